Source: an optimization exercise on an open RTL-to-GDS flow (aim: small area). Production flows keep margins and buffers that such runs may drop.
Only simulation tests tie the RTL to the original design; equivalence was not proved.
Order is by start time. A run may have started before the one above it ended, and the first run may already hold edits.
The series may have gaps, and a smaller design here may also do less where the tests do not look.
Power is estimated from default activity; no workload was simulated.

## flow/constraint.sdc

```tcl
create_clock -name core_clock -period 20.0 [get_ports {clk}]
set_input_delay 4.0000 -clock core_clock [delete_from_list [all_inputs] [get_ports {clk}]]
set_output_delay 4.0000 -clock core_clock [all_outputs]
set_load 0.01 [all_outputs]
```

## flow/design.v

```verilog
module seven_seg (A, B, C, D, led_a, led_b, led_c, led_d, led_e, led_f, led_g);
	input A, B, C, D;
	output led_a, led_b, led_c, led_d, led_e, led_f, 
             led_g;
	assign led_a = ~(A | C | B&D | ~B&~D);
	assign led_b = ~(~B | ~C&~D | C&D);
	assign led_c = ~(B | ~C | D);
	assign led_d = ~(~B&~D | C&~D | B&~C&D | ~B&C | A);
	assign led_e = ~(~B&~D | C&~D);
	assign led_f = ~(A | ~C&~D | B&~C | B&~D);
	assign led_g = ~(A | B&~C | ~B&C | C&~D);
endmodule
module clk_div (
    input clk,
    input reset,
    output reg CLK1Hz,
    output tick
);
    localparam [4:0] HALF_COUNT = 5'd24;
    reg [4:0] count;
    assign tick = (count >= HALF_COUNT) && !CLK1Hz;
    always @(posedge clk or posedge reset) begin
        if (reset) begin
            count <= 5'd0;
            CLK1Hz <= 1'b0;
        end else begin
            if (count >= HALF_COUNT) begin
                count <= 5'd0;
                CLK1Hz <= ~CLK1Hz;   
            end else begin
                count <= count + 1'b1;
            end
        end
    end
endmodule
module timer (
    input clk, reset,
    input en,
    output reg [9:0] timer_count  
);
always @(posedge clk or posedge reset)
begin
    if(reset)  
        timer_count <= 10'b0000000000;  
    else if(en) begin
        if(timer_count >= 10'd999)  
            timer_count <= 10'b0000000000;  
        else
            timer_count <= timer_count + 10'b0000000001;  
    end
end
endmodule
module car_enter_exit (
  input clk, reset,
  input car_enter, car_exit,
  input [2:0] car_sel,
  input [9:0] timer_count,
  output reg car1_state, car2_state, car3_state,
  output reg [9:0] car1_enter_time, car2_enter_time, car3_enter_time,
  output reg [9:0] car1_count, car2_count, car3_count,
  output reg [9:0] car1_cost, car2_cost, car3_cost,
  output reg [9:0] current_cost,
  output reg write_entry,
  output reg write_cost,
  output reg [9:0] entry_time_in,
  output reg [9:0] cost_in
);
    always @(posedge clk or posedge reset) begin
        if (reset) begin
            car1_count <= 10'd0;
            car2_count <= 10'd0;
            car3_count <= 10'd0;
            current_cost <= 10'd0;
            car1_state <= 0;  
            car2_state <= 0;  
            car3_state <= 0;  
            car1_cost <= 10'd0;  
            car2_cost <= 10'd0;  
            car3_cost <= 10'd0;  
            car1_enter_time <= 10'd0;  
            car2_enter_time <= 10'd0;  
            car3_enter_time <= 10'd0;  
            write_entry <= 1'b0;
            write_cost <= 1'b0;
            entry_time_in <= 10'd0;
            cost_in <= 10'd0;
        end else begin
            if (car_enter) begin
                case (car_sel)
                    3'b001: begin
                            car1_enter_time <= timer_count;
                            car1_state <= 1;  
                            car1_cost <= 10'd0;  
                            current_cost <= 10'd0;  
                            write_entry <= 1'b1;
                            entry_time_in <= timer_count;
                            cost_in <= 10'd0;
                    end
                    3'b010: begin
                            car2_enter_time <= timer_count;
                            car2_state <= 1;  
                            car2_cost <= 10'd0;  
                            current_cost <= 10'd0;  
                            write_entry <= 1'b1;
                            entry_time_in <= timer_count;
                            cost_in <= 10'd0;
                    end
                    3'b100: begin
                            car3_enter_time <= timer_count;
                            car3_state <= 1;  
                            car3_cost <= 10'd0;  
                            current_cost <= 10'd0;  
                            write_entry <= 1'b1;
                            entry_time_in <= timer_count;
                            cost_in <= 10'd0;
                    end
                    default: begin
                            current_cost <= 10'd0;  
                            write_entry <= 1'b0;
                            write_cost <= 1'b0;
                    end
                endcase
            end else if (car_exit) begin
                case (car_sel)
                    3'b001: begin
                            if (car1_state) begin  
                                car1_state <= 0;  
                                car1_cost <= (timer_count - car1_enter_time);  
                                current_cost <= (timer_count - car1_enter_time);  
                                car1_enter_time <= 10'd0;  
                                write_cost <= 1'b1;
                                cost_in <= (timer_count - car1_enter_time);
                            end
                    end
                    3'b010: begin
                            if (car2_state) begin  
                                car2_state <= 0;  
                                car2_cost <= (timer_count - car2_enter_time);  
                                current_cost <= (timer_count - car2_enter_time);  
                                car2_enter_time <= 10'd0;  
                                write_cost <= 1'b1;
                                cost_in <= (timer_count - car2_enter_time);
                            end
                    end
                    3'b100: begin
                            if (car3_state) begin  
                                car3_state <= 0;  
                                car3_cost <= (timer_count - car3_enter_time);  
                                current_cost <= (timer_count - car3_enter_time);  
                                car3_enter_time <= 10'd0;  
                                write_cost <= 1'b1;
                                cost_in <= (timer_count - car3_enter_time);
                            end
                    end
                    default: begin
                            current_cost <= 10'd0;  
                            write_entry <= 1'b0;
                            write_cost <= 1'b0;
                    end
                endcase
            end else begin
                write_entry <= 1'b0;
                write_cost <= 1'b0;
            end
        end
    end
endmodule
module memory (
    input clk,
    input reset,
    input [2:0] car_sel,          
    input write_entry,            
    input write_cost,             
    input [9:0] entry_time_in,    
    input [9:0] cost_in,          
    output reg [9:0] entry_time_out,  
    output reg [9:0] cost_out         
);
    reg [9:0] entry_time_mem [2:0];
    reg [9:0] cost_mem [2:0];
    integer i;
    reg [1:0] car_index;
    always @(*) begin
        case (car_sel)
            3'b001: car_index = 2'd0;   
            3'b010: car_index = 2'd1;   
            3'b100: car_index = 2'd2;   
            default: car_index = 2'd0;  
        endcase
    end
    always @(posedge clk or posedge reset) begin
        if (reset) begin
            for (i = 0; i < 3; i = i + 1) begin
                entry_time_mem[i] <= 10'd0;
                cost_mem[i] <= 10'd0;
            end
        end else begin
            if (write_entry) begin
                entry_time_mem[car_index] <= entry_time_in;
            end
            if (write_cost) begin
                cost_mem[car_index] <= cost_in;
            end
        end
    end
    always @(*) begin
        entry_time_out = entry_time_mem[car_index];
        cost_out = cost_mem[car_index];
    end
endmodule
module flags (
    input clk,
    input reset,
    input car1_state,
    input car2_state,
    input car3_state,
    output reg full_flag,
    output reg empty_flag
);
    always @(posedge clk or posedge reset) begin
        if (reset) begin
            full_flag <= 0;
            empty_flag <= 1;
        end else begin
            if (car1_state && car2_state && car3_state) begin
                full_flag <= 1;  
                empty_flag <= 0;  
            end else if (!car1_state && !car2_state && !car3_state) begin
                full_flag <= 0;  
                empty_flag <= 1;  
            end else begin
                full_flag <= 0;  
                empty_flag <= 0;  
            end
        end
    end
endmodule
module parking_system_top (
    input clk,
    input reset,
    input car_enter,
    input car_exit,
    input [2:0] car_sel,          
    output wire car1_state,
    output wire car2_state,
    output wire car3_state,
    output full_flag,
    output empty_flag,
    output [6:0] led_timer_1,
    output [6:0] led_timer_2,
    output [6:0] led_timer_3,
    output [6:0] led_cost_1,
    output [6:0] led_cost_2,
    output [6:0] led_cost_3
);
    wire [9:0] timer_count;
    wire [9:0] car1_enter_time, car2_enter_time, car3_enter_time;
    wire [9:0] car1_cost, car2_cost, car3_cost;
    wire [9:0] car1_count, car2_count, car3_count;
    wire [9:0] current_cost;
    wire write_entry;
    wire write_cost;
    wire [9:0] entry_time_in;
    wire [9:0] cost_in;
    wire [9:0] entry_time_out;
    wire [9:0] cost_out;
    wire CLK1Hz;
    wire tick_1hz;
    reg [3:0] bcd_units;     
    reg [3:0] bcd_tens;      
    reg [3:0] bcd_hundreds;  
    reg [3:0] timer_units;     
    reg [3:0] timer_tens;      
    reg [3:0] timer_hundreds;  
    always @(*) begin
        timer_units = timer_count % 10;
        timer_tens = (timer_count / 10) % 10;
        timer_hundreds = (timer_count / 100) % 10;
    end
    seven_seg timer_display1 (
        .A(timer_units[3]),
        .B(timer_units[2]),
        .C(timer_units[1]),
        .D(timer_units[0]),
        .led_a(led_timer_3[0]),
        .led_b(led_timer_3[1]),
        .led_c(led_timer_3[2]),
        .led_d(led_timer_3[3]),
        .led_e(led_timer_3[4]),
        .led_f(led_timer_3[5]),
        .led_g(led_timer_3[6])
    );
    seven_seg timer_display2 (
        .A(timer_tens[3]),
        .B(timer_tens[2]),
        .C(timer_tens[1]),
        .D(timer_tens[0]),
        .led_a(led_timer_2[0]),
        .led_b(led_timer_2[1]),
        .led_c(led_timer_2[2]),
        .led_d(led_timer_2[3]),
        .led_e(led_timer_2[4]),
        .led_f(led_timer_2[5]),
        .led_g(led_timer_2[6])
    );
    seven_seg timer_display3 (
        .A(timer_hundreds[3]),
        .B(timer_hundreds[2]),
        .C(timer_hundreds[1]),
        .D(timer_hundreds[0]),
        .led_a(led_timer_1[0]),
        .led_b(led_timer_1[1]),
        .led_c(led_timer_1[2]),
        .led_d(led_timer_1[3]),
        .led_e(led_timer_1[4]),
        .led_f(led_timer_1[5]),
        .led_g(led_timer_1[6])
    );
    always @(*) begin
        bcd_units = current_cost % 10;
        bcd_tens = (current_cost / 10) % 10;
        bcd_hundreds = (current_cost / 100) % 10;
    end
    clk_div clk_div_inst (
        .clk(clk),
        .reset(reset),
        .CLK1Hz(CLK1Hz),
        .tick(tick_1hz)
    );
    timer timer_inst (
        .clk(clk),
        .reset(reset),
        .en(tick_1hz),
        .timer_count(timer_count)
    );
    car_enter_exit car_ctrl (
        .clk(clk),
        .reset(reset),
        .car_enter(car_enter),
        .car_exit(car_exit),
        .car_sel(car_sel),
        .timer_count(timer_count),
        .car1_state(car1_state),
        .car2_state(car2_state),
        .car3_state(car3_state),
        .car1_enter_time(car1_enter_time),
        .car2_enter_time(car2_enter_time),
        .car3_enter_time(car3_enter_time),
        .car1_count(car1_count),
        .car2_count(car2_count),
        .car3_count(car3_count),
        .car1_cost(car1_cost),
        .car2_cost(car2_cost),
        .car3_cost(car3_cost),
        .current_cost(current_cost),
        .write_entry(write_entry),
        .write_cost(write_cost),
        .entry_time_in(entry_time_in),
        .cost_in(cost_in)
    );
    memory mem (
        .clk(clk),
        .reset(reset),
        .car_sel(car_sel),
        .write_entry(write_entry),
        .write_cost(write_cost),
        .entry_time_in(entry_time_in),
        .cost_in(cost_in),
        .entry_time_out(entry_time_out),
        .cost_out(cost_out)
    );
    flags flag_ctrl (
        .clk(clk),
        .reset(reset),
        .car1_state(car1_state),
        .car2_state(car2_state),
        .car3_state(car3_state),
        .full_flag(full_flag),
        .empty_flag(empty_flag)
    );
    seven_seg cost_display1 (
        .A(bcd_units[3]),
        .B(bcd_units[2]),
        .C(bcd_units[1]),
        .D(bcd_units[0]),
        .led_a(led_cost_3[0]),
        .led_b(led_cost_3[1]),
        .led_c(led_cost_3[2]),
        .led_d(led_cost_3[3]),
        .led_e(led_cost_3[4]),
        .led_f(led_cost_3[5]),
        .led_g(led_cost_3[6])
    );
    seven_seg cost_display2 (
        .A(bcd_tens[3]),
        .B(bcd_tens[2]),
        .C(bcd_tens[1]),
        .D(bcd_tens[0]),
        .led_a(led_cost_2[0]),
        .led_b(led_cost_2[1]),
        .led_c(led_cost_2[2]),
        .led_d(led_cost_2[3]),
        .led_e(led_cost_2[4]),
        .led_f(led_cost_2[5]),
        .led_g(led_cost_2[6])
    );
    seven_seg cost_display3 (
        .A(bcd_hundreds[3]),
        .B(bcd_hundreds[2]),
        .C(bcd_hundreds[1]),
        .D(bcd_hundreds[0]),
        .led_a(led_cost_1[0]),
        .led_b(led_cost_1[1]),
        .led_c(led_cost_1[2]),
        .led_d(led_cost_1[3]),
        .led_e(led_cost_1[4]),
        .led_f(led_cost_1[5]),
        .led_g(led_cost_1[6])
    );
endmodule
```

## flow/run.sh

```bash
#!/bin/bash
# synth_recipe.tcl (not shown) runs the flow's synth.tcl, then flattens the netlist and writes it again
# the make line also repeats each setting of config.mk as NAME=value (left out here)
make -C /OpenROAD-flow-scripts/flow DESIGN_CONFIG=/design/flow/config.mk WORK_HOME=/design/flow/orfs CLKGATE_MAP_FILE= SYNTH_SCRIPT=/design/flow/synth_recipe.tcl finish
```

## flow/config.mk

```make
export PLATFORM = sky130hd
export DESIGN_NAME = parking_system_top
export DESIGN_NICKNAME = parking_system_top
export VERILOG_FILES = /design/flow/design.v
export SDC_FILE = /design/flow/constraint.sdc
export NUM_CORES = 4
export LEC_CHECK = 0
export CAP_MARGIN = 20
export CORE_MARGIN = 2
export CORE_UTILIZATION = 40
export SLEW_MARGIN = 20
```

==> impl_metrics.json, run 1 <==
{
  "cp_common_cell": "ha_1",
  "grt_pass1_vias": 8494,
  "cts_resized": 0,
  "numCtsBuffers": 9,
  "worstPathMaxFanout": 23,
  "cts_tree": "yes",
  "row_count": 55,
  "place_ws_ns": 6.784,
  "drtIter0Drc": 757,
  "cts.path.max_buffers": 2,
  "port_buffers": 53,
  "power_uw": 905.6,
  "sw_frac_of_total": 0.4217,
  "dpl.hpwl_mm": 18.27,
  "synth_seq_cells": 61,
  "numClockSinks": 61,
  "num_vias": 9357,
  "postCtsHoldBufs": 0,
  "dieArea_mm2": 0.02405,
  "synth_top_area_share": 0.1645,
  "worstSetupEndpointType": "output pin",
  "start_util": 0.4057,
  "crit_path_max_incr_delay_ns": 0.83,
  "yosys_warnings": 8,
  "syn_avg_cell_area_um2": 7.171,
  "ant_nets": 0,
  "synth_common_cells": "126 x nand2_1, 116 x nor2_1, 114 x a21oi_1",
  "p_comb_frac": 0.654,
  "syn-cell-area_mm2": 0.009129,
  "gp_congestion": 0.8924,
  "required_ns": 16.00,
  "die_y_um": 155.1,
  "maxSlewViolCount": 0,
  "htree_levels": 3,
  "yosysTopAreaCell": "dfrtp_1",
  "cts_setup_buffers": 0,
  "pwr_density_cell_mw_per_mm2": 92.84,
  "yosysMostFrequentCell": "nand2_1",
  "clock_skew_ns": 0.004417,
  "p_int_uw": 523.7,
  "synth_cells": 1273,
  "clkLatencyLatePin_ns": 0.33,
  "critPathKind": "reg2out",
  "grtUsageTotal": 0.2031,
  "grt_pass1_wl_mm": 41.73,
  "leakagePower_nw": 3.880,
  "antenna_cells": 0,
  "worstPathArrival_ns": 9.66,
  "io-pin-count": 54,
  "post-route-drc-count": 0,
  "power_switching_uw": 381.9,
  "fin_nets": 1262,
  "finish.instance_area_mm2": 0.009754,
  "max-cap-violations": 0,
  "dominantRegCellSynth": "dfrtp_1",
  "grt_start_max_net_pins": 62,
  "synth_edf_count": 0,
  "cp_slowest_cell": "dfrtp_1",
  "via_per_inst": 6.180,
  "setup_violations": 0,
  "tightest_slew_ns": 0.9820,
  "grt-ovfl-total": 0,
  "post-route-period-util": 0.6830,
  "peakVddDrop_mv": 0.07491,
  "power_frac_seq": 0.153,
  "outcome": "timing/DRC/antenna clean",
  "die-width_um": 155.1,
  "clock.fmax_mhz": 73.20,
  "synthArstFlopShare": 1.000,
  "hp-class": "reg2reg",
  "finalSetupTns_ns": 0,
  "first_pass_iters": 5,
  "rsz0062_at_grt": "no",
  "yosysSeqAreaShare": 0.1674,
  "antenna_found_initial": 0,
  "fin_ws_ns": 6.340,
  "area_growth_pct": 6.853,
  "wl_per_cell_um": 16.41,
  "final_cells": 1514,
  "yosys-top-cells-area": "dfrtp_1 16%, a21oi_1 6.3%, nand2_1 5.2%, nor2_1 4.8%, o21ai_0 4.7%",
  "synthesis.nets": 1311,
  "hold_viol": 0,
  "placed_cell_area_mm2": 0.009409,
  "setup.worst_path.start_class": "register",
  "core_mm2": 0.02250,
  "drive_above_1_share": 0.06916,
  "clock_power_share": 0.192,
  "clk_pin_slew_worst_paths_ns": 0.05,
  "dpl.cell_count": 1498,
  "slew_headroom": 0.3454,
  "nFillCells": 2284,
  "ctsRootBufferMaster": "clkbuf_16",
  "wl_mm": 24.84,
  "fin_crit_ns": 13.66,
  "yosysUniqueCellTypes": 109
}
cell families after synthesis:
logic type                 synth area share
xor gates and xnor gates            0.05455
DFF                                  0.1674
AOI/OAI and AO/OA                    0.3531
adders and majority gates           0.04989
and+or+nand+nor                      0.2590
buffers and inverters               0.09484
muxes                               0.02124
layer usage:
layer	up-vias	routed length, µm	track usage
li1	4612	-	-
met1	4440	11450	0.2679
met2	259	11870	0.3458
met3	46	940	0.02201
met4	0	578	0.06966
met5	-	0	0
area by class of cell:
class	count	area, µm²	share of cell area
tap	285	356.6	0.03656
clock inverter	3	65.06	0.006670
clock buffer	13	280.3	0.02873
inverter	49	183.9	0.01886
sequential	61	1528	0.1566
timing repair buffer	63	605.6	0.06208
multi-input combinational	1040	6735	0.6905
state kept, by name, summed over array words and instances (netlist names):
name	cells
car_ctrl.car1_state	1
car_ctrl.car3_enter_time	10
car_ctrl.car1_enter_time	10
flag_ctrl.empty_flag	1
timer_inst.timer_count	10
car_ctrl.car2_enter_time	10
clk_div_inst.CLK1Hz	1
car_ctrl.car2_state	1
car_ctrl.current_cost	10
flag_ctrl.full_flag	1
car_ctrl.car3_state	1
clk_div_inst.count	5
final timing paths:
check,cells after the start,end,from,slack (ns)
min reg2reg,1,clk_div_inst.count[0],clk_div_inst.count[0],0.46
max,30,led_cost_2[6],car_ctrl.current_cost[8],6.34
max in group asynchronous,3,car_ctrl.car1_enter_time[0],reset,15.29
min,1,clk_div_inst.count[0],clk_div_inst.count[0],0.46
min in group asynchronous,3,flag_ctrl.full_flag,reset,4.21
max reg2reg,16,car_ctrl.current_cost[9],car_ctrl.car1_enter_time[1],16.89
per-stage QoR:
stage               hold WS (ns)  utilization
floorplan                 0.4280            -
global placement          0.4530       0.4181
detailed placement        0.4529       0.4181
CTS                       0.4645       0.4335
global route              0.5010       0.4335
finish                    0.4576       0.4335
layout by cell type (no fill, tap or decap), drive strengths merged, types with 11 or more instances in the layout:
cell	synthesis	routed
o21ai	94	94
inv	40	40
nand2	127	127
dfrtp	60	60
or2	11	11
clkbuf	54	13
o31ai	13	13
nor3	38	38
nor2b	12	12
xnor2	49	49
or3	15	15
nor4	11	11
o211ai	16	16
mux2i	11	11
o22ai	21	21
nor2	118	118
ha	30	30
nand2b	20	20
o221ai	12	12
a22o	32	32
a21o	25	25
and2	15	15
a21oi	114	114
a31oi	11	11
nand3	46	46
clkdlybuf4s50	0	53
a211oi	22	22
power by group through the flow:
stage / registers, mW / clock network [mW] / logic [mW]
finish: 0.139 / 0.174 / 0.593
global route: 0.140 / 0.183 / 0.652
CTS: 0.138 / 0.178 / 0.591
detailed placement: 0.140 / 0 / 0.589
global placement: 0.140 / 0 / 0.589
floorplan: 0.135 / 0 / 0.489
worst max-delay path: cells and delay by family, from the launching register on:
| family | cells | cell delay, ns |
|---|---|---|
| DFF | 1 | 0.83 |
| and+or+nand+nor | 10 | 2.77 |
| AOI/OAI and AO/OA | 11 | 3.26 |
| buffers and inverters | 3 | 0.89 |
| muxes | 3 | 0.58 |
| adders and majority gates | 3 | 1.00 |
==> run 2, diff against run 1 <==
==> flow/design.v (replaced) <==
module parking_system_top(clk, reset, car_enter, car_exit, car_sel, car1_state, car2_state, car3_state, full_flag, empty_flag, led_timer_1, led_timer_2, led_timer_3, led_cost_1, led_cost_2, led_cost_3);
  input clk;
  wire clk;
  input reset;
  wire reset;
  input car_enter;
  wire car_enter;
  input car_exit;
  wire car_exit;
  input [2:0] car_sel;
  wire [2:0] car_sel;
  output car1_state;
  wire car1_state;
  output car2_state;
  wire car2_state;
  output car3_state;
  wire car3_state;
  output full_flag;
  wire full_flag;
  output empty_flag;
  wire empty_flag;
  output [6:0] led_timer_1;
  wire [6:0] led_timer_1;
  output [6:0] led_timer_2;
  wire [6:0] led_timer_2;
  output [6:0] led_timer_3;
  wire [6:0] led_timer_3;
  output [6:0] led_cost_1;
  wire [6:0] led_cost_1;
  output [6:0] led_cost_2;
  wire [6:0] led_cost_2;
  output [6:0] led_cost_3;
  wire [6:0] led_cost_3;
  reg car_ctrl_car1_state ;
  reg car_ctrl_car2_state ;
  reg car_ctrl_car3_state ;
  wire car_ctrl_car_enter ;
  wire car_ctrl_car_exit ;
  wire [2:0] car_ctrl_car_sel ;
  wire car_ctrl_clk ;
  wire [3:0] car_ctrl_du ;
  wire [3:0] car_ctrl_eh ;
  wire [3:0] car_ctrl_et ;
  wire [3:0] car_ctrl_eu ;
  wire car_ctrl_in1 ;
  wire car_ctrl_in2 ;
  wire car_ctrl_in3 ;
  wire car_ctrl_mem_clk ;
  reg [11:0] car_ctrl_mem_r1 ;
  reg [11:0] car_ctrl_mem_r2 ;
  reg [11:0] car_ctrl_mem_r3 ;
  wire [11:0] car_ctrl_mem_wdata ;
  wire [2:0] car_ctrl_mem_we ;
  reg [2:0] car_ctrl_ptr ;
  wire [11:0] car_ctrl_r1 ;
  wire [11:0] car_ctrl_r2 ;
  wire [11:0] car_ctrl_r3 ;
  wire car_ctrl_reset ;
  wire [3:0] car_ctrl_sub_h_a ;
  wire [3:0] car_ctrl_sub_t_a ;
  wire [3:0] car_ctrl_sub_u_a ;
  wire car_ctrl_sub_u_bi ;
  wire [4:0] car_ctrl_sub_u_br ;
  wire [3:0] car_ctrl_sub_u_d ;
  wire [3:0] car_ctrl_sub_u_x ;
  wire [11:0] car_ctrl_timer_bcd ;
  wire [11:0] car_ctrl_wdata ;
  wire clk_div_inst_clk ;
  wire clk_div_inst_fb ;
  reg clk_div_inst_ph ;
  reg [4:0] clk_div_inst_q ;
  wire clk_div_inst_reset ;
  wire cost_display1_off14 ;
  wire [6:0] cost_display1_seg ;
  wire cost_display2_off14 ;
  wire [6:0] cost_display2_seg ;
  wire cost_display3_off14 ;
  wire [6:0] cost_display3_seg ;
  wire flag_ctrl_car1_state ;
  wire flag_ctrl_car2_state ;
  wire flag_ctrl_car3_state ;
  wire flag_ctrl_clk ;
  reg flag_ctrl_empty_flag ;
  reg flag_ctrl_full_flag ;
  wire flag_ctrl_reset ;
  wire n_0;
  wire n_1;
  wire n_10;
  wire n_100;
  wire n_101;
  wire n_102;
  wire n_103;
  wire n_104;
  wire n_105;
  wire n_106;
  wire n_107;
  wire n_108;
  wire n_109;
  wire n_11;
  wire n_110;
  wire n_111;
  wire n_112;
  wire n_113;
  wire n_114;
  wire n_115;
  wire n_116;
  wire n_117;
  wire n_118;
  wire n_119;
  wire n_12;
  wire n_120;
  wire n_121;
  wire n_122;
  wire n_123;
  wire n_124;
  wire n_125;
  wire n_126;
  wire n_127;
  wire n_128;
  wire n_129;
  wire n_13;
  wire n_130;
  wire n_131;
  wire n_132;
  wire n_133;
  wire n_134;
  wire n_135;
  wire n_136;
  wire n_137;
  wire n_138;
  wire n_139;
  wire n_14;
  wire n_140;
  wire n_141;
  wire n_142;
  wire n_143;
  wire n_144;
  wire n_145;
  wire n_146;
  wire n_147;
  wire n_148;
  wire n_149;
  wire n_15;
  wire n_150;
  wire n_151;
  wire n_152;
  wire n_153;
  wire n_154;
  wire n_155;
  wire n_156;
  wire n_157;
  wire n_158;
  wire n_159;
  wire n_16;
  wire n_160;
  wire n_161;
  wire n_162;
  wire n_163;
  wire n_164;
  wire n_165;
  wire n_166;
  wire n_167;
  wire n_168;
  wire n_169;
  wire n_17;
  wire n_170;
  wire n_171;
  wire n_172;
  wire n_173;
  wire n_174;
  wire n_175;
  wire n_176;
  wire n_177;
  wire n_178;
  wire n_179;
  wire n_18;
  wire n_180;
  wire n_181;
  wire n_182;
  wire n_183;
  wire n_184;
  wire n_185;
  wire n_186;
  wire n_187;
  wire n_188;
  wire n_189;
  wire n_19;
  wire n_190;
  wire n_191;
  wire n_192;
  wire n_193;
  wire n_194;
  wire n_195;
  wire n_196;
  wire n_197;
  wire n_198;
  wire n_199;
  wire n_2;
  wire n_20;
  wire n_200;
  wire n_201;
  wire n_202;
  wire n_203;
  wire n_204;
  wire n_205;
  wire n_206;
  wire n_207;
  wire n_208;
  wire n_209;
  wire n_21;
  wire n_210;
  wire n_211;
  wire n_212;
  wire n_213;
  wire n_214;
  wire n_215;
  wire n_216;
  wire n_217;
  wire n_218;
  wire n_219;
  wire n_22;
  wire n_220;
  wire n_221;
  wire n_222;
  wire n_223;
  wire n_224;
  wire n_225;
  wire n_226;
  wire n_227;
  wire n_228;
  wire n_229;
  wire n_23;
  wire n_230;
  wire n_231;
  wire n_232;
  wire n_233;
  wire n_234;
  wire n_235;
  wire n_236;
  wire n_237;
  wire n_238;
  wire n_239;
  wire n_24;
  wire n_240;
  wire n_241;
  wire n_242;
  wire n_243;
  wire n_244;
  wire n_245;
  wire n_246;
  wire n_247;
  wire n_248;
  wire n_249;
  wire n_25;
  wire n_250;
  wire n_251;
  wire n_252;
  wire n_253;
  wire n_254;
  wire n_255;
  wire n_256;
  wire n_257;
  wire n_258;
  wire n_259;
  wire n_26;
  wire n_260;
  wire n_261;
  wire n_262;
  wire n_263;
  wire n_264;
  wire n_265;
  wire n_266;
  wire n_267;
  wire n_268;
  wire n_269;
  wire n_27;
  wire n_270;
  wire n_271;
  wire n_272;
  wire n_273;
  wire n_274;
  wire n_275;
  wire n_276;
  wire n_277;
  wire n_278;
  wire n_279;
  wire n_28;
  wire n_280;
  wire n_29;
  wire n_3;
  wire n_30;
  wire n_31;
  wire n_32;
  wire n_33;
  wire n_34;
  wire n_35;
  wire n_36;
  wire n_37;
  wire n_38;
  wire n_39;
  wire n_4;
  wire n_40;
  wire n_41;
  wire n_42;
  wire n_43;
  wire n_44;
  wire n_45;
  wire n_46;
  wire n_47;
  wire n_48;
  wire n_49;
  wire n_5;
  wire n_50;
  wire n_51;
  wire n_52;
  wire n_53;
  wire n_54;
  wire n_55;
  wire n_56;
  wire n_57;
  wire n_58;
  wire n_59;
  wire n_6;
  wire n_60;
  wire n_61;
  wire n_62;
  wire n_63;
  wire n_64;
  wire n_65;
  wire n_66;
  wire n_67;
  wire n_68;
  wire n_69;
  wire n_7;
  wire n_70;
  wire n_71;
  wire n_72;
  wire n_73;
  wire n_74;
  wire n_75;
  wire n_76;
  wire n_77;
  wire n_78;
  wire n_79;
  wire n_8;
  wire n_80;
  wire n_81;
  wire n_82;
  wire n_83;
  wire n_84;
  wire n_85;
  wire n_86;
  wire n_87;
  wire n_88;
  wire n_89;
  wire n_9;
  wire n_90;
  wire n_91;
  wire n_92;
  wire n_93;
  wire n_94;
  wire n_95;
  wire n_96;
  wire n_97;
  wire n_98;
  wire n_99;
  wire [11:0] timer_bcd;
  wire [3:0] timer_display1_d ;
  wire timer_display1_off14 ;
  wire [6:0] timer_display1_seg ;
  wire [3:0] timer_display2_d ;
  wire timer_display2_off14 ;
  wire [6:0] timer_display2_seg ;
  wire [3:0] timer_display3_d ;
  wire timer_display3_off14 ;
  wire [6:0] timer_display3_seg ;
  wire timer_inst_clk ;
  reg [3:0] timer_inst_hun ;
  reg [3:0] timer_inst_one ;
  wire timer_inst_reset ;
  reg [3:0] timer_inst_ten ;
  assign n_116 = ~timer_inst_hun [0];
  assign n_115 = car_sel[1] & ~(car_sel[0]);
  assign n_114 = n_115 & ~(car_sel[2]);
  assign n_113 = car_exit & ~(car_enter);
  assign n_112 = car_ctrl_car2_state  & n_113;
  assign n_196 = n_114 & n_112;
  assign n_111 = ~(car_ctrl_mem_r2 [11] & n_196);
  assign n_110 = ~(car_sel[1] | car_sel[0]);
  assign n_109 = car_sel[2] & n_110;
  assign n_108 = car_ctrl_car3_state  & n_113;
  assign n_144 = n_109 & n_108;
  assign n_107 = car_sel[0] & ~(car_sel[1]);
  assign n_106 = n_107 & ~(car_sel[2]);
  assign n_105 = car_ctrl_car1_state  & n_113;
  assign n_195 = n_106 & n_105;
  assign n_104 = ~((car_ctrl_mem_r3 [11] & n_144) | (n_195 & car_ctrl_mem_r1 [11]));
  assign n_103 = n_111 & n_104;
  assign n_102 = ~(timer_inst_hun [3] | n_103);
  assign n_101 = ~(car_ctrl_mem_r2 [10] & n_196);
  assign n_100 = ~((car_ctrl_mem_r3 [10] & n_144) | (n_195 & car_ctrl_mem_r1 [10]));
  assign n_99 = n_101 & n_100;
  assign n_98 = timer_inst_hun [2] | n_99;
  assign n_97 = ~(car_ctrl_mem_r3 [9] & n_144);
  assign n_96 = ~((car_ctrl_mem_r2 [9] & n_196) | (n_195 & car_ctrl_mem_r1 [9]));
  assign n_95 = n_97 & n_96;
  assign n_94 = ~(timer_inst_hun [1] | n_95);
  assign n_93 = ~(car_ctrl_mem_r2 [8] & n_196);
  assign n_92 = ~((car_ctrl_mem_r3 [8] & n_144) | (n_195 & car_ctrl_mem_r1 [8]));
  assign n_91 = n_93 & n_92;
  assign n_90 = timer_inst_hun [0] | n_91;
  assign n_89 = ~(car_ctrl_mem_r3 [7] & n_144);
  assign n_88 = ~((car_ctrl_mem_r2 [7] & n_196) | (n_195 & car_ctrl_mem_r1 [7]));
  assign n_87 = n_89 & n_88;
  assign n_86 = ~(timer_inst_ten [3] | n_87);
  assign n_85 = ~(car_ctrl_mem_r2 [6] & n_196);
  assign n_84 = ~((car_ctrl_mem_r3 [6] & n_144) | (n_195 & car_ctrl_mem_r1 [6]));
  assign n_83 = n_85 & n_84;
  assign n_82 = timer_inst_ten [2] | n_83;
  assign n_81 = ~(car_ctrl_mem_r3 [5] & n_144);
  assign n_80 = ~((car_ctrl_mem_r2 [5] & n_196) | (n_195 & car_ctrl_mem_r1 [5]));
  assign n_79 = n_81 & n_80;
  assign n_78 = ~(timer_inst_ten [1] | n_79);
  assign n_77 = ~(car_ctrl_mem_r3 [4] & n_144);
  assign n_76 = ~((car_ctrl_mem_r2 [4] & n_196) | (n_195 & car_ctrl_mem_r1 [4]));
  assign n_75 = n_77 & n_76;
  assign n_74 = timer_inst_ten [0] | n_75;
  assign n_73 = ~(car_ctrl_mem_r2 [3] & n_196);
  assign n_72 = ~((car_ctrl_mem_r3 [3] & n_144) | (n_195 & car_ctrl_mem_r1 [3]));
  assign n_71 = n_73 & n_72;
  assign n_70 = ~(timer_inst_one [3] | n_71);
  assign n_69 = ~(car_ctrl_mem_r3 [2] & n_144);
  assign n_68 = ~((car_ctrl_mem_r2 [2] & n_196) | (n_195 & car_ctrl_mem_r1 [2]));
  assign n_67 = n_69 & n_68;
  assign n_66 = timer_inst_one [2] | n_67;
  assign n_65 = ~(car_ctrl_mem_r2 [1] & n_196);
  assign n_64 = ~((car_ctrl_mem_r3 [1] & n_144) | (n_195 & car_ctrl_mem_r1 [1]));
  assign n_63 = n_65 & n_64;
  assign n_62 = ~(timer_inst_one [1] | n_63);
  assign n_61 = ~(car_ctrl_mem_r2 [0] & n_196);
  assign n_60 = ~((car_ctrl_mem_r3 [0] & n_144) | (n_195 & car_ctrl_mem_r1 [0]));
  assign n_59 = n_61 & n_60;
  assign n_58 = ~(timer_inst_one [0] | n_59);
  assign n_57 = ~(timer_inst_one [1] & n_63);
  assign n_56 = n_62 | ~(n_57);
  assign n_55 = ~((n_58 & n_57) | n_62);
  assign n_54 = ~(timer_inst_one [2] ^ n_67);
  assign n_53 = ~((n_55 | n_54) & n_66);
  assign n_52 = timer_inst_one [3] ^ n_71;
  assign n_51 = ~((n_53 & n_52) | n_70);
  assign n_50 = ~(timer_inst_ten [0] ^ n_75);
  assign n_49 = ~((n_51 | n_50) & n_74);
  assign n_48 = ~(timer_inst_ten [1] & n_79);
  assign n_47 = n_78 | ~(n_48);
  assign n_46 = ~((n_49 & n_48) | n_78);
  assign n_45 = ~(timer_inst_ten [2] ^ n_83);
  assign n_44 = ~((n_46 | n_45) & n_82);
  assign n_43 = ~(timer_inst_ten [3] & n_87);
  assign n_42 = n_86 | ~(n_43);
  assign n_41 = ~((n_44 & n_43) | n_86);
  assign n_40 = ~(timer_inst_hun [0] ^ n_91);
  assign n_39 = ~((n_41 | n_40) & n_90);
  assign n_38 = ~(timer_inst_hun [1] & n_95);
  assign n_37 = n_94 | ~(n_38);
  assign n_36 = ~((n_39 & n_38) | n_94);
  assign n_35 = ~(timer_inst_hun [2] ^ n_99);
  assign n_34 = ~((n_36 | n_35) & n_98);
  assign n_33 = ~(timer_inst_hun [3] ^ n_103);
  assign n_32 = ~n_33;
  assign n_31 = ~((n_34 & n_32) | n_102);
  assign n_30 = ~n_31;
  assign n_29 = ~(n_55 ^ n_54);
  assign n_28 = n_58 ^ n_56;
  assign n_27 = n_51 | ~(n_28);
  assign n_26 = ~((n_29 & n_28) | n_51);
  assign n_25 = ~(n_29 ^ n_27);
  assign n_24 = ~(n_53 ^ n_52);
  assign n_23 = ~(n_26 ^ n_24);
  assign n_22 = n_31 | n_23;
  assign n_21 = n_31 | ~(n_25);
  assign n_20 = ~(n_31 ^ n_25);
  assign car_ctrl_eu [2] = n_22 & n_20;
  assign n_19 = n_51 ^ n_28;
  assign n_18 = ~n_19;
  assign n_17 = ~(n_21 & n_18);
  assign car_ctrl_eu [1] = ~(n_22 & n_17);
  assign n_16 = n_51 ^ n_50;
  assign n_15 = ~((n_21 | n_19) & n_22);
  assign n_14 = n_16 | ~(n_15);
  assign n_13 = ~(n_44 ^ n_42);
  assign n_12 = ~(n_49 ^ n_47);
  assign n_11 = n_46 ^ n_45;
  assign n_10 = ~(n_12 | n_11);
  assign n_9 = ~(n_41 | n_10);
  assign n_8 = ~(n_13 ^ n_9);
  assign n_7 = ~n_8;
  assign n_6 = n_14 | n_8;
  assign n_5 = ~(n_41 | n_12);
  assign n_4 = ~(n_11 ^ n_5);
  assign n_3 = ~(n_41 ^ n_12);
  assign n_2 = n_11 & ~(n_3);
  assign n_1 = n_4 & n_3;
  assign n_0 = ~((n_14 & n_1) | n_2);
  assign n_280 = ~((n_6 | n_4) & n_0);
  assign car_ctrl_et [2] = n_30 ? n_280 : n_4;
  assign n_279 = n_8 | ~(n_3);
  assign n_278 = ~(n_14 & n_279);
  assign n_277 = ~((n_6 | n_2) & n_278);
  assign n_276 = n_30 ? n_277 : n_3;
  assign car_ctrl_et [1] = ~n_276;
  assign car_ctrl_et [0] = ~(n_16 ^ n_15);
  assign n_275 = n_36 ^ n_35;
  assign n_274 = ~(n_39 ^ n_37);
  assign n_273 = ~(n_31 | n_274);
  assign n_272 = ~(n_11 | n_3);
  assign n_271 = n_14 | ~(n_272);
  assign n_270 = ~((n_7 & n_271) | n_31);
  assign n_269 = n_41 ^ n_40;
  assign n_268 = n_270 & ~(n_269);
  assign n_267 = n_273 | n_268;
  assign car_ctrl_eh [2] = ~(n_275 ^ n_267);
  assign n_266 = ~(n_31 ^ n_274);
  assign n_265 = ~(n_34 ^ n_33);
  assign n_264 = ~(n_275 | n_274);
  assign n_263 = ~(n_31 | n_264);
  assign n_262 = ~(n_265 ^ n_263);
  assign n_261 = ~n_262;
  assign n_260 = ~(n_268 & n_261);
  assign n_259 = n_266 | n_260;
  assign car_ctrl_eh [1] = n_266 ^ n_260;
  assign car_ctrl_eh [0] = ~(n_270 ^ n_269);
  assign n_258 = clk_div_inst_q [4] & ~(clk_div_inst_q [3]);
  assign n_257 = ~(clk_div_inst_q [1] | clk_div_inst_q [0]);
  assign n_256 = ~(n_258 & n_257);
  assign n_255 = ~(clk_div_inst_ph  | n_256);
  assign n_254 = timer_inst_one [0] & n_255;
  assign n_253 = ~(timer_inst_one [1] & timer_inst_one [0]);
  assign n_252 = ~(timer_inst_one [1] & n_254);
  assign n_251 = timer_inst_one [2] & ~(n_253);
  assign n_194 = ~(timer_inst_one [2] ^ n_252);
  assign n_250 = timer_inst_one [3] | ~(n_254);
  assign n_193 = ~(timer_inst_one [1] ^ n_250);
  assign n_192 = timer_inst_one [0] ^ n_255;
  assign n_249 = timer_inst_one [3] & n_254;
  assign n_248 = ~(timer_inst_one [3] & n_254);
  assign n_247 = timer_inst_ten [0] & n_249;
  assign n_246 = ~(timer_inst_ten [0] & n_249);
  assign n_245 = timer_inst_ten [2] | ~(timer_inst_ten [1]);
  assign n_244 = ~(timer_inst_ten [1] & timer_inst_ten [0]);
  assign n_243 = timer_inst_ten [2] & n_244;
  assign n_242 = ~((n_248 | n_244) & timer_inst_ten [2]);
  assign n_191 = ~((n_246 | n_245) & n_242);
  assign n_241 = n_247 & ~(timer_inst_ten [3]);
  assign n_240 = timer_inst_ten [1] & n_241;
  assign n_190 = timer_inst_ten [1] ^ n_241;
  assign n_189 = ~(timer_inst_ten [0] ^ n_248);
  assign n_239 = ~(timer_inst_ten [3] & n_247);
  assign n_238 = n_116 | n_239;
  assign n_237 = timer_inst_hun [2] | ~(timer_inst_hun [1]);
  assign n_236 = ~(timer_inst_hun [1] & timer_inst_hun [0]);
  assign n_235 = timer_inst_hun [2] & n_236;
  assign n_234 = ~((n_239 | n_236) & timer_inst_hun [2]);
  assign n_188 = ~((n_238 | n_237) & n_234);
  assign n_233 = ~(timer_inst_hun [3] | n_238);
  assign n_232 = timer_inst_hun [1] & n_233;
  assign n_187 = timer_inst_hun [1] ^ n_233;
  assign n_186 = ~(timer_inst_hun [0] ^ n_239);
  assign n_231 = ~(car_ctrl_mem_r1 [9] & car_ctrl_ptr [0]);
  assign n_230 = ~((car_ctrl_mem_r2 [9] & car_ctrl_ptr [1]) | (car_ctrl_ptr [2] & car_ctrl_mem_r3 [9]));
  assign n_229 = n_231 & n_230;
  assign n_228 = ~(car_ctrl_mem_r1 [8] & car_ctrl_ptr [0]);
  assign n_227 = ~((car_ctrl_mem_r2 [8] & car_ctrl_ptr [1]) | (car_ctrl_ptr [2] & car_ctrl_mem_r3 [8]));
  assign n_226 = n_228 & n_227;
  assign n_225 = n_229 | n_226;
  assign n_224 = ~(car_ctrl_mem_r2 [10] & car_ctrl_ptr [1]);
  assign n_223 = ~((car_ctrl_mem_r1 [10] & car_ctrl_ptr [0]) | (car_ctrl_ptr [2] & car_ctrl_mem_r3 [10]));
  assign n_222 = n_224 & n_223;
  assign n_221 = ~(car_ctrl_mem_r2 [11] & car_ctrl_ptr [1]);
  assign n_220 = ~((car_ctrl_mem_r1 [11] & car_ctrl_ptr [0]) | (car_ctrl_ptr [2] & car_ctrl_mem_r3 [11]));
  assign n_219 = n_221 & n_220;
  assign n_218 = n_222 & n_219;
  assign n_217 = n_225 & ~(n_218);
  assign n_216 = n_222 & ~(n_229);
  assign led_cost_1[6] = ~(n_217 | n_216);
  assign n_215 = timer_inst_ten [2] & ~(timer_inst_ten [1]);
  assign led_timer_2[4] = timer_inst_ten [0] | n_215;
  assign n_214 = timer_inst_ten [3] | timer_inst_ten [2];
  assign n_213 = ~(timer_inst_ten [1] | n_214);
  assign timer_display2_off14  = timer_inst_ten [0] ? n_213 : n_215;
  assign n_212 = timer_inst_ten [1] | timer_inst_ten [0];
  assign led_timer_2[1] = n_243 & n_212;
  assign led_timer_2[2] = ~(timer_inst_ten [0] | n_245);
  assign n_211 = timer_inst_ten [2] & ~(n_244);
  assign led_timer_2[3] = timer_display2_off14  | n_211;
  assign n_210 = ~(n_244 & n_214);
  assign led_timer_2[5] = n_212 & n_210;
  assign led_timer_2[6] = n_245 & n_210;
  assign n_209 = timer_inst_one [2] & ~(timer_inst_one [1]);
  assign led_timer_3[4] = timer_inst_one [0] | n_209;
  assign n_208 = timer_inst_one [2] | timer_inst_one [3];
  assign n_207 = ~(timer_inst_one [1] | n_208);
  assign timer_display1_off14  = timer_inst_one [0] ? n_207 : n_209;
  assign n_206 = ~(timer_inst_one [1] | timer_inst_one [0]);
  assign n_205 = timer_inst_one [2] & n_253;
  assign led_timer_3[1] = n_205 & ~(n_206);
  assign n_204 = timer_inst_one [1] & ~(timer_inst_one [2]);
  assign led_timer_3[2] = n_204 & ~(timer_inst_one [0]);
  assign led_timer_3[3] = n_251 | timer_display1_off14 ;
  assign n_203 = ~(car_ctrl_mem_r1 [4] & car_ctrl_ptr [0]);
  assign n_202 = ~((car_ctrl_mem_r2 [4] & car_ctrl_ptr [1]) | (car_ctrl_ptr [2] & car_ctrl_mem_r3 [4]));
  assign n_201 = n_203 & n_202;
  assign n_200 = ~(car_ctrl_mem_r1 [5] & car_ctrl_ptr [0]);
  assign n_199 = ~((car_ctrl_mem_r2 [5] & car_ctrl_ptr [1]) | (car_ctrl_ptr [2] & car_ctrl_mem_r3 [5]));
  assign n_198 = n_200 & n_199;
  assign n_197 = ~(car_ctrl_mem_r1 [6] & car_ctrl_ptr [0]);
  assign n_185 = ~((car_ctrl_mem_r2 [6] & car_ctrl_ptr [1]) | (car_ctrl_ptr [2] & car_ctrl_mem_r3 [6]));
  assign n_184 = n_197 & n_185;
  assign n_183 = ~(car_ctrl_mem_r1 [7] & car_ctrl_ptr [0]);
  assign n_182 = ~((car_ctrl_mem_r2 [7] & car_ctrl_ptr [1]) | (car_ctrl_ptr [2] & car_ctrl_mem_r3 [7]));
  assign n_181 = n_183 & n_182;
  assign n_180 = n_184 & n_181;
  assign n_179 = ~(n_198 & n_180);
  assign n_178 = n_184 | ~(n_198);
  assign n_177 = n_201 & ~(n_198);
  assign led_cost_2[4] = ~(n_201 & n_178);
  assign n_176 = n_201 ? n_178 : n_179;
  assign cost_display2_off14  = ~n_176;
  assign led_timer_3[5] = ~((n_253 & n_208) | n_206);
  assign n_175 = timer_inst_hun [2] & ~(timer_inst_hun [1]);
  assign led_timer_1[4] = timer_inst_hun [0] | n_175;
  assign n_174 = timer_inst_hun [3] | timer_inst_hun [2];
  assign n_173 = ~(timer_inst_hun [1] | n_174);
  assign timer_display3_off14  = timer_inst_hun [0] ? n_173 : n_175;
  assign n_172 = ~(n_201 & n_198);
  assign n_171 = n_201 | n_198;
  assign n_170 = n_172 & n_171;
  assign led_cost_2[1] = n_170 & ~(n_184);
  assign led_timer_3[6] = n_251 | n_207;
  assign n_169 = car_ctrl_car1_state  & car_ctrl_car2_state ;
  assign n_167 = car_ctrl_car3_state  & n_169;
  assign n_168 = ~(car_ctrl_car1_state  | car_ctrl_car2_state );
  assign n_166 = n_168 & ~(car_ctrl_car3_state );
  assign car_ctrl_eu [3] = ~((n_30 | n_23) & (n_21 | n_18));
  assign led_cost_2[2] = n_184 & n_177;
  assign n_165 = n_184 | n_171;
  assign led_cost_2[3] = ~(n_176 & n_165);
  assign n_164 = n_229 ^ n_226;
  assign led_cost_1[1] = n_164 & ~(n_222);
  assign n_163 = timer_inst_hun [1] | timer_inst_hun [0];
  assign led_timer_1[1] = n_235 & n_163;
  assign n_162 = ~(n_180 & n_172);
  assign led_cost_2[5] = ~(n_171 & n_162);
  assign n_161 = n_14 ? n_272 : n_1;
  assign car_ctrl_et [3] = n_30 ? n_161 : n_8;
  assign car_ctrl_eh [3] = ~((n_268 | n_261) & (n_259 | n_275));
  assign car_ctrl_in1  = car_enter & n_106;
  assign car_ctrl_in2  = car_enter & n_114;
  assign car_ctrl_in3  = car_enter & n_109;
  assign car_ctrl_mem_we [2] = n_144 | car_ctrl_in3 ;
  assign car_ctrl_mem_we [0] = n_195 | car_ctrl_in1 ;
  assign car_ctrl_mem_we [1] = n_196 | car_ctrl_in2 ;
  assign n_160 = n_222 | ~(n_229);
  assign led_cost_1[4] = ~(n_226 & n_160);
  assign n_159 = ~((n_229 & n_218) | n_226);
  assign cost_display3_off14  = led_cost_1[4] & ~(n_159);
  assign n_158 = ~(n_236 & n_174);
  assign led_timer_1[6] = n_237 & n_158;
  assign led_cost_1[5] = ~((n_229 & n_226) | n_217);
  assign led_cost_1[2] = n_226 & n_216;
  assign led_cost_2[6] = ~(n_179 & n_165);
  assign led_timer_1[2] = n_116 & ~(n_237);
  assign car_ctrl_eu [0] = ~(timer_inst_one [0] ^ n_59);
  assign n_157 = ~(n_225 | n_222);
  assign led_cost_1[3] = cost_display3_off14  | n_157;
  assign n_156 = ~(car_ctrl_mem_r1 [0] & car_ctrl_ptr [0]);
  assign n_117 = ~((car_ctrl_mem_r2 [0] & car_ctrl_ptr [1]) | (car_ctrl_ptr [2] & car_ctrl_mem_r3 [0]));
  assign n_118 = n_156 & n_117;
  assign n_119 = ~(car_ctrl_mem_r1 [1] & car_ctrl_ptr [0]);
  assign n_120 = ~((car_ctrl_mem_r2 [1] & car_ctrl_ptr [1]) | (car_ctrl_ptr [2] & car_ctrl_mem_r3 [1]));
  assign n_121 = n_119 & n_120;
  assign n_123 = ~(car_ctrl_mem_r1 [2] & car_ctrl_ptr [0]);
  assign n_125 = ~((car_ctrl_mem_r2 [2] & car_ctrl_ptr [1]) | (car_ctrl_ptr [2] & car_ctrl_mem_r3 [2]));
  assign n_128 = n_123 & n_125;
  assign n_129 = ~(car_ctrl_mem_r1 [3] & car_ctrl_ptr [0]);
  assign n_131 = ~((car_ctrl_mem_r2 [3] & car_ctrl_ptr [1]) | (car_ctrl_ptr [2] & car_ctrl_mem_r3 [3]));
  assign n_132 = n_129 & n_131;
  assign n_133 = n_128 & n_132;
  assign n_134 = ~(n_121 & n_133);
  assign n_135 = n_128 | ~(n_121);
  assign n_136 = n_118 & ~(n_121);
  assign led_cost_3[4] = ~(n_118 & n_135);
  assign n_137 = n_118 ? n_135 : n_134;
  assign cost_display1_off14  = ~n_137;
  assign n_138 = ~(n_118 & n_121);
  assign n_139 = n_118 | n_121;
  assign n_140 = n_128 | ~(n_139);
  assign led_cost_3[1] = n_138 & ~(n_140);
  assign led_cost_3[2] = n_128 & n_136;
  assign n_141 = n_128 | n_139;
  assign led_cost_3[3] = ~(n_137 & n_141);
  assign n_142 = n_114 | ~(car_exit);
  assign n_143 = n_106 | n_142;
  assign n_145 = ~(car_enter | n_195);
  assign n_146 = ~(n_196 | n_144);
  assign n_147 = n_145 & n_146;
  assign n_130 = ~((n_109 | n_143) & n_147);
  assign n_148 = timer_inst_hun [2] & ~(n_236);
  assign led_timer_1[3] = timer_display3_off14  | n_148;
  assign n_149 = ~((n_255 & n_251) | timer_inst_one [3]);
  assign n_127 = n_248 & ~(n_149);
  assign n_150 = ~((timer_inst_ten [3] & n_246) | (n_240 & timer_inst_ten [2]));
  assign n_126 = ~n_150;
  assign n_151 = ~(n_133 & n_138);
  assign led_cost_3[5] = ~(n_139 & n_151);
  assign n_152 = ~((timer_inst_hun [3] & n_238) | (n_232 & timer_inst_hun [2]));
  assign n_124 = ~n_152;
  assign n_153 = clk_div_inst_q [0] | ~(clk_div_inst_q [3]);
  assign n_154 = ~(clk_div_inst_q [0] & clk_div_inst_q [2]);
  assign n_155 = clk_div_inst_q [2] & ~(clk_div_inst_q [4]);
  assign clk_div_inst_fb  = ~((clk_div_inst_q [4] & n_154) | (n_155 & n_153));
  assign n_122 = ~(clk_div_inst_ph  ^ n_256);
  assign led_timer_1[5] = n_163 & n_158;
  assign led_cost_3[6] = ~(n_134 & n_141);
  always @(posedge clk, posedge reset)
    if (reset) car_ctrl_ptr [0] <= 1'h0;
    else if (n_130) car_ctrl_ptr [0] <= n_195;
  always @(posedge clk, posedge reset)
    if (reset) car_ctrl_ptr [1] <= 1'h0;
    else if (n_130) car_ctrl_ptr [1] <= n_196;
  always @(posedge clk, posedge reset)
    if (reset) car_ctrl_ptr [2] <= 1'h0;
    else if (n_130) car_ctrl_ptr [2] <= n_144;
  always @(posedge clk, posedge reset)
    if (reset) car_ctrl_car1_state  <= 1'h0;
    else if (car_ctrl_mem_we [0]) car_ctrl_car1_state  <= car_ctrl_in1 ;
  always @(posedge clk, posedge reset)
    if (reset) car_ctrl_car3_state  <= 1'h0;
    else if (car_ctrl_mem_we [2]) car_ctrl_car3_state  <= car_ctrl_in3 ;
  always @(posedge clk, posedge reset)
    if (reset) car_ctrl_car2_state  <= 1'h0;
    else if (car_ctrl_mem_we [1]) car_ctrl_car2_state  <= car_ctrl_in2 ;
  always @(posedge clk)
    if (car_ctrl_mem_we [2]) car_ctrl_mem_r3 [0] <= car_ctrl_eu [0];
  always @(posedge clk)
    if (car_ctrl_mem_we [2]) car_ctrl_mem_r3 [1] <= car_ctrl_eu [1];
  always @(posedge clk)
    if (car_ctrl_mem_we [2]) car_ctrl_mem_r3 [2] <= car_ctrl_eu [2];
  always @(posedge clk)
    if (car_ctrl_mem_we [2]) car_ctrl_mem_r3 [3] <= car_ctrl_eu [3];
  always @(posedge clk)
    if (car_ctrl_mem_we [2]) car_ctrl_mem_r3 [4] <= car_ctrl_et [0];
  always @(posedge clk)
    if (car_ctrl_mem_we [2]) car_ctrl_mem_r3 [5] <= car_ctrl_et [1];
  always @(posedge clk)
    if (car_ctrl_mem_we [2]) car_ctrl_mem_r3 [6] <= car_ctrl_et [2];
  always @(posedge clk)
    if (car_ctrl_mem_we [2]) car_ctrl_mem_r3 [7] <= car_ctrl_et [3];
  always @(posedge clk)
    if (car_ctrl_mem_we [2]) car_ctrl_mem_r3 [8] <= car_ctrl_eh [0];
  always @(posedge clk)
    if (car_ctrl_mem_we [2]) car_ctrl_mem_r3 [9] <= car_ctrl_eh [1];
  always @(posedge clk)
    if (car_ctrl_mem_we [2]) car_ctrl_mem_r3 [10] <= car_ctrl_eh [2];
  always @(posedge clk)
    if (car_ctrl_mem_we [2]) car_ctrl_mem_r3 [11] <= car_ctrl_eh [3];
  always @(posedge clk)
    if (car_ctrl_mem_we [1]) car_ctrl_mem_r2 [0] <= car_ctrl_eu [0];
  always @(posedge clk)
    if (car_ctrl_mem_we [1]) car_ctrl_mem_r2 [1] <= car_ctrl_eu [1];
  always @(posedge clk)
    if (car_ctrl_mem_we [1]) car_ctrl_mem_r2 [2] <= car_ctrl_eu [2];
  always @(posedge clk)
    if (car_ctrl_mem_we [1]) car_ctrl_mem_r2 [3] <= car_ctrl_eu [3];
  always @(posedge clk)
    if (car_ctrl_mem_we [1]) car_ctrl_mem_r2 [4] <= car_ctrl_et [0];
  always @(posedge clk)
    if (car_ctrl_mem_we [1]) car_ctrl_mem_r2 [5] <= car_ctrl_et [1];
  always @(posedge clk)
    if (car_ctrl_mem_we [1]) car_ctrl_mem_r2 [6] <= car_ctrl_et [2];
  always @(posedge clk)
    if (car_ctrl_mem_we [1]) car_ctrl_mem_r2 [7] <= car_ctrl_et [3];
  always @(posedge clk)
    if (car_ctrl_mem_we [1]) car_ctrl_mem_r2 [8] <= car_ctrl_eh [0];
  always @(posedge clk)
    if (car_ctrl_mem_we [1]) car_ctrl_mem_r2 [9] <= car_ctrl_eh [1];
  always @(posedge clk)
    if (car_ctrl_mem_we [1]) car_ctrl_mem_r2 [10] <= car_ctrl_eh [2];
  always @(posedge clk)
    if (car_ctrl_mem_we [1]) car_ctrl_mem_r2 [11] <= car_ctrl_eh [3];
  always @(posedge clk)
    if (car_ctrl_mem_we [0]) car_ctrl_mem_r1 [0] <= car_ctrl_eu [0];
  always @(posedge clk)
    if (car_ctrl_mem_we [0]) car_ctrl_mem_r1 [1] <= car_ctrl_eu [1];
  always @(posedge clk)
    if (car_ctrl_mem_we [0]) car_ctrl_mem_r1 [2] <= car_ctrl_eu [2];
  always @(posedge clk)
    if (car_ctrl_mem_we [0]) car_ctrl_mem_r1 [3] <= car_ctrl_eu [3];
  always @(posedge clk)
    if (car_ctrl_mem_we [0]) car_ctrl_mem_r1 [4] <= car_ctrl_et [0];
  always @(posedge clk)
    if (car_ctrl_mem_we [0]) car_ctrl_mem_r1 [5] <= car_ctrl_et [1];
  always @(posedge clk)
    if (car_ctrl_mem_we [0]) car_ctrl_mem_r1 [6] <= car_ctrl_et [2];
  always @(posedge clk)
    if (car_ctrl_mem_we [0]) car_ctrl_mem_r1 [7] <= car_ctrl_et [3];
  always @(posedge clk)
    if (car_ctrl_mem_we [0]) car_ctrl_mem_r1 [8] <= car_ctrl_eh [0];
  always @(posedge clk)
    if (car_ctrl_mem_we [0]) car_ctrl_mem_r1 [9] <= car_ctrl_eh [1];
  always @(posedge clk)
    if (car_ctrl_mem_we [0]) car_ctrl_mem_r1 [10] <= car_ctrl_eh [2];
  always @(posedge clk)
    if (car_ctrl_mem_we [0]) car_ctrl_mem_r1 [11] <= car_ctrl_eh [3];
  always @(posedge clk, posedge reset)
    if (reset) clk_div_inst_q [0] <= 1'h0;
    else clk_div_inst_q [0] <= clk_div_inst_fb ;
  always @(posedge clk, posedge reset)
    if (reset) clk_div_inst_q [1] <= 1'h0;
    else clk_div_inst_q [1] <= clk_div_inst_q [0];
  always @(posedge clk, posedge reset)
    if (reset) clk_div_inst_q [2] <= 1'h0;
    else clk_div_inst_q [2] <= clk_div_inst_q [1];
  always @(posedge clk, posedge reset)
    if (reset) clk_div_inst_q [3] <= 1'h0;
    else clk_div_inst_q [3] <= clk_div_inst_q [2];
  always @(posedge clk, posedge reset)
    if (reset) clk_div_inst_q [4] <= 1'h0;
    else clk_div_inst_q [4] <= clk_div_inst_q [3];
  always @(posedge clk, posedge reset)
    if (reset) clk_div_inst_ph  <= 1'h0;
    else clk_div_inst_ph  <= n_122;
  always @(posedge clk, posedge reset)
    if (reset) timer_inst_one [0] <= 1'h0;
    else timer_inst_one [0] <= n_192;
  always @(posedge clk, posedge reset)
    if (reset) timer_inst_one [1] <= 1'h0;
    else timer_inst_one [1] <= n_193;
  always @(posedge clk, posedge reset)
    if (reset) timer_inst_one [2] <= 1'h0;
    else timer_inst_one [2] <= n_194;
  always @(posedge clk, posedge reset)
    if (reset) timer_inst_one [3] <= 1'h0;
    else timer_inst_one [3] <= n_127;
  always @(posedge clk, posedge reset)
    if (reset) timer_inst_hun [0] <= 1'h0;
    else timer_inst_hun [0] <= n_186;
  always @(posedge clk, posedge reset)
    if (reset) timer_inst_hun [1] <= 1'h0;
    else timer_inst_hun [1] <= n_187;
  always @(posedge clk, posedge reset)
    if (reset) timer_inst_hun [2] <= 1'h0;
    else timer_inst_hun [2] <= n_188;
  always @(posedge clk, posedge reset)
    if (reset) timer_inst_hun [3] <= 1'h0;
    else timer_inst_hun [3] <= n_124;
  always @(posedge clk, posedge reset)
    if (reset) timer_inst_ten [0] <= 1'h0;
    else timer_inst_ten [0] <= n_189;
  always @(posedge clk, posedge reset)
    if (reset) timer_inst_ten [1] <= 1'h0;
    else timer_inst_ten [1] <= n_190;
  always @(posedge clk, posedge reset)
    if (reset) timer_inst_ten [2] <= 1'h0;
    else timer_inst_ten [2] <= n_191;
  always @(posedge clk, posedge reset)
    if (reset) timer_inst_ten [3] <= 1'h0;
    else timer_inst_ten [3] <= n_126;
  always @(posedge clk, posedge reset)
    if (reset) flag_ctrl_full_flag  <= 1'h0;
    else flag_ctrl_full_flag  <= n_167;
  always @(posedge clk, posedge reset)
    if (reset) flag_ctrl_empty_flag  <= 1'h1;
    else flag_ctrl_empty_flag  <= n_166;
  assign flag_ctrl_car3_state  = car_ctrl_car3_state ;
  assign flag_ctrl_car2_state  = car_ctrl_car2_state ;
  assign flag_ctrl_car1_state  = car_ctrl_car1_state ;
  assign flag_ctrl_reset  = reset;
  assign flag_ctrl_clk  = clk;
  assign car_ctrl_clk  = clk;
  assign car_ctrl_reset  = reset;
  assign car_ctrl_car_enter  = car_enter;
  assign car_ctrl_car_exit  = car_exit;
  assign car_ctrl_car_sel  = car_sel;
  assign car_ctrl_timer_bcd  = { timer_inst_hun , timer_inst_ten , timer_inst_one  };
  assign timer_display3_d  = timer_inst_hun ;
  assign timer_display3_seg  = { led_timer_1[6:1], timer_display3_off14  };
  assign cost_display1_seg  = { led_cost_3[6:1], cost_display1_off14  };
  assign car_ctrl_r1  = car_ctrl_mem_r1 ;
  assign car_ctrl_r2  = car_ctrl_mem_r2 ;
  assign car_ctrl_r3  = car_ctrl_mem_r3 ;
  assign car_ctrl_sub_u_x [0] = car_ctrl_eu [0];
  assign car_ctrl_sub_u_br [0] = 1'h0;
  assign car_ctrl_sub_u_d  = { car_ctrl_du [3:1], car_ctrl_eu [0] };
  assign car_ctrl_sub_u_bi  = 1'h0;
  assign car_ctrl_sub_u_a  = timer_inst_one ;
  assign car_ctrl_sub_t_a  = timer_inst_ten ;
  assign timer_display1_seg  = { led_timer_3[6:1], timer_display1_off14  };
  assign timer_display1_d  = timer_inst_one ;
  assign car_ctrl_du [0] = car_ctrl_eu [0];
  assign car_ctrl_sub_h_a  = timer_inst_hun ;
  assign cost_display2_seg  = { led_cost_2[6:1], cost_display2_off14  };
  assign car_ctrl_mem_wdata  = { car_ctrl_eh , car_ctrl_et , car_ctrl_eu  };
  assign car_ctrl_mem_clk  = clk;
  assign timer_inst_clk  = clk;
  assign timer_inst_reset  = reset;
  assign timer_display2_d  = timer_inst_ten ;
  assign timer_display2_seg  = { led_timer_2[6:1], timer_display2_off14  };
  assign car_ctrl_wdata  = { car_ctrl_eh , car_ctrl_et , car_ctrl_eu  };
  assign clk_div_inst_clk  = clk;
  assign clk_div_inst_reset  = reset;
  assign cost_display3_seg  = { led_cost_1[6:1], cost_display3_off14  };
  assign timer_bcd = { timer_inst_hun , timer_inst_ten , timer_inst_one  };
  assign led_cost_3[0] = cost_display1_off14 ;
  assign led_cost_2[0] = cost_display2_off14 ;
  assign led_cost_1[0] = cost_display3_off14 ;
  assign led_timer_3[0] = timer_display1_off14 ;
  assign led_timer_2[0] = timer_display2_off14 ;
  assign led_timer_1[0] = timer_display3_off14 ;
  assign empty_flag = flag_ctrl_empty_flag ;
  assign full_flag = flag_ctrl_full_flag ;
  assign car3_state = car_ctrl_car3_state ;
  assign car2_state = car_ctrl_car2_state ;
  assign car1_state = car_ctrl_car1_state ;
endmodule
==> flow/flow/run.sh (new file) <==
#!/bin/bash
# The standard layout (standard.sh: the ORFS flow and synthesis, unchanged), with two
# changes to how the layout is built:
#  - ports are buffered with the smallest buffer (sky130_fd_sc_hd__buf_1) instead of the
#    default pick, which is a 10 um2 delay buffer; every port still gets its buffer;
#  - clock tree synthesis uses small clock buffers and no dummy loads.
set -euo pipefail
export BUFFER_PORTS_ARGS="-buffer_cell sky130_fd_sc_hd__buf_1"
export CTS_ARGS="-sink_clustering_enable -repair_clock_nets -dont_use_dummy_load -buf_list {sky130_fd_sc_hd__clkbuf_2 sky130_fd_sc_hd__clkbuf_4} -root_buf sky130_fd_sc_hd__clkbuf_4 -sink_clustering_size 20"
bash standard.sh > standard.log 2>&1
==> flow/standard.sh (new file) <==
#!/bin/bash
# synth_recipe.tcl (not shown) runs the flow's synth.tcl, then flattens the netlist and writes it again
# the make line also repeats each setting of config.mk as NAME=value (left out here)
make -C /OpenROAD-flow-scripts/flow DESIGN_CONFIG=/design/flow/config.mk WORK_HOME=/design/flow/orfs CLKGATE_MAP_FILE= SYNTH_SCRIPT=/design/flow/synth_recipe.tcl "${@:-finish}"
removed: flow/run.sh
==> impl_metrics.json, run 2 <==
{
  "antenna_found_initial": 0,
  "area_growth_pct": 7.011,
  "synth_cells": 347,
  "numClockSinks": 62,
  "rsz0062_at_grt": "no",
  "yosysSeqAreaShare": 0.4646,
  "synth_common_cells": "36 x edfxtp_1, 36 x inv_1, 30 x nand2_1",
  "hp-class": "reg2reg",
  "setup_violations": 0,
  "cts_tree": "yes",
  "post-route-period-util": 0.5865,
  "reg_top3": "car_ctrl_mem_r1: 12 flops, car_ctrl_mem_r2: 12 flops, car_ctrl_mem_r3: 12 flops",
  "core_mm2": 0.009153,
  "yosysTopAreaCell": "edfxtp_1",
  "dpl.hpwl_mm": 5.435,
  "yosysUniqueCellTypes": 50,
  "syn_avg_cell_area_um2": 10.75,
  "slew_headroom": 0.2984,
  "rrSetupSlack_ns": 12.10,
  "synthArstFlopShare": 0.4194,
  "synthesis.nets": 384,
  "outcome": "timing/DRC/antenna clean",
  "clkLatencyLatePin_ns": 0.42,
  "antenna_cells": 0,
  "met1_usage": 0.2234,
  "ctsRootBufferMaster": "clkbuf_4",
  "io-pin-count": 54,
  "cts_resized": 0,
  "wl_per_cell_um": 15.16,
  "crit_path_max_incr_delay_ns": 0.60,
  "worstPathMaxFanout": 14,
  "die_y_um": 100.6,
  "maxSlewViolCount": 0,
  "yosys-top-cells-area": "edfxtp_1 29%, dfrtp_1 17%, ha_1 6.4%, fa_1 5.9%, a222oi_1 5.4%",
  "yosys_warnings": 1,
  "layout_common_cells": "53 x buf_1, 36 x edfxtp_1, 35 x inv_1",
  "clock.fmax_mhz": 85.25,
  "wl_mm": 7.506,
  "synth_seq_cells": 62,
  "start_util": 0.4075,
  "nFillCells": 865,
  "worstSetupEndpointType": "register",
  "synth_edf_count": 36,
  "row_count": 35,
  "htree_levels": 3,
  "peakVddDrop_mv": 0.02432,
  "grt_start_max_net_pins": 27,
  "drtIter0Drc": 232,
  "cts.path.max_buffers": 2,
  "grt-ovfl-total": 0,
  "final_common_cell": "buf_1",
  "max-cap-violations": 0,
  "top_usage_layer": "met2",
  "cts_setup_buffers": 0,
  "finalSetupTns_ns": 0,
  "grt_pass1_vias": 2466,
  "worstPathArrival_ns": 11.92,
  "numCtsBuffers": 9,
  "dieArea_mm2": 0.01011,
  "num_vias": 2701,
  "ant_nets": 0,
  "syn-cell-area_mm2": 0.003730,
  "cp_slowest_cell": "and3_1",
  "die-width_um": 100.6,
  "gp_congestion": 0.8046,
  "met2_usage": 0.2334,
  "fin_crit_ns": 11.73,
  "pwr_density_cell_mw_per_mm2": 63.33,
  "setup.worst_path.start_class": "input port",
  "hold_viol": 0,
  "power_uw": 252.8,
  "via_per_inst": 5.457,
  "port_buffers": 53,
  "leakagePower_nw": 1.745,
  "grt_pass1_wl_mm": 12.12,
  "cp_common_cell": "fa_1",
  "grtUsageTotal": 0.1555,
  "post-route-drc-count": 0,
  "clk_pin_slew_worst_paths_ns": 0.08,
  "dominantRegCellSynth": "edfxtp_1",
  "drive_above_1_share": 0.04167,
  "fin_nets": 423,
  "required_ns": 20.19,
  "grt_util_met3": 0.02913,
  "postCtsHoldBufs": 0,
  "first_pass_iters": 5,
  "clock_skew_ns": 0.03243,
  "critPathKind": "in2reg",
  "tightest_slew_ns": 1.052,
  "synth_top_area_share": 0.2898
}
## run 2: cell count changes after synthesis, moves of 32 or more
cell / before / now
nand3_1: 45 / 6
xnor2_1: 48 / 8
edfxtp_1: 0 / 36
nor3_1: 38 / 6
buf_4: 45 / 8
nand2_1: 126 / 30
o21ai_0: 86 / 14
a21oi_1: 114 / 15
dfrtp_1: 60 / 25
clkbuf_1: 54 / 11
nor2_1: 116 / 13
## run 2: per-layer routing
metal,part of all wire,up-vias
li1,-,1321
met1,0.49,1278
met2,0.44,94
met3,0.058,8
met4,0.012,0
met5,0,-
## run 2: path summary, 6_finish.rpt
path	from	to	depth (start not counted)
min in group asynchronous	reset	timer_inst_one[2]	2
max	car_sel[2]	car_ctrl_mem_r3[11]	33
min	clk_div_inst_q[1]	clk_div_inst_q[2]	0
max reg2reg	car_ctrl_car2_state	car_ctrl_mem_r3[11]	31
min reg2reg	clk_div_inst_q[1]	clk_div_inst_q[2]	0
max in group asynchronous	reset	timer_inst_hun[1]	2
## run 2: cell families (layout without fill, tap and decap cells)
family | count (synthesis) | count (layout) | synth area share
XOR/XNOR | 14 | 14 | 0.03288
AND/OR/NAND/NOR | 93 | 93 | 0.1265
buffers and inverters | 61 | 98 | 0.07481
flip-flops | 62 | 62 | 0.4646
multiplexers | 5 | 5 | 0.01342
AO/OA/AOI/OAI | 81 | 81 | 0.1624
adder cells (fa/ha/maj) | 31 | 31 | 0.1255
## run 2: cell type report
class	instances	area, µm²	share of cell area
clock buffer	9	67.56	0.01693
inverter	36	135.1	0.03386
multi-input combinational	224	1718	0.4304
sequential	62	1733	0.4342
tap	111	138.9	0.03480
timing repair buffer	53	198.9	0.04984
## run 2: power by group
part	switching (mW)	internal, mW	total (mW)
combinational	0.0270	0.0160	0.0430
sequential	0.00383	0.146	0.149
clock	0.0394	0.0209	0.0603
total	0.0703	0.182	0.253
## run 2: per-stage QoR
step           instances  setup slack, ns  utilization  hold slack (ns)  instance area [µm²]
2_1_floorplan        347            8.985            -           0.3548                 3730
5_1_grt              495            7.527       0.4361           0.4051                 3991
3_5_place_dp         486            7.805       0.4287           0.3755                 3924
4_1_cts              495            8.219       0.4361           0.3997                 3991
6_report             495            8.269       0.4361           0.3954                 3991
3_3_place_gp         486            8.073       0.4287           0.3640                 3924
## run 2: critical path: cells and delay by family
family	cells	cell delay, ns
buffers and inverters	8	0.82
adder cells (fa/ha/maj)	16	5.06
AO/OA/AOI/OAI	4	0.60
AND/OR/NAND/NOR	5	1.39
==> run 3, diff against run 2 <==
--- a/flow/config.mk
+++ b/flow/config.mk
@@ -7,5 +7,5 @@
 export LEC_CHECK = 0
 export CAP_MARGIN = 20
 export CORE_MARGIN = 2
-export CORE_UTILIZATION = 40
+export CORE_UTILIZATION = 70
 export SLEW_MARGIN = 20
==> impl_metrics.json, run 3 <==
{
  "outcome": "timing/DRC/antenna clean",
  "worstPathArrival_ns": 11.84,
  "setup.worst_path.start_class": "input port",
  "antenna_found_initial": 0,
  "die-width_um": 77.00,
  "gp_congestion": 0.8013,
  "clkLatencyLatePin_ns": 0.40,
  "min_from": "clk_div_inst_q[1]",
  "io-pin-count": 54,
  "peakVddDrop_mv": 0.04538,
  "synth_common_cells": "36 x edfxtp_1, 36 x inv_1, 30 x nand2_1",
  "reg_top3": "car_ctrl_mem_r1: 12 flops, car_ctrl_mem_r2: 12 flops, car_ctrl_mem_r3: 12 flops",
  "cts_tree": "yes",
  "antenna_cells": 0,
  "worstSetupEndpointType": "register",
  "drtIter0Drc": 433,
  "synth_edf_count": 36,
  "worstPathMaxFanout": 14,
  "dominantRegCellSynth": "edfxtp_1",
  "placed_cell_area_mm2": 0.003872,
  "nFillCells": 377,
  "required_ns": 20.08,
  "numClockSinks": 62,
  "slew_headroom": 0.4286,
  "multi_input_area_mm2": 0.001718,
  "register_area_mm2": 0.001733,
  "rsz0062_at_grt": "no",
  "clk_pin_slew_worst_paths_ns": 0.09,
  "grt_start_max_net_pins": 27,
  "crit_path_max_incr_delay_ns": 0.68,
  "met3_length_um": 453,
  "grt-ovfl-total": 0,
  "maxSlewViolCount": 0,
  "worstHoldPathCells": 0,
  "post-route-drc-count": 0,
  "synthArstFlopShare": 0.4194,
  "cts_setup_buffers": 0,
  "met1Wirelength_mm": 3.088,
  "start_util": 0.7257,
  "yosys-top-cells-area": "edfxtp_1 29%, dfrtp_1 17%, ha_1 6.4%, fa_1 5.9%, a222oi_1 5.4%",
  "reg2reg_to": "car_ctrl_mem_r3[5]",
  "wl_mm": 6.999,
  "first_pass_iters": 6,
  "grtUsageTotal": 0.2578,
  "ant_nets": 0,
  "cp_num_cells": 28,
  "htree_levels": 3,
  "hold_end": "clk_div_inst_q[2]",
  "port_buffers": 53,
  "clock.fmax_mhz": 85.04,
  "syn_avg_cell_area_um2": 10.75,
  "row_count": 26,
  "path_buf_inv": 9,
  "synthesis.nets": 384,
  "hp-class": "reg2reg",
  "hold_viol": 0,
  "yosysSeqAreaShare": 0.4646,
  "power_uw": 250.6,
  "rrSetupSlack_ns": 12.15,
  "final_common_cell": "buf_1",
  "area_growth_pct": 5.770,
  "met2_length_mm": 3.372,
  "cp_common_cell": "fa_1",
  "yosysTopAreaCell": "edfxtp_1",
  "fin_crit_ns": 11.76,
  "post-route-period-util": 0.5880,
  "yosysUniqueCellTypes": 50,
  "die_y_um": 77.00,
  "fin_nets": 424,
  "finalSetupTns_ns": 0,
  "via_per_inst": 6.035,
  "cts.path.max_buffers": 2,
  "cp_top_family": "adder cells",
  "yosys_warnings": 1,
  "synth_seq_cells": 62,
  "dpl.hpwl_mm": 4.977,
  "core_mm2": 0.005140,
  "synth_top_area_share": 0.2898,
  "finish.instance_area_mm2": 0.003945,
  "numCtsBuffers": 9,
  "grt_pass1_wl_mm": 11.63,
  "r2r-start": "car_ctrl_car3_state",
  "ctsRootBufferMaster": "clkbuf_4",
  "critPathKind": "in2reg",
  "syn-cell-area_mm2": 0.003730,
  "postCtsHoldBufs": 0,
  "grt_pass1_vias": 2519,
  "layout_common_cells": "53 x buf_1, 36 x edfxtp_1, 35 x inv_1",
  "tightest_slew_ns": 0.8572,
  "cp_slowest_cell": "o311ai_0",
  "num_vias": 2746,
  "drive_above_1_share": 0.04416,
  "dieArea_mm2": 0.005928,
  "clock_skew_ns": 0.03482,
  "cts_resized": 0,
  "synth_cells": 347,
  "pwr_density_cell_mw_per_mm2": 63.51,
  "highest_layer": "met4",
  "leakagePower_nw": 1.749,
  "max-cap-violations": 0,
  "setup_violations": 0,
  "wl_per_cell_um": 15.38,
  "rr_worst_depth": 26
}
-- run 3: cell counts after synthesis --
Identical to the previous run, type by type.
-- run 3: worst max path at each step --
| stage | from | endpoint | slack (ns) |
|---|---|---|---|
| detailed placement | car_sel[2] | car_ctrl_mem_r1[9] | 7.88 |
| CTS | car_sel[2] | car_ctrl_mem_r3[11] | 8.27 |
| finish | car_sel[2] | car_ctrl_mem_r3[5] | 8.24 |
| floorplan | car_sel[2] | car_ctrl_mem_r1[9] | 8.98 |
| global placement | car_sel[2] | car_ctrl_mem_r1[9] | 8.14 |
| global route | car_sel[1] | car_ctrl_mem_r3[11] | 7.60 |
-- run 3: layout make-up --
cell class	count	share of cell area
timing repair buffer	54	0.05170
clock buffer	9	0.01713
multi-input combinational	224	0.4355
sequential	62	0.4393
inverter	36	0.03425
tap	70	0.02220
-- run 3: logic make-up after synthesis --
family,synth area share
AND/OR/NAND/NOR,0.1265
AO/OA/AOI/OAI,0.1624
flip-flops,0.4646
buffers and inverters,0.07481
adder cells (fa/ha/maj),0.1255
XOR/XNOR,0.03288
multiplexers,0.01342
-- run 3: power by group --
part / internal (mW) / switching [mW] / leakage [nW]
combinational: 0.0160 / 0.0270 / 1.04
clock: 0.0209 / 0.0373 / 0.0414
sequential: 0.146 / 0.00376 / 0.667
-- run 3: worst reg2reg max path: stages (launching register included) --
cell      delay [ns]
dfrtp_1         0.44
and3_1          0.53
a222oi_1        0.20
inv_1           0.10
ha_1            0.14
inv_1           0.05
fa_1            0.44
fa_1            0.43
fa_1            0.42
inv_1           0.11
fa_1            0.17
inv_1           0.05
fa_1            0.44
fa_1            0.44
fa_1            0.45
inv_1           0.11
fa_1            0.21
fa_1            0.17
inv_1           0.05
fa_1            0.42
fa_1            0.58
inv_1           0.20
ha_1            0.22
a21o_1          0.13
ha_1            0.25
inv_1           0.11
o311ai_0        0.68
-- run 3: per-stage QoR --
step / setup WS, ns / util / std cells / hold WS [ns]
2_1_floorplan: 8.985 / - / 347 / 0.3548
3_5_place_dp: 7.879 / 0.7534 / 445 / 0.3637
6_report: 8.240 / 0.7675 / 455 / 0.4025
5_1_grt: 7.600 / 0.7675 / 455 / 0.4205
3_3_place_gp: 8.141 / 0.7534 / 445 / 0.3708
4_1_cts: 8.265 / 0.7666 / 454 / 0.4085
-- run 3: per-layer routing --
metal  vias to the layer above  GRT usage
li1                       1323          -
met1                      1312     0.3469
met2                       103     0.4079
met3                         8    0.07882
met4                         0    0.07857
met5                         -          0
==> run 4, diff against run 3 <==
==> flow/flow/run.sh (replaced) <==
#!/bin/bash
# The standard layout (standard.sh: the ORFS flow and its standard synthesis), with three
# changes to how the layout is built:
#  - after the standard synthesis, its combinational logic is re-mapped for area by Yosys/ABC
#    (flow/reopt.tcl: amap); the registers are kept exactly as the standard synthesis made
#    them (same cells, same names); the rest of the flow then runs on that netlist;
#  - ports are buffered with the smallest buffer (sky130_fd_sc_hd__buf_1) instead of the
#    default pick, a 10 um2 delay buffer; every port still gets its buffer;
#  - clock tree synthesis uses small clock buffers and no dummy loads.
set -euo pipefail
export BUFFER_PORTS_ARGS="-buffer_cell sky130_fd_sc_hd__buf_1"
export CTS_ARGS="-sink_clustering_enable -repair_clock_nets -dont_use_dummy_load -buf_list {sky130_fd_sc_hd__clkbuf_2 sky130_fd_sc_hd__clkbuf_4} -root_buf sky130_fd_sc_hd__clkbuf_4 -sink_clustering_size 20"
bash standard.sh synth > synth.log 2>&1
res=orfs/results/$FLOW_PLATFORM/parking_system_top/base
cp "$res/1_2_yosys.v" standard_synth.v
export REOPT_LIB=$FLOW_HOME/platforms/$FLOW_PLATFORM/lib/sky130_fd_sc_hd__tt_025C_1v80.lib
export REOPT_IN=$PWD/standard_synth.v
export REOPT_OUT=$PWD/reopt_synth.v
yosys -c flow/reopt.tcl > reopt.log 2>&1
cp reopt_synth.v "$res/1_2_yosys.v"
bash standard.sh > standard.log 2>&1
==> flow/flow/reopt.tcl (new file) <==
# Re-map the combinational logic of the standard synthesis for area (yosys -c).
# The registers are kept as they are: same cells, same instance names.
yosys -import
set lib $::env(REOPT_LIB)
read_liberty -ignore_miss_func $lib
read_verilog $::env(REOPT_IN)
hierarchy -top $::env(FLOW_TOP)
tee -o $::env(REOPT_IN).stat stat -liberty $lib $::env(FLOW_TOP)
# registers stay cells; every other cell is replaced by its logic function
setattr -mod -set keep_hierarchy 1 sky130_fd_sc_hd__df* sky130_fd_sc_hd__edf*
flatten
select $::env(FLOW_TOP)
opt_clean
abc -liberty $lib -dont_use sky130_fd_sc_hd__probe_p_8 -dont_use sky130_fd_sc_hd__probec_p_8 -dont_use sky130_fd_sc_hd__lpflow_bleeder_1 -dont_use sky130_fd_sc_hd__lpflow_clkbufkapwr_1 -dont_use sky130_fd_sc_hd__lpflow_clkbufkapwr_16 -dont_use sky130_fd_sc_hd__lpflow_clkbufkapwr_2 -dont_use sky130_fd_sc_hd__lpflow_clkbufkapwr_4 -dont_use sky130_fd_sc_hd__lpflow_clkbufkapwr_8 -dont_use sky130_fd_sc_hd__lpflow_clkinvkapwr_1 -dont_use sky130_fd_sc_hd__lpflow_clkinvkapwr_16 -dont_use sky130_fd_sc_hd__lpflow_clkinvkapwr_2 -dont_use sky130_fd_sc_hd__lpflow_clkinvkapwr_4 -dont_use sky130_fd_sc_hd__lpflow_clkinvkapwr_8 -dont_use sky130_fd_sc_hd__lpflow_decapkapwr_12 -dont_use sky130_fd_sc_hd__lpflow_decapkapwr_3 -dont_use sky130_fd_sc_hd__lpflow_decapkapwr_4 -dont_use sky130_fd_sc_hd__lpflow_decapkapwr_6 -dont_use sky130_fd_sc_hd__lpflow_decapkapwr_8 -dont_use sky130_fd_sc_hd__lpflow_inputiso0n_1 -dont_use sky130_fd_sc_hd__lpflow_inputiso0p_1 -dont_use sky130_fd_sc_hd__lpflow_inputiso1n_1 -dont_use sky130_fd_sc_hd__lpflow_inputiso1p_1 -dont_use sky130_fd_sc_hd__lpflow_inputisolatch_1 -dont_use sky130_fd_sc_hd__lpflow_isobufsrc_1 -dont_use sky130_fd_sc_hd__lpflow_isobufsrc_16 -dont_use sky130_fd_sc_hd__lpflow_isobufsrc_2 -dont_use sky130_fd_sc_hd__lpflow_isobufsrc_4 -dont_use sky130_fd_sc_hd__lpflow_isobufsrc_8 -dont_use sky130_fd_sc_hd__lpflow_isobufsrckapwr_16 -dont_use sky130_fd_sc_hd__lpflow_lsbuf_lh_hl_isowell_tap_1 -dont_use sky130_fd_sc_hd__lpflow_lsbuf_lh_hl_isowell_tap_2 -dont_use sky130_fd_sc_hd__lpflow_lsbuf_lh_hl_isowell_tap_4 -dont_use sky130_fd_sc_hd__lpflow_lsbuf_lh_isowell_4 -dont_use sky130_fd_sc_hd__lpflow_lsbuf_lh_isowell_tap_1 -dont_use sky130_fd_sc_hd__lpflow_lsbuf_lh_isowell_tap_2 -dont_use sky130_fd_sc_hd__lpflow_lsbuf_lh_isowell_tap_4  -script {+strash;dch;amap;topo}
opt_clean -purge
hilomap -singleton -hicell sky130_fd_sc_hd__conb_1 HI -locell sky130_fd_sc_hd__conb_1 LO
insbuf -buf sky130_fd_sc_hd__buf_1 A X
opt_clean -purge
tee -o $::env(REOPT_OUT).stat stat -liberty $lib $::env(FLOW_TOP)
write_verilog -noattr -nohex -nodec -selected $::env(REOPT_OUT)
--- a/flow/config.mk
+++ b/flow/config.mk
@@ -7,5 +7,5 @@
 export LEC_CHECK = 0
 export CAP_MARGIN = 20
 export CORE_MARGIN = 2
-export CORE_UTILIZATION = 70
+export CORE_UTILIZATION = 40
 export SLEW_MARGIN = 20
==> impl_metrics.json, run 4 <==
{
  "outcome": "timing/DRC/antenna clean",
  "syn-cell-area_mm2": 0.003420,
  "worstHoldPathCells": 0,
  "drive_above_1_share": 0.03704,
  "via_per_inst": 5.560,
  "rsz0062_at_grt": "no",
  "numClockSinks": 62,
  "cts_tree": "yes",
  "reg_top3": "car_ctrl_mem_r1: 12 flops, car_ctrl_mem_r2: 12 flops, car_ctrl_mem_r3: 12 flops",
  "pwr_density_cell_mw_per_mm2": 63.22,
  "synth_cells": 391,
  "clock.fmax_mhz": 92.74,
  "antenna_cells": 0,
  "post-route-drc-count": 0,
  "cts_setup_buffers": 0,
  "postCtsHoldBufs": 0,
  "placed_cell_area_mm2": 0.003795,
  "hp-class": "reg2reg",
  "setup.worst_path.start_class": "input port",
  "peakVddDrop_mv": 0.02586,
  "critPathKind": "in2reg",
  "fin_crit_ns": 10.78,
  "num_vias": 3136,
  "io-pin-count": 54,
  "finish.instance_area_mm2": 0.003862,
  "grt_start_max_net_pins": 27,
  "maxSlewViolCount": 0,
  "nFillCells": 839,
  "cp_common_cell": "nor2_1",
  "worstPathArrival_ns": 10.92,
  "crit_path_max_incr_delay_ns": 0.33,
  "core_mm2": 0.008258,
  "antenna_found_initial": 0,
  "hold_viol": 0,
  "start_util": 0.4141,
  "leakagePower_nw": 1.408,
  "synthesis.nets": 398,
  "numCtsBuffers": 9,
  "cp_num_cells": 46,
  "cp_top_family": "simple AND/OR/NAND/NOR gates",
  "max-cap-violations": 0,
  "area_growth_pct": 12.95,
  "dpl.hpwl_mm": 5.575,
  "ctsRootBufferMaster": "clkbuf_4",
  "tightest_slew_ns": 0.8642,
  "finalSetupTns_ns": 0,
  "dieArea_mm2": 0.009305,
  "die-width_um": 96.46,
  "gp_congestion": 0.8548,
  "fin_nets": 468,
  "first_pass_iters": 5,
  "worstSetupEndpointType": "register",
  "syn_avg_cell_area_um2": 8.746,
  "drtIter0Drc": 171,
  "grt_pass1_vias": 2762,
  "clkLatencyLatePin_ns": 0.40,
  "port_buffers": 53,
  "layout_common_cells": "80 x nor2_1, 53 x buf_1, 52 x clkinv_1",
  "worstPathMaxFanout": 13,
  "row_count": 33,
  "grt_pass1_wl_mm": 12.72,
  "path_buf_inv": 10,
  "grtUsageTotal": 0.1784,
  "cts_resized": 0,
  "clk_pin_slew_worst_paths_ns": 0.09,
  "clock_skew_ns": 0.02714,
  "required_ns": 20.13,
  "cts.path.max_buffers": 2,
  "htree_levels": 3,
  "final_common_cell": "nor2_1",
  "cp_slowest_cell": "clkinv_1",
  "slew_headroom": 0.4239,
  "post-route-period-util": 0.5392,
  "grt-ovfl-total": 0,
  "wl_mm": 7.616,
  "setup_violations": 0,
  "ant_nets": 0,
  "rr_worst_depth": 43,
  "die_y_um": 96.46,
  "yosys_warnings": 1,
  "wl_per_cell_um": 13.50
}
-- run 4: cell count changes in the layout (fill, tap and decap cells not counted), sizes merged, moves of 6 or more --
cell and delta:
fa -11, o22ai +11, a21oi +18, nor3 +8, xnor2 -8, inv -35, and2 -6, o21ai +19
nor2 +67, buf +6, ha -19, clkinv +52
-- run 4: path summary, 6_finish.rpt --
path | from | end | slack [ns]
max in group asynchronous | reset | timer_inst_one[1] | 15.97
max | car_sel[0] | car_ctrl_mem_r1[9] | 9.22
max reg2reg | car_ctrl_car3_state | car_ctrl_mem_r1[9] | 12.83
min in group asynchronous | reset | car_ctrl_car1_state | 3.63
min reg2reg | clk_div_inst_q[1] | clk_div_inst_q[2] | 0.39
min | clk_div_inst_q[1] | clk_div_inst_q[2] | 0.39
-- run 4: layer usage --
metal,up-vias,part of all wire,routed length (µm),track usage
met3,7,0.045,343,0.03336
met1,1461,0.48,3639,0.2384
met5,-,0,0,0
li1,1600,-,-,-
met4,0,0.0095,72,0.06690
met2,68,0.47,3561,0.2894
-- run 4: area by class of cell --
class                           count  area (µm²)  share of cell area
Sequential cell                    62        1733              0.4487
Multi-Input combinational cell    276        1488              0.3852
Timing Repair Buffer               59       244.0             0.06317
Inverter                           53       198.9             0.05151
Tap cell                          105       131.4             0.03401
Clock buffer                        9       67.56             0.01749
-- run 4: metrics by stage --
step	util	setup WS (ns)	hold WS [ns]	power [mW]	instances
floorplan	-	9.541	0.3540	0.1770	391
global placement	0.4595	8.934	0.3670	0.1880	555
detailed placement	0.4595	8.793	0.3708	0.1887	555
CTS	0.4677	9.197	0.3901	0.2465	564
global route	0.4677	7.988	0.4100	0.2584	564
finish	0.4677	9.217	0.3881	0.2442	564
-- run 4: power breakdown --
group	switching, mW	total [mW]	internal (mW)
clock network	0.0375	0.0584	0.0209
logic	0.0261	0.0390	0.0129
registers	0.00353	0.147	0.143
==> run 5, diff against run 4 <==
--- a/flow/config.mk
+++ b/flow/config.mk
@@ -8,4 +8,5 @@
 export CAP_MARGIN = 20
 export CORE_MARGIN = 2
 export CORE_UTILIZATION = 40
+export GPL_TIMING_DRIVEN = 0
 export SLEW_MARGIN = 20
==> impl_metrics.json, run 5 <==
{
  "outcome": "timing/DRC/antenna clean",
  "multi_input_area_mm2": 0.001504,
  "htree_levels": 3,
  "grt_start_max_net_pins": 27,
  "drive_above_1_share": 0.03532,
  "numClockSinks": 62,
  "clock_skew_ns": 0.03019,
  "cts_tree": "yes",
  "maxSlewViolCount": 0,
  "synthesis.nets": 398,
  "die_y_um": 96.46,
  "core_mm2": 0.008258,
  "first_pass_iters": 6,
  "clkLatencyLatePin_ns": 0.39,
  "clk_pin_slew_worst_paths_ns": 0.09,
  "ant_nets": 0,
  "area_growth_pct": 12.11,
  "max-cap-violations": 0,
  "wl_per_cell_um": 14.06,
  "syn-cell-area_mm2": 0.003420,
  "grtUsageTotal": 0.1790,
  "post-route-drc-count": 0,
  "ctsRootBufferMaster": "clkbuf_4",
  "port_buffers": 53,
  "final_util": 0.4642,
  "cp_top_family": "simple AND/OR/NAND/NOR gates",
  "dpl.hpwl_mm": 5.675,
  "hp-class": "reg2reg",
  "timing.hold.ws_ns": 0.3911,
  "start_util": 0.4141,
  "synth_cells": 391,
  "grt-ovfl-total": 0,
  "register_area_mm2": 0.001733,
  "gp_congestion": 0.8138,
  "cts_resized": 0,
  "io-pin-count": 54,
  "finalSetupTns_ns": 0,
  "antenna_found_initial": 0,
  "grt_pass1_vias": 2713,
  "row_count": 33,
  "cts_setup_buffers": 0,
  "yosys_warnings": 1,
  "grt_pass1_wl_mm": 12.75,
  "place_ws_ns": 7.928,
  "fin_crit_ns": 11.62,
  "crit_path_max_incr_delay_ns": 0.80,
  "path_buf_inv": 9,
  "postCtsHoldBufs": 0,
  "rsz0062_at_grt": "no",
  "fin_nets": 462,
  "slew_headroom": 0.3056,
  "cp_slowest_cell": "nor2_1",
  "required_ns": 20.14,
  "antenna_cells": 0,
  "tightest_slew_ns": 1.038,
  "critPathKind": "in2reg",
  "worstPathMaxFanout": 13,
  "pwr_density_cell_mw_per_mm2": 63.74,
  "worstPathArrival_ns": 11.76,
  "wl_mm": 7.843,
  "worstSetupEndpointType": "register",
  "numCtsBuffers": 9,
  "setup.worst_path.start_class": "input port",
  "layout_common_cells": "78 x nor2_1, 53 x buf_1, 52 x clkinv_1",
  "post-route-period-util": 0.5808,
  "dieArea_mm2": 0.009305,
  "via_per_inst": 5.606,
  "leakagePower_nw": 1.380,
  "num_vias": 3128,
  "reg_top3": "car_ctrl_mem_r1: 12 flops, car_ctrl_mem_r2: 12 flops, car_ctrl_mem_r3: 12 flops",
  "setup_violations": 0,
  "clock.fmax_mhz": 86.09,
  "cp_common_cell": "nor2_1",
  "hold_viol": 0,
  "drtIter0Drc": 233,
  "die-width_um": 96.46,
  "cts.path.max_buffers": 2,
  "fin_ws_ns": 8.385,
  "peakVddDrop_mv": 0.03149,
  "final_common_cell": "nor2_1",
  "nFillCells": 822,
  "syn_avg_cell_area_um2": 8.746
}
==> run 5: through the flow <==
| stage | power [mW] | cells | instance area [µm²] |
|---|---|---|---|
| 2_1_floorplan | 0.1770 | 391 | 3420 |
| 3_5_place_dp | 0.1887 | 549 | 3761 |
| 3_3_place_gp | 0.1875 | 549 | 3750 |
| 4_1_cts | 0.2474 | 558 | 3829 |
| 6_report | 0.2444 | 558 | 3834 |
| 5_1_grt | 0.2594 | 558 | 3834 |
==> run 5: layout make-up <==
cell class | count | share of cell area
clock buffer | 9 | 0.01762
inverter | 53 | 0.05189
multi-input combinational | 276 | 0.3923
sequential | 62 | 0.4520
tap | 105 | 0.03427
timing repair buffer | 53 | 0.05189
==> run 5: power by group <==
part / total (mW) / leakage (nW) / switching (mW) / internal [mW]
sequential: 0.147 / 0.665 / 0.00354 / 0.143
clock: 0.0583 / 0.0414 / 0.0375 / 0.0209
combinational: 0.0391 / 0.674 / 0.0266 / 0.0125
==> run 5: worst paths after layout <==
check                                    startpoint  cells after the start            endpoint  slack (ns)
worst max-delay path                     car_sel[0]                     45  car_ctrl_mem_r1[9]        8.38
worst min-delay path              clk_div_inst_q[1]                      0   clk_div_inst_q[2]        0.39
worst max register to register  car_ctrl_car1_state                     42  car_ctrl_mem_r1[9]       12.03
worst min register to register    clk_div_inst_q[1]                      0   clk_div_inst_q[2]        0.39
max in group asynchronous                     reset                      2   timer_inst_ten[0]       15.95
min in group asynchronous                     reset                      2   clk_div_inst_q[0]        3.63
==> run 5: metal layers <==
| layer | up-vias | track usage | share of wire |
|---|---|---|---|
| met3 | 4 | 0.04189 | 0.053 |
| met2 | 83 | 0.2975 | 0.49 |
| met4 | 0 | 0.04930 | 0.0045 |
| met5 | - | 0 | 0 |
| li1 | 1589 | - | - |
| met1 | 1452 | 0.2351 | 0.46 |
==> run 6, diff against run 5 <==
--- a/flow/config.mk
+++ b/flow/config.mk
@@ -5,8 +5,8 @@
 export SDC_FILE = /design/flow/constraint.sdc
 export NUM_CORES = 4
 export LEC_CHECK = 0
-export CAP_MARGIN = 20
+export CAP_MARGIN = 0
 export CORE_MARGIN = 2
 export CORE_UTILIZATION = 40
 export GPL_TIMING_DRIVEN = 0
-export SLEW_MARGIN = 20
+export SLEW_MARGIN = 0
==> impl_metrics.json, run 6 <==
{
  "pwr_density_cell_mw_per_mm2": 63.63,
  "numCtsBuffers": 9,
  "drtIter0Drc": 218,
  "die_y_um": 96.46,
  "required_ns": 20.20,
  "cp-startpoint": "car_sel[1]",
  "cts_setup_buffers": 0,
  "post-route-period-util": 0.5829,
  "grt_start_max_net_pins": 27,
  "antenna_cells": 0,
  "start_util": 0.4141,
  "final_util": 0.4664,
  "wl_per_cell_um": 14.06,
  "numClockSinks": 62,
  "fin_nets": 465,
  "io-pin-count": 54,
  "clkLatencyLatePin_ns": 0.39,
  "grtUsageTotal": 0.1791,
  "dpl.hpwl_mm": 5.783,
  "core_mm2": 0.008258,
  "via_per_inst": 5.640,
  "grt-ovfl-total": 0,
  "ant_nets": 0,
  "htree_levels": 3,
  "finalSetupTns_ns": 0,
  "reg_top3": "car_ctrl_mem_r1: 12 flops, car_ctrl_mem_r2: 12 flops, car_ctrl_mem_r3: 12 flops",
  "clock.fmax_mhz": 85.77,
  "worstSetupEndpointType": "register",
  "cts_tree": "yes",
  "outcome": "timing/DRC/antenna clean",
  "max-cap-violations": 0,
  "peakVddDrop_mv": 0.03147,
  "clock_skew_ns": 0.02427,
  "nFillCells": 790,
  "area_growth_pct": 12.62,
  "clk_pin_slew_worst_paths_ns": 0.09,
  "hold_viol": 0,
  "hold_end": "clk_div_inst_q[2]",
  "r2r-start": "car_ctrl_car2_state",
  "slew_headroom": 0.2442,
  "synth_cells": 391,
  "post-route-drc-count": 0,
  "die-width_um": 96.46,
  "dpl.cell_count": 552,
  "postCtsHoldBufs": 0,
  "num_vias": 3164,
  "rsz0062_at_grt": "no",
  "first_pass_iters": 5,
  "layout_common_cells": "80 x nor2_1, 53 x clkinv_1, 53 x buf_1",
  "critPathKind": "in2reg",
  "rr_worst_depth": 42,
  "setup_violations": 0,
  "cts.path.max_buffers": 2,
  "hp-class": "reg2reg",
  "worstPathArrival_ns": 11.86,
  "place_ws_ns": 7.943,
  "ctsRootBufferMaster": "clkbuf_4",
  "grt_pass1_wl_mm": 12.84,
  "port_buffers": 53,
  "row_count": 33,
  "min_from": "clk_div_inst_q[1]",
  "reg2reg_to": "car_ctrl_mem_r1[11]",
  "yosys_warnings": 1,
  "gp_congestion": 0.8138,
  "crit_path_max_incr_delay_ns": 0.86,
  "cp_slowest_cell": "nor2_1",
  "fin_crit_ns": 11.66,
  "cts_resized": 0,
  "leakagePower_nw": 1.391,
  "tightest_slew_ns": 1.130,
  "fin_ws_ns": 8.341,
  "syn_avg_cell_area_um2": 8.746,
  "final_common_cell": "nor2_1",
  "cp_common_cell": "nor2_1",
  "syn-cell-area_mm2": 0.003420,
  "worstHoldPathCells": 0,
  "worstPathMaxFanout": 14,
  "drive_above_1_share": 0.02851,
  "maxSlewViolCount": 0,
  "wl_mm": 7.886,
  "dieArea_mm2": 0.009305,
  "setup.worst_path.start_class": "input port",
  "grt_pass1_vias": 2737,
  "final_cells": 561,
  "antenna_found_initial": 0,
  "rrSetupSlack_ns": 11.94,
  "synthesis.nets": 398
}
==> run 6: area by class of cell <==
cell class	instances	area, µm²	area share
clock buffers	9	67.56	0.01754
inverters	53	198.9	0.05166
multi-input cells	276	1488	0.3863
flip-flops and latches	62	1733	0.4500
well taps	105	131.4	0.03411
repair buffers	56	232.7	0.06043
==> run 6: per-stage QoR <==
step / power, mW / cell area (µm²) / hold WS, ns
floorplan: 0.1770 / 3420 / 0.3540
global placement: 0.1875 / 3750 / 0.3581
detailed placement: 0.1891 / 3784 / 0.3603
CTS: 0.2476 / 3851 / 0.3845
global route: 0.2598 / 3851 / 0.3897
finish: 0.2451 / 3851 / 0.3826
==> run 6: critical path, delay by kind of cell <==
| kind | cells | cell delay, ns |
|---|---|---|
| simple gates | 21 | 3.81 |
| compound gates | 15 | 2.84 |
| buf+inv | 9 | 1.22 |
==> run 6: power breakdown <==
part           internal, mW  switching [mW]
Combinational        0.0129          0.0266
Sequential            0.143         0.00361
Clock                0.0209          0.0378
Total                 0.177          0.0680
==> run 6: layer usage <==
metal	track usage	vias to the layer above	wire length [µm]
li1	-	1599	-
met1	0.2386	1481	3624
met2	0.2946	78	3825
met3	0.03801	6	377
met4	0.05399	0	59
met5	0	-	0
==> run 6: worst max-delay path by stage <==
stage | to | slack, ns | cells past startpoint
after floorplan | car_ctrl_mem_r1[9] | 9.54 | 44
after global placement | car_ctrl_mem_r1[9] | 8.10 | 45
after detailed placement | car_ctrl_mem_r1[9] | 7.94 | 45
after CTS | car_ctrl_mem_r1[11] | 8.35 | 45
after global routing | car_ctrl_mem_r3[11] | 7.15 | 45
final | car_ctrl_mem_r1[11] | 8.34 | 45

-- port drivers added, routing unchanged --
In the flow no input, the clock included, has a driving cell. The finished layouts below were timed again as built, in two steps.
Step 1, drivers: a clkbuf_16 drives clk and a buf_2 each remaining input, both assumed.
Step 2, shift: input delay + t, output delay - t, t = (earliest + latest rising clock arrival at the registers) / 2. This alone moves slack from input paths to output paths.
Three values: ideal, step 1, step 2; two values: the first two.
| run | shift t [ns] | setup slack, ns | hold slack, ns | worst slew at a driven data input, ns |
|---|---|---|---|---|
| run 1 | 0.368 | 6.340 / 6.299 / 6.667 | 0.458 / 0.458 / 0.458 | 0.03 |
| run 2 | 0.429 | 8.269 / 8.272 / 7.843 | 0.395 / 0.395 / 0.395 | 0.03 |
| run 3 | 0.408 | 8.240 / 8.246 / 7.838 | 0.402 / 0.402 / 0.402 | 0.03 |
| run 4 | 0.413 | 9.217 / 9.216 / 8.803 | 0.388 / 0.388 / 0.388 | 0.03 |
| run 5 | 0.407 | 8.385 / 8.392 / 7.985 | 0.391 / 0.391 / 0.391 | 0.03 |
| run 6 | 0.411 | 8.341 / 8.346 / 7.935 | 0.383 / 0.383 / 0.383 | 0.03 |
After both steps every run listed still meets setup and hold. For run 2, which loses most, drivers alone change the setup slack by +0.003 ns; drivers and shift together by -0.426 ns.
